This is an optimization exercise on Yosys and OpenROAD, whose aim is small area and a short achievable clock period, not a production implementation.
The RTL was checked by simulation tests, not by an equivalence proof against the original design.
The runs stand in the order in which they began. Some may have run side by side, so a run need not build on the results above it, and the first need not be the original design.
Some runs may be left out. An edit can pass the tests and still lose a function that they never use.
The flow treats the clock pin as an ideal source, which a real chip does not have.
Power figures rest on the tool's default switching activity, not on a simulated workload.

## design/flow/config.mk

```make
export PLATFORM = sky130hd
export DESIGN_NAME = mmu
export DESIGN_NICKNAME = mmu
export VERILOG_FILES = /design/flow/design.v
export SDC_FILE = /design/flow/constraint.sdc
export NUM_CORES = 4
export LEC_CHECK = 0
export CAP_MARGIN = 20
export CORE_MARGIN = 2
export CORE_UTILIZATION = 70
export CTS_CLUSTER_DIAMETER = 100
export CTS_CLUSTER_SIZE = 30
export PLACE_DENSITY = 0.8
export SETUP_SLACK_MARGIN = 2.8
export SLEW_MARGIN = 20
export SYNTH_HIERARCHICAL = 1
```

## design/flow/standard.sh

```bash
#!/bin/bash
# synth_recipe.tcl (not shown) runs the flow's synth.tcl, then flattens the netlist and writes it again
# the make line also repeats each setting of config.mk as NAME=value (left out here)
make -C /OpenROAD-flow-scripts/flow DESIGN_CONFIG=/design/flow/config.mk WORK_HOME=/design/flow/orfs CLKGATE_MAP_FILE= SYNTH_SCRIPT=/design/flow/synth_recipe.tcl "${@:-finish}"
```

## design/flow/flow/run.sh

```bash
#!/bin/bash
set -euo pipefail
export BUFFER_PORTS_ARGS="-buffer_cell sky130_fd_sc_hd__buf_2"
export PRE_IO_PLACEMENT_TCL="$PWD/flow/io.tcl"
bash standard.sh > standard_make.log 2>&1
```

## design/flow/constraint.sdc

```tcl
create_clock -name core_clock -period 6.0 [get_ports {clk}]
set_input_delay 1.2000 -clock core_clock [delete_from_list [all_inputs] [get_ports {clk}]]
set_output_delay 1.2000 -clock core_clock [all_outputs]
set_load 0.01 [all_outputs]
```

## design/flow/design.v

```verilog
module BRAM_SSP(
		clk, wen, wen_n, rsel, fwd, din, dout
		);
   input          clk;
   input  [255:0] wen;      
   input  [255:0] wen_n;    
   input  [63:0]  rsel;     
   input          fwd;      
   input  [31:0]  din;      
   output [31:0]  dout;     
   wire [31:0] 	  words [0:63];
   genvar w, b;
   generate
      for (w = 0; w < 64; w = w + 1) begin : g_w
	 reg  [31:0] word;
	 wire [31:0] nxt;
	 for (b = 0; b < 32; b = b + 1) begin : g_b
	    c_ao22 u (.a0(wen[4*w+b/8]), .b0(din[b]),
		      .a1(wen_n[4*w+b/8]), .b1(word[b]), .y(nxt[b]));
	 end
	 always @(posedge clk)
	   word <= nxt;
	 assign words[w] = word;
      end
      for (b = 0; b < 32; b = b + 1) begin : g_r
	 wire [22:0] t;
	 wire [5:0]  u;
	 wire [2:0]  v;
	 genvar k;
	 for (k = 0; k < 21; k = k + 1) begin : g_t
	    c_aoi222 a (.a0(rsel[3*k]),   .b0(words[3*k][b]),
			.a1(rsel[3*k+1]), .b1(words[3*k+1][b]),
			.a2(rsel[3*k+2]), .b2(words[3*k+2][b]), .y(t[k]));
	 end
	 c_nand2 a21 (.a(rsel[63]), .b(words[63][b]), .y(t[21]));
	 c_nand2 a22 (.a(fwd), .b(din[b]), .y(t[22]));
	 c_nand4 n0 (.a(t[0]),  .b(t[1]),  .c(t[2]),  .d(t[3]),  .y(u[0]));
	 c_nand4 n1 (.a(t[4]),  .b(t[5]),  .c(t[6]),  .d(t[7]),  .y(u[1]));
	 c_nand4 n2 (.a(t[8]),  .b(t[9]),  .c(t[10]), .d(t[11]), .y(u[2]));
	 c_nand4 n3 (.a(t[12]), .b(t[13]), .c(t[14]), .d(t[15]), .y(u[3]));
	 c_nand4 n4 (.a(t[16]), .b(t[17]), .c(t[18]), .d(t[19]), .y(u[4]));
	 c_nand3 n5 (.a(t[20]), .b(t[21]), .c(t[22]), .y(u[5]));
	 c_nor2  r0 (.a(u[0]), .b(u[1]), .y(v[0]));
	 c_nor2  r1 (.a(u[2]), .b(u[3]), .y(v[1]));
	 c_nor2  r2 (.a(u[4]), .b(u[5]), .y(v[2]));
	 c_nand3 o  (.a(v[0]), .b(v[1]), .c(v[2]), .y(dout[b]));
      end
   endgenerate
endmodule  
module c_ao22(a0, b0, a1, b1, y);
   input a0, b0, a1, b1;
   output y;
   assign y = (a0 & b0) | (a1 & b1);
endmodule
module c_aoi222(a0, b0, a1, b1, a2, b2, y);
   input a0, b0, a1, b1, a2, b2;
   output y;
   assign y = ~((a0 & b0) | (a1 & b1) | (a2 & b2));
endmodule
module c_and4(a, b, c, d, y);
   input a, b, c, d;
   output y;
   assign y = a & b & c & d;
endmodule
module c_and3(a, b, c, y);
   input a, b, c;
   output y;
   assign y = a & b & c;
endmodule
module c_nand4(a, b, c, d, y);
   input a, b, c, d;
   output y;
   assign y = ~(a & b & c & d);
endmodule
module c_nand3(a, b, c, y);
   input a, b, c;
   output y;
   assign y = ~(a & b & c);
endmodule
module c_nand2(a, b, y);
   input a, b;
   output y;
   assign y = ~(a & b);
endmodule
module c_nor2(a, b, y);
   input a, b;
   output y;
   assign y = ~(a | b);
endmodule
module mmu(
	   clk, resetb, dm_we,
	   im_addr, im_do, dm_addr, dm_di, dm_do,
	   dm_be, is_signed,
	   im_addr_out, im_data,
	   io_addr, io_en, io_we, io_data_read, io_data_write
	   );
   input wire clk, resetb, dm_we;
   input wire [31:0] im_addr, dm_addr, dm_di;
   input wire [3:0]  dm_be;
   input wire 	     is_signed;
   output wire [11:2] im_addr_out;
   input wire [31:0]  im_data, io_data_read;
   output reg [31:0]  io_data_write;
   output wire [31:0] dm_do;
   output reg [31:0]  im_do;
   output reg [7:0]   io_addr;
   output reg 	      io_en, io_we;
   assign im_addr_out[11:2] = im_addr[11:2];
   wire is_dm = (dm_addr[31] == 1'b0) && (dm_addr[30:28] != 3'b0);
   wire is_io = (dm_addr[31:8] == 24'h800000);
   wire [31:0] wdata;
   assign wdata[7:0]   = dm_di[7:0];
   assign wdata[15:8]  = dm_be[0] ? dm_di[15:8]  : dm_di[7:0];
   assign wdata[23:16] = dm_be[0] ? dm_di[23:16] : dm_di[7:0];
   assign wdata[31:24] = dm_be[0] ? dm_di[31:24] : (dm_be[2] ? dm_di[15:8] : dm_di[7:0]);
   wire [7:0] a_hi, a_lo;
   genvar k, l;
   generate
      for (k = 0; k < 8; k = k + 1) begin : g_pre
	 assign a_hi[k] = (dm_addr[7:5] == k);
	 assign a_lo[k] = (dm_addr[4:2] == k);
      end
   endgenerate
   wire [3:0]  lane_wr = {4{dm_we & is_dm}} & dm_be;
   wire [7:0]  a_lo_r  = a_lo & {8{~dm_we}};
   wire [31:0] a_lo_w;                  
   wire [255:0] wen, wen_n;
   wire [63:0] rsel;
   generate
      for (k = 0; k < 8; k = k + 1) begin : g_low
	 assign a_lo_w[4*k +: 4] = {4{a_lo[k]}} & lane_wr;
      end
      for (k = 0; k < 64; k = k + 1) begin : g_word
	 for (l = 0; l < 4; l = l + 1) begin : g_lane
	    c_nor2  we_p (.a(~a_hi[k/8]), .b(~a_lo_w[4*(k%8)+l]), .y(wen[4*k+l]));
	    c_nand2 we_n (.a(a_hi[k/8]), .b(a_lo_w[4*(k%8)+l]), .y(wen_n[4*k+l]));
	 end
	 c_nor2 rs (.a(~a_hi[k/8]), .b(~a_lo_r[k%8]), .y(rsel[k]));
      end
   endgenerate
   wire [31:0] ram_do;
   BRAM_SSP ram (
		 .clk(clk), .wen(wen), .wen_n(wen_n), .rsel(rsel), .fwd(dm_we),
		 .din(wdata), .dout(ram_do)
		 );
   wire b0001 = (dm_be == 4'b0001);
   wire b0010 = (dm_be == 4'b0010);
   wire b0011 = (dm_be == 4'b0011);
   wire b0100 = (dm_be == 4'b0100);
   wire b1000 = (dm_be == 4'b1000);
   wire b1100 = (dm_be == 4'b1100);
   wire b1111 = (dm_be == 4'b1111);
   wire [12:0] ctl = {
		      is_signed & b1000,                
		      is_signed & b0010,                
		      is_signed & (b1000 | b1100),      
		      is_signed & b0100,                
		      is_signed & (b0010 | b0011),      
		      is_signed & b0001,                
		      b1111,                            
		      b1100,                            
		      b1111 | b0011,                    
		      b1000,                            
		      b0100 | b1100,                    
		      b0010,                            
		      b1111 | b0011 | b0001             
		      };
   reg [12:0] cm;      
   reg [12:0] ci;      
   reg [31:0] rdata;   
   always @(posedge clk) begin
      cm <= ctl & {13{is_dm}};
      ci <= ctl & {13{is_io}};
      rdata <= ram_do;
      io_addr <= dm_addr[7:0];
      io_data_write <= wdata;
   end
   always @(posedge clk, negedge resetb) begin
      if (!resetb) begin
	 im_do <= 32'h00000013;
	 io_en <= 1'b0;
	 io_we <= 1'b0;
      end
      else begin
	 im_do <= im_data;
	 io_en <= is_io;
	 io_we <= is_io & dm_we;
      end
   end
   wire [31:0] v = io_data_read;
   wire [31:0] d = rdata;
   wire [15:0] st;
   wire        sbv_n, sbd_n, shv_n, shd_n;
   c_nand2 sb0 (.a(ci[7]),  .b(v[7]),  .y(st[0]));
   c_nand2 sb1 (.a(ci[11]), .b(v[15]), .y(st[1]));
   c_nand2 sb2 (.a(ci[9]),  .b(v[23]), .y(st[2]));
   c_nand2 sb3 (.a(ci[12]), .b(v[31]), .y(st[3]));
   c_and4  sbv (.a(st[0]), .b(st[1]), .c(st[2]), .d(st[3]), .y(sbv_n));
   c_nand2 sb4 (.a(cm[7]),  .b(d[7]),  .y(st[4]));
   c_nand2 sb5 (.a(cm[11]), .b(d[15]), .y(st[5]));
   c_nand2 sb6 (.a(cm[9]),  .b(d[23]), .y(st[6]));
   c_nand2 sb7 (.a(cm[12]), .b(d[31]), .y(st[7]));
   c_and4  sbd (.a(st[4]), .b(st[5]), .c(st[6]), .d(st[7]), .y(sbd_n));
   c_nand2 sh0 (.a(ci[7]),  .b(v[7]),  .y(st[8]));
   c_nand2 sh1 (.a(ci[8]),  .b(v[15]), .y(st[9]));
   c_nand2 sh2 (.a(ci[9]),  .b(v[23]), .y(st[10]));
   c_nand2 sh3 (.a(ci[10]), .b(v[31]), .y(st[11]));
   c_and4  shv (.a(st[8]), .b(st[9]), .c(st[10]), .d(st[11]), .y(shv_n));
   c_nand2 sh4 (.a(cm[7]),  .b(d[7]),  .y(st[12]));
   c_nand2 sh5 (.a(cm[8]),  .b(d[15]), .y(st[13]));
   c_nand2 sh6 (.a(cm[9]),  .b(d[23]), .y(st[14]));
   c_nand2 sh7 (.a(cm[10]), .b(d[31]), .y(st[15]));
   c_and4  shd (.a(st[12]), .b(st[13]), .c(st[14]), .d(st[15]), .y(shd_n));
   genvar j;
   generate
      for (j = 0; j < 8; j = j + 1) begin : g_lo
	 wire [7:0] t;
	 wire [1:0] a;
	 c_nand2 t0 (.a(ci[0]), .b(v[j]),    .y(t[0]));
	 c_nand2 t1 (.a(ci[1]), .b(v[8+j]),  .y(t[1]));
	 c_nand2 t2 (.a(ci[2]), .b(v[16+j]), .y(t[2]));
	 c_nand2 t3 (.a(ci[3]), .b(v[24+j]), .y(t[3]));
	 c_nand2 t4 (.a(cm[0]), .b(d[j]),    .y(t[4]));
	 c_nand2 t5 (.a(cm[1]), .b(d[8+j]),  .y(t[5]));
	 c_nand2 t6 (.a(cm[2]), .b(d[16+j]), .y(t[6]));
	 c_nand2 t7 (.a(cm[3]), .b(d[24+j]), .y(t[7]));
	 c_and4  a0 (.a(t[0]), .b(t[1]), .c(t[2]), .d(t[3]), .y(a[0]));
	 c_and4  a1 (.a(t[4]), .b(t[5]), .c(t[6]), .d(t[7]), .y(a[1]));
	 c_nand2 o  (.a(a[0]), .b(a[1]), .y(dm_do[j]));
      end
      for (j = 8; j < 16; j = j + 1) begin : g_mid
	 wire [3:0] t;
	 wire 	    a;
	 c_nand2 t0 (.a(ci[4]), .b(v[j]),    .y(t[0]));
	 c_nand2 t1 (.a(ci[5]), .b(v[j+16]), .y(t[1]));
	 c_nand2 t2 (.a(cm[4]), .b(d[j]),    .y(t[2]));
	 c_nand2 t3 (.a(cm[5]), .b(d[j+16]), .y(t[3]));
	 c_and4  a0 (.a(t[0]), .b(t[1]), .c(t[2]), .d(t[3]), .y(a));
	 c_nand3 o  (.a(a), .b(sbv_n), .c(sbd_n), .y(dm_do[j]));
      end
      for (j = 16; j < 32; j = j + 1) begin : g_hi
	 wire [1:0] t;
	 c_nand2 t0 (.a(ci[6]), .b(v[j]), .y(t[0]));
	 c_nand2 t1 (.a(cm[6]), .b(d[j]), .y(t[1]));
	 c_nand4 o  (.a(t[0]), .b(t[1]), .c(shv_n), .d(shd_n), .y(dm_do[j]));
      end
   endgenerate
endmodule  
```

## design/flow/flow/io.tcl

```tcl
# Pin groups: each output beside the input it depends on most.
set_io_pin_constraint -group -order -pin_names {io_data_read[0] dm_do[0] io_data_read[1] dm_do[1] io_data_read[2] dm_do[2] io_data_read[3] dm_do[3] io_data_read[4] dm_do[4] io_data_read[5] dm_do[5] io_data_read[6] dm_do[6] io_data_read[7] dm_do[7] io_data_read[8] dm_do[8] io_data_read[9] dm_do[9] io_data_read[10] dm_do[10] io_data_read[11] dm_do[11] io_data_read[12] dm_do[12] io_data_read[13] dm_do[13] io_data_read[14] dm_do[14] io_data_read[15] dm_do[15] io_data_read[16] dm_do[16] io_data_read[17] dm_do[17] io_data_read[18] dm_do[18] io_data_read[19] dm_do[19] io_data_read[20] dm_do[20] io_data_read[21] dm_do[21] io_data_read[22] dm_do[22] io_data_read[23] dm_do[23] io_data_read[24] dm_do[24] io_data_read[25] dm_do[25] io_data_read[26] dm_do[26] io_data_read[27] dm_do[27] io_data_read[28] dm_do[28] io_data_read[29] dm_do[29] io_data_read[30] dm_do[30] io_data_read[31] dm_do[31]}
set_io_pin_constraint -group -order -pin_names {im_addr[2] im_addr_out[2] im_addr[3] im_addr_out[3] im_addr[4] im_addr_out[4] im_addr[5] im_addr_out[5] im_addr[6] im_addr_out[6] im_addr[7] im_addr_out[7] im_addr[8] im_addr_out[8] im_addr[9] im_addr_out[9] im_addr[10] im_addr_out[10] im_addr[11] im_addr_out[11]}
set_io_pin_constraint -group -order -pin_names {dm_di[0] io_data_write[0] dm_di[1] io_data_write[1] dm_di[2] io_data_write[2] dm_di[3] io_data_write[3] dm_di[4] io_data_write[4] dm_di[5] io_data_write[5] dm_di[6] io_data_write[6] dm_di[7] io_data_write[7] dm_di[8] io_data_write[8] dm_di[9] io_data_write[9] dm_di[10] io_data_write[10] dm_di[11] io_data_write[11] dm_di[12] io_data_write[12] dm_di[13] io_data_write[13] dm_di[14] io_data_write[14] dm_di[15] io_data_write[15] dm_di[16] io_data_write[16] dm_di[17] io_data_write[17] dm_di[18] io_data_write[18] dm_di[19] io_data_write[19] dm_di[20] io_data_write[20] dm_di[21] io_data_write[21] dm_di[22] io_data_write[22] dm_di[23] io_data_write[23] dm_di[24] io_data_write[24] dm_di[25] io_data_write[25] dm_di[26] io_data_write[26] dm_di[27] io_data_write[27] dm_di[28] io_data_write[28] dm_di[29] io_data_write[29] dm_di[30] io_data_write[30] dm_di[31] io_data_write[31]}
set_io_pin_constraint -group -order -pin_names {im_data[0] im_do[0] im_data[1] im_do[1] im_data[2] im_do[2] im_data[3] im_do[3] im_data[4] im_do[4] im_data[5] im_do[5] im_data[6] im_do[6] im_data[7] im_do[7] im_data[8] im_do[8] im_data[9] im_do[9] im_data[10] im_do[10] im_data[11] im_do[11] im_data[12] im_do[12] im_data[13] im_do[13] im_data[14] im_do[14] im_data[15] im_do[15] im_data[16] im_do[16] im_data[17] im_do[17] im_data[18] im_do[18] im_data[19] im_do[19] im_data[20] im_do[20] im_data[21] im_do[21] im_data[22] im_do[22] im_data[23] im_do[23] im_data[24] im_do[24] im_data[25] im_do[25] im_data[26] im_do[26] im_data[27] im_do[27] im_data[28] im_do[28] im_data[29] im_do[29] im_data[30] im_do[30] im_data[31] im_do[31]}
```

==> results.txt, run 1 <==
status=finished clean; Worst Tran Pin Value=1150 ps; Seq/Total Area, Yosys=58.5%; Synth top area share=57.3%; clk_skew=13.3 ps; dpl hpwl=171,000 um; WL final=257,000 um; syn nets=6,497; RSZ-0062 raised after global routing=yes; clock latency (worst-skew pair)=720 ps; WL/cell=31.3 um; top cells by area, synth=dfxtp_1, a22o_1, a222oi_1; CP endpoint kind=flip-flop; yosys warns=8; Placed Cells=8,099; Worst path top cell family by delay=simple AND/OR/NAND/NOR gates; sequence of cells on the critical path=buf_4, buf_4, nand4b_1, nor2_2, nand2_1, a22o_1; max cap viols=0; syn avg cell area=11.8 um2; Clock power frac=29.0%; most common cell after layout, fill and taps aside=dfxtp_1; Final Hold Vio Count=0; first-pass GRT wire length=380,000 um; CTS Root Cell=clkbuf_16; Final ANT Viol Nets=0; nets=6,965; drt via density=7.97; Worst setup SP type=primary input; Worst Path Arrival=4040 ps; most frequent CP cell=buf_4; Hold Crit Class=flip-flop to flip-flop; Leak=30.9 nW; Final Util=77.1%; Fmax=292 MHz; Final Critical Period=3430 ps; vias in the first global route=60,300; Int Pwr=18.4 mW; Via Count=65,400; Yosys top cell by area=dfxtp_1; CP max stage cell=nor2_2; Ports=284; Max-slew headroom=23.2%; Yosys reg bits=2,180; DR DRC count=0; setup total negative slack=0 ps; switching power=5.64 mW; Comb pwr share=6.3%; Seq pwr share=64.7%; die footprint=0.110 mm2; PortBufs=241; DR pass1 iterations=12; GRT Overall Usage=44.2%; count of final setup violators=0; area delta synth->final=9.66%; die height=331 um; Mapped Area=0.0750 mm2; Setup CP Type=primary input to flip-flop; antenna violations before repair=10; Synth Instances=6,329; VDD IR-drop max=0.000339 V; First DRT Iteration DRCs=14,500; layout cell share with drive strength beyond 1=11.0%; Buf/Inv on CP=2; Yosys cell types=42; CP peak stage delay=850 ps; largest net degree at the start of global routing=68; CTS H-tree depth=3; Sink Count=2,180; most frequent cells in the layout=dfxtp_1, a22o_1, a222oi_1; worst-path fanout max=20; Clk pin slew, worst setup/hold paths=110 ps; Power Density=292 mW/mm2; core area=0.107 mm2; final count of pins violating max slew=0; FP Rows=120; TritonCTS Buffers=82; hold_buf cts=0; CTS tree=done; CP required=6610 ps; setup ws final=2570 ps; Max clock buf depth=3; Final Wtd Congestion=1.02; switching share of power=23.5%; die width=331 um; total gr overflow=0; Starting Density=70.3%; DP Worst Slack=1550 ps; Tcrit/Tclk final=57.1%; Finished Layout Cells=8,213
## per-stage QoR
stage / instance area (um2) / hold WS, ps / total power [mW]
5_1_grt: 82200 / 491 / 24.6
4_1_cts: 81800 / 483 / 23.9
3_5_place_dp: 79200 / 451 / 17.2
2_1_floorplan: 75200 / 438 / 16.5
3_3_place_gp: 79200 / 451 / 17.2
6_report: 82200 / 482 / 24.0
## cell families (layout without fill, tap and decap cells)
kind of cell / count (synthesis) / after routing / share of synthesized area (%)
XOR/XNOR: 1 / 1 / 0.0117
buffers and inverters: 39 / 513 / 0.274
multiplexers: 8 / 8 / 0.107
AO/OA/AOI/OAI: 2729 / 2729 / 33.0
flip-flops: 2180 / 2180 / 58.5
other: 0 / 3 / 0
AND/OR/NAND/NOR: 1372 / 1376 / 8.19
## routing by layer
metal	share of wire, %	GRT usage [%]
met1	38	60.6
met2	43	65.5
met3	15	13.3
met4	4.6	17.8
met5	0.048	0.347
## layout make-up
class                           instances  area [um2]
Antenna cell                            3        7.51
Sequential cell                      2180       43800
Clock inverter                          1        11.3
Clock buffer                           93        2240
Inverter                               10        51.3
Multi-Input combinational cell       4114       31800
Fill cell                            7123       24400
Timing Repair Buffer                  409        2520
Tap cell                             1403        1760
## state kept, by name, summed over array words and instances (netlist names)
register       flops
ci                13
cm                13
im_do             32
io_addr            8
io_data_write     32
io_en              1
io_we              1
ram.g_w.word    2048
rdata             32
## Yosys stat by module (local to each module, per instance)
module	cell area, um2	flip-flops and latches	times used
BRAM_SSP	41000	2048	1
mmu	4260	132	1
c_aoi222	10.0	0	672
c_and4	8.76	0	28
c_ao22	8.76	0	2048
c_nand4	6.26	0	176
c_nand3	5.00	0	72
c_nand2	3.75	0	472
c_nor2	3.75	0	416
## cell usage after synthesis (all sizes together)
cell    count
dfstp       3
a22o     2048
o21ai       9
nor4        7
nand4     178
or2         2
nor3b       2
clkbuf     11
inv        10
mux2i       8
dfxtp    2146
xnor2       1
or3         3
and4       28
nand2     557
nor3       17
nor2      465
a222oi    672
and2        1
dfrtp      31
and3        2
nand3      77
nand4b      4
or3b        5
buf        18
and3b       2
nand3b      5
or4b        2
nor4b       4
or4         1
nand2b     10
## power by group through the flow
stage                     Combinational, mW  Clock (mW)  Sequential [mW]
after floorplan                       0.819           0             15.7
after global placement                 1.36           0             15.8
after detailed placement               1.41           0             15.8
after CTS                              1.43        6.96             15.5
after global routing                   1.56        7.41             15.6
final                                  1.51        6.97             15.5
## path summary, 6_finish.rpt
check,start,endpoint,slack (ps),cells past startpoint
max reg2reg,ram.g_w[36].word[1]$_DFF_P_,rdata[1]$_DFF_P_,4100,4
max in group asynchronous,resetb,im_do[6]$_DFF_PN0_,4910,1
min reg2reg,ram.g_w[28].word[0]$_DFF_P_,ram.g_w[28].word[0]$_DFF_P_,480,1
min,ram.g_w[28].word[0]$_DFF_P_,ram.g_w[28].word[0]$_DFF_P_,480,1
min in group asynchronous,resetb,im_do[30]$_DFF_PN0_,570,1
max,dm_we,ram.g_w[62].word[15]$_DFF_P_,2570,6
## timing repair
action,4_1_cts,5_1_grt
endpoints found under the setup margin,1416,1185
buffers inserted,4,9
pin swaps,11,31
cloned,3,1
gates resized for setup,86,96
==> run 2, diff against run 1 <==
==> design/flow/flow/run.sh (replaced) <==
#!/bin/bash
set -euo pipefail
export BUFFER_PORTS_ARGS="-buffer_cell sky130_fd_sc_hd__buf_2"
export PRE_IO_PLACEMENT_TCL="$PWD/flow/io.tcl"
export FASTROUTE_TCL="$PWD/flow/fastroute.tcl"
export POST_CTS_TCL="$PWD/flow/post_cts.tcl"
bash standard.sh > standard_make.log 2>&1
==> design/flow/flow/fastroute.tcl (new file) <==
# Global routing layer capacities: reserve more of met1 and met2 for pin
# access, so that global routes use met3 and met4 more.
set_global_routing_layer_adjustment met1 0.45
set_global_routing_layer_adjustment met2 0.3
set_global_routing_layer_adjustment met3-met5 0.15
set_routing_layers -clock met3-met5
set_routing_layers -signal met1-met5
==> design/flow/flow/post_cts.tcl (new file) <==
# After CTS (sourced by ORFS's cts step through POST_CTS_TCL): further setup
# repair in steps of rising margin, then legalize the placement again.
estimate_parasitics -placement
proc my_wns {} { return [sta::time_sta_ui [sta::worst_slack_cmd max]] }
puts "post_cts: start wns [my_wns] area [rsz::design_area]"
foreach m {2.9 3.0 3.1 3.2} {
  repair_timing -setup -setup_margin $m -repair_tns 100 -match_cell_footprint -verbose
  puts "post_cts: margin $m wns [my_wns] area [rsz::design_area]"
}
detailed_placement
check_placement -verbose
estimate_parasitics -placement
puts "post_cts: end wns [my_wns] area [rsz::design_area]"
==> run 2 against run 1 <==
Still clean. Clock power about the same. Die area unchanged. Power up 0.33%. Setup slack better by 270 ps. Fmax up 8.6%. Sequential cell count unchanged. Synthesized cell count unchanged. Global-route usage up 9.1 points. Sequential share of layout area down 0.66 points. Critical path depth up 4.
==> results.txt, run 2 <==
status=finished clean; most instantiated cells after synthesis=dfxtp_1, a22o_1, a222oi_1; VDD IR-drop max=0.000290 V; die height=331 um; switching power=5.69 mW; final count of pins violating max slew=0; dpl cell area=0.0792 mm2; Worst Tran Pin Value=1070 ps; Hold Crit Class=flip-flop to flip-flop; Worst setup SP type=primary input; syn avg cell area=11.8 um2; CP required=6590 ps; WL final=264,000 um; Worst Path Arrival=3750 ps; first-pass GRT wire length=393,000 um; Starting Density=70.3%; worst-path fanout max=32; Tcrit/Tclk final=52.6%; CP endpoint kind=flip-flop; Yosys cell types=42; die width=331 um; Power Density=289 mW/mm2; top_reg_cell synth=dfxtp_1; Comb pwr share=6.5%; Seq pwr share=64.5%; Mapped Area=0.0750 mm2; area delta synth->final=11.1%; First DRT Iteration DRCs=10,200; Via Count=65,000; asr flop ratio synth=1.56%; Clk pin slew, worst setup/hold paths=110 ps; Final Hold Vio Count=0; dpl hpwl=172,000 um; FP Rows=120; count of final setup violators=0; GRT Overall Usage=53.3%; Ports=284; DR pass1 iterations=10; Synth Instances=6,329; clk_skew=17.7 ps; die footprint=0.110 mm2; core area=0.107 mm2; Yosys reg bits=2,180; Final Wtd Congestion=1.04; antenna violations before repair=10; PortBufs=241; Seq/Total Area, Yosys=58.5%; RSZ-0062 raised after global routing=no; Sink Count=2,180; layout cell share with drive strength beyond 1=13.0%; clock latency (worst-skew pair)=730 ps; max reg flops=2,048; nets=6,995; setup total negative slack=0 ps; Post-synth EDFFs=0; drt via density=7.88; Overall Power=24.1 mW; syn nets=6,497; max cap viols=0; Synth top area share=57.3%; most frequent cells in the layout=dfxtp_1, a22o_1, a222oi_1; largest net degree at the start of global routing=69; yosys warns=8; Fmax=317 MHz; cell area after layout=0.0833 mm2; top-count cell post-synth=dfxtp_1; vias in the first global route=65,400; top cells by area, synth=dfxtp_1, a22o_1, a222oi_1; most common cell after layout, fill and taps aside=dfxtp_1; Max-slew headroom=29.0%; Int Pwr=18.4 mW; Leak=31.4 nW; Final ANT Viol Nets=0; Final Critical Period=3150 ps; Final Util=78.1%; Biggest register=ram.g_w.word; switching share of power=23.6%; Yosys top cell by area=dfxtp_1; DR DRC count=0; Clock power frac=29.0%; total gr overflow=0; CTS tree=done; Setup CP Type=primary input to flip-flop; WL/cell=32.0 um
[run 2: cell counts after synthesis]
Identical to the previous run, type by type.
[run 2: critical path, cell delays in order]
cell	delay (ps)
buf_4	240
and3b_2	280
nand2_4	180
buf_4	190
nor2_2	40
buf_4	250
a222oi_1	570
nand4_1	360
nor2_1	300
nand3_1	120
[run 2: cell type report]
cell class                      instances  area, um2
Sequential cell                      2180      43900
Clock inverter                          3       47.5
Timing Repair Buffer                  432       3160
Antenna cell                            3       7.51
Inverter                               10       57.6
Tap cell                             1403       1760
Multi-Input combinational cell       4119      32200
Fill cell                            6998      23300
Clock buffer                           92       2200
Timing Repair inverter                  2       15.0
[run 2: power groups by stage]
| stage | registers [mW] | logic [mW] | clock network [mW] |
|---|---|---|---|
| after global placement | 15.8 | 1.35 | 0 |
| after floorplan | 15.7 | 0.819 | 0 |
| after global routing | 15.6 | 1.64 | 7.43 |
| after detailed placement | 15.8 | 1.41 | 0 |
| final | 15.5 | 1.57 | 6.98 |
[run 2: per-module statistics from Yosys (local to each module, per instance)]
module    times used  cell area, um2  flops+latches  cells inside
mmu                1            4260            132           397
c_and4            28            8.76              0             1
c_nand4          176            6.26              0             1
BRAM_SSP           1           41000           2048          2048
c_ao22          2048            8.76              0             1
c_nand2          472            3.75              0             1
c_nand3           72            5.00              0             1
c_aoi222         672            10.0              0             1
c_nor2           416            3.75              0             1
[run 2: cells by family (layout without fill, tap and decap cells)]
group	Yosys count	count (layout)	synth area share, %
flops	2180	2180	58.5
compound gates	2729	2729	33.0
simple gates	1372	1381	8.19
other cells	0	3	0
mux	8	8	0.107
buf+inv	39	539	0.274
xor+xnor	1	1	0.0117
[run 2: metrics by stage]
stage / instances / setup slack (ps) / hold WS (ps)
final: 8244 / 2850 / 482
after floorplan: 6329 / 2430 / 438
after detailed placement: 8091 / 1470 / 451
after global placement: 8091 / 1530 / 451
after global routing: 8242 / 2830 / 489
[run 2: per-layer routing]
metal	track usage, %	part of all wire (%)	vias up
li1	-	-	27600
met1	74.0	35	31200
met2	73.9	41	4910
met3	31.9	17	1228
met4	30.0	7.3	18
met5	0	0.051	-
[run 2: final timing paths]
check / start / end / slack (ps) / cells after the start
max: dm_addr[3] / rdata[27]$_DFF_P_ / 2850 / 10
min: ram.g_w[63].word[17]$_DFF_P_ / ram.g_w[63].word[17]$_DFF_P_ / 480 / 1
max reg2reg: ram.g_w[12].word[27]$_DFF_P_ / rdata[27]$_DFF_P_ / 4150 / 4
min reg2reg: ram.g_w[63].word[17]$_DFF_P_ / ram.g_w[63].word[17]$_DFF_P_ / 480 / 1
max in group asynchronous: resetb / im_do[11]$_DFF_PN0_ / 4940 / 1
min in group asynchronous: resetb / im_do[31]$_DFF_PN0_ / 550 / 1
==> run 3, diff against run 2 <==
--- a/design/flow/design.v
+++ b/design/flow/design.v
@@ -57,4 +57,9 @@
    output y;
    assign y = ~((a0 & b0) | (a1 & b1) | (a2 & b2));
+endmodule
+module c_and2(a, b, y);
+   input a, b;
+   output y;
+   assign y = a & b;
 endmodule
 module c_and4(a, b, c, d, y);
@@ -122,19 +127,24 @@
       end
    endgenerate
-   wire [3:0]  lane_wr = {4{dm_we & is_dm}} & dm_be;
-   wire [7:0]  a_lo_r  = a_lo & {8{~dm_we}};
-   wire [31:0] a_lo_w;                  
+   wire [3:0]   lane_wr = {4{dm_we & is_dm}} & dm_be;
+   wire 	rd_n = dm_we;
+   wire [31:0]  a_lo_w, a_lo_w_n;        
+   wire [7:0] 	a_lo_r_n;                
    wire [255:0] wen, wen_n;
-   wire [63:0] rsel;
+   wire [63:0]  rsel;
    generate
       for (k = 0; k < 8; k = k + 1) begin : g_low
-	 assign a_lo_w[4*k +: 4] = {4{a_lo[k]}} & lane_wr;
+	 for (l = 0; l < 4; l = l + 1) begin : g_lane
+	    c_nand2 wn (.a(a_lo[k]), .b(lane_wr[l]), .y(a_lo_w_n[4*k+l]));
+	    c_and2  wp (.a(a_lo[k]), .b(lane_wr[l]), .y(a_lo_w[4*k+l]));
+	 end
+	 c_nand2 rn (.a(a_lo[k]), .b(~rd_n), .y(a_lo_r_n[k]));
       end
       for (k = 0; k < 64; k = k + 1) begin : g_word
 	 for (l = 0; l < 4; l = l + 1) begin : g_lane
-	    c_nor2  we_p (.a(~a_hi[k/8]), .b(~a_lo_w[4*(k%8)+l]), .y(wen[4*k+l]));
-	    c_nand2 we_n (.a(a_hi[k/8]), .b(a_lo_w[4*(k%8)+l]), .y(wen_n[4*k+l]));
-	 end
-	 c_nor2 rs (.a(~a_hi[k/8]), .b(~a_lo_r[k%8]), .y(rsel[k]));
+	    c_nor2  we_p (.a(~a_hi[k/8]), .b(a_lo_w_n[4*(k%8)+l]), .y(wen[4*k+l]));
+	    c_nand2 we_n (.a(a_hi[k/8]),  .b(a_lo_w[4*(k%8)+l]),   .y(wen_n[4*k+l]));
+	 end
+	 c_nor2 rs (.a(~a_hi[k/8]), .b(a_lo_r_n[k%8]), .y(rsel[k]));
       end
    endgenerate
==> run 3 against run 2 <==
Power up 0.23%. Cell count is 0.51% lower. Setup slack worse by 57 ps. Fmax fell by 1.8%. Clock-buffer cell count fell by 2. Register-to-register slack got worse by 110 ps. Clock power about the same. Cell area increased by 0.21%. Combinational power increased by 6%. Non-clock buffer count shrank 21. Synthesized cell count down 0.30%. Largest cell class unchanged.
==> results.txt, run 3 <==
status=finished clean; Synth top area share=57.4%; asr flop ratio synth=1.56%; drt via density=7.95; RSZ-0062 raised after global routing=no; CTS tree=done; Leak=31.3 nW; Yosys top cell by area=dfxtp_1; most instantiated cells after synthesis=dfxtp_1, a22o_1, a222oi_1; Worst Path Arrival=3810 ps; Reg2Reg Depth=4; Fmax=311 MHz; yosys warns=8; CP max stage cell=a222oi_1; nets=6,962; die footprint=0.110 mm2; layout cell share with drive strength beyond 1=14.5%; Worst Hold Depth=1; die height=331 um; Yosys cell types=34; antenna violations before repair=20; Mapped Area=0.0749 mm2; setup total negative slack=0 ps; Power Density=289 mW/mm2; core area=0.106 mm2; CP peak stage delay=670 ps; Post-synth EDFFs=0; hold_sp=ram.g_w[49].word[3]$_DFF_P_; reg2reg start=ram.g_w[42].word[21]$_DFF_P_; most common cell after layout, fill and taps aside=dfxtp_1; Crit Reg-Reg Endpoint=rdata[21]$_DFF_P_; most frequent cells in the layout=dfxtp_1, a22o_1, a222oi_1; clk_skew=19.6 ps; Setup CP Type=primary input to flip-flop; GRT Overall Usage=54.9%; Biggest register=ram.g_w.word; Yosys reg bits=2,180; PortBufs=241; max reg flops=2,048; DR DRC count=0; Post-Synth Adder-Cell Area=0%; first-pass GRT wire length=397,000 um; FP Rows=119; VDD IR-drop max=0.000256 V; Clk pin slew, worst setup/hold paths=110 ps; dpl hpwl=174,000 um; Tcrit/Tclk final=53.5%; complex-gate fraction of the synthesized area=33.0%; Hold Crit Class=flip-flop to flip-flop; Synth Instances=6,310; WL final=271,000 um; count of final setup violators=0; CP required=6600 ps; max cap viols=0; syn nets=6,478; DR pass1 iterations=10; Ports=284; Final Wtd Congestion=1.03; Via Count=65,200; largest net degree at the start of global routing=68; Sink Count=2,180; Worst Tran Pin Value=1120 ps; worst-path fanout max=32; top-count cell post-synth=dfxtp_1; CP endpoint kind=flip-flop; Worst setup SP type=primary input; end of the worst hold path=ram.g_w[49].word[3]$_DFF_P_; area share of and/or/nand/nor cells after synthesis=8.15%; Post-Synth XOR/XNOR Area=0.0117%; Final Critical Period=3210 ps; vias in the first global route=65,400; sequence of cells on the critical path=buf_4, nor3b_1, buf_4, nand2_8, nor2_2, buf_6, a222oi_1, nand4_1, nor2_2, nand3_1; final count of pins violating max slew=0; largest family of logic cells by synthesized area=compound AO/OA/AOI/OAI gates; top_reg_cell synth=dfxtp_1; Seq/Total Area, Yosys=58.5%; Starting Density=70.8%; die width=331 um; Final Hold Vio Count=0; clock latency (worst-skew pair)=720 ps; syn avg cell area=11.9 um2; mux cell area share after synthesis=0.107%; First DRT Iteration DRCs=9,280; R2R setup slack=4040 ps; Final ANT Viol Nets=0; top cells by area, synth=dfxtp_1, a22o_1, a222oi_1; Overall Power=24.1 mW; WL/cell=33.0 um; area delta synth->final=11.5%; Max-slew headroom=23.9%; total gr overflow=0
-- run 3: changes by cell type after synthesis, sizes merged, moves of 3 or more --
cell and delta:
nor4b -4, nand3 -3, and2 +31, nor2 -29, or3b -3, clkbuf -7, and3 +4
-- run 3: cells by family (layout without fill, tap and decap cells) --
kind of cell	count (synthesis)	count (layout)
buffers and inverters	30	513
AO/OA/AOI/OAI	2729	2733
XOR/XNOR	1	1
other	0	9
AND/OR/NAND/NOR	1362	1367
multiplexers	8	8
flip-flops	2180	2180
-- run 3: per-module statistics from Yosys (local to each module, per instance) --
module | area (um2) | cells
c_aoi222 | 10.0 | 1
c_ao22 | 8.76 | 1
c_nand2 | 3.75 | 1
BRAM_SSP | 41000 | 2048
c_and4 | 8.76 | 1
mmu | 3830 | 306
c_and2 | 6.26 | 1
c_nor2 | 3.75 | 1
c_nand3 | 5.00 | 1
c_nand4 | 6.26 | 1
-- run 3: area by class of cell --
| class | count | area (um2) |
|---|---|---|
| Tap cell | 1391 | 1740 |
| Clock inverter | 2 | 20.0 |
| Timing Repair Buffer | 411 | 3080 |
| Antenna cell | 9 | 22.5 |
| Clock buffer | 90 | 2190 |
| Sequential cell | 2180 | 43900 |
| Fill cell | 6788 | 22200 |
| Timing Repair inverter | 1 | 7.51 |
| Inverter | 9 | 60.1 |
| Multi-Input combinational cell | 4109 | 32500 |
-- run 3: per-stage QoR --
step / cells / setup WS [ps] / util (%) / hold slack, ps / cell area (um2)
after global placement: 8056 / 1750 / 74.8 / 450 / 79100
after floorplan: 6310 / 2430 / - / 438 / 75100
after detailed placement: 8056 / 1710 / 74.8 / 451 / 79100
after global routing: 8196 / 2820 / 79.0 / 491 / 83500
final: 8202 / 2790 / 79.0 / 480 / 83500
-- run 3: worst max-delay path, delay by kind of cell --
kind            cells  cell delay [ps]
simple gates        6             1310
compound gates      1              670
buf+inv             3              590
-- run 3: worst max-delay path by stage --
stage | endpoint | depth (start not counted) | from
floorplan | rdata[24]$_DFF_P_ | 6 | dm_addr[5]
global placement | rdata[12]$_DFF_P_ | 9 | dm_addr[6]
detailed placement | rdata[21]$_DFF_P_ | 10 | dm_addr[4]
global route | dm_do[8] | 5 | io_data_read[7]
finish | rdata[21]$_DFF_P_ | 10 | dm_addr[3]
-- run 3: routing by layer --
layer	GRT usage [%]	part of all wire, %
met5	1.65	0.16
met2	73.9	40
met1	73.2	34
met3	35.3	18
met4	35.5	8.5
-- run 3: power by group --
group          internal, mW  switching (mW)
Combinational         0.626            1.04
Clock                  2.63            4.32
Sequential             15.1           0.407
==> run 4, diff against run 3 <==
--- a/design/flow/design.v
+++ b/design/flow/design.v
@@ -57,9 +57,4 @@
    output y;
    assign y = ~((a0 & b0) | (a1 & b1) | (a2 & b2));
-endmodule
-module c_and2(a, b, y);
-   input a, b;
-   output y;
-   assign y = a & b;
 endmodule
 module c_and4(a, b, c, d, y);
@@ -127,24 +122,19 @@
       end
    endgenerate
-   wire [3:0]   lane_wr = {4{dm_we & is_dm}} & dm_be;
-   wire 	rd_n = dm_we;
-   wire [31:0]  a_lo_w, a_lo_w_n;        
-   wire [7:0] 	a_lo_r_n;                
+   wire [3:0]  lane_wr = {4{dm_we & is_dm}} & dm_be;
+   wire [7:0]  a_lo_r  = a_lo & {8{~dm_we}};
+   wire [31:0] a_lo_w;                  
    wire [255:0] wen, wen_n;
-   wire [63:0]  rsel;
+   wire [63:0] rsel;
    generate
       for (k = 0; k < 8; k = k + 1) begin : g_low
-	 for (l = 0; l < 4; l = l + 1) begin : g_lane
-	    c_nand2 wn (.a(a_lo[k]), .b(lane_wr[l]), .y(a_lo_w_n[4*k+l]));
-	    c_and2  wp (.a(a_lo[k]), .b(lane_wr[l]), .y(a_lo_w[4*k+l]));
-	 end
-	 c_nand2 rn (.a(a_lo[k]), .b(~rd_n), .y(a_lo_r_n[k]));
+	 assign a_lo_w[4*k +: 4] = {4{a_lo[k]}} & lane_wr;
       end
       for (k = 0; k < 64; k = k + 1) begin : g_word
 	 for (l = 0; l < 4; l = l + 1) begin : g_lane
-	    c_nor2  we_p (.a(~a_hi[k/8]), .b(a_lo_w_n[4*(k%8)+l]), .y(wen[4*k+l]));
-	    c_nand2 we_n (.a(a_hi[k/8]),  .b(a_lo_w[4*(k%8)+l]),   .y(wen_n[4*k+l]));
+	    c_nor2  we_p (.a(~a_hi[k/8]), .b(~a_lo_w[4*(k%8)+l]), .y(wen[4*k+l]));
+	    c_nand2 we_n (.a(a_hi[k/8]), .b(a_lo_w[4*(k%8)+l]), .y(wen_n[4*k+l]));
 	 end
-	 c_nor2 rs (.a(~a_hi[k/8]), .b(a_lo_r_n[k%8]), .y(rsel[k]));
+	 c_nor2 rs (.a(~a_hi[k/8]), .b(~a_lo_r[k%8]), .y(rsel[k]));
       end
    endgenerate
==> design/flow/flow/run.sh (replaced) <==
#!/bin/bash
set -euo pipefail
export BUFFER_PORTS_ARGS="-buffer_cell sky130_fd_sc_hd__buf_1"
export PRE_IO_PLACEMENT_TCL="$PWD/flow/io.tcl"
export FASTROUTE_TCL="$PWD/flow/fastroute.tcl"
export POST_CTS_TCL="$PWD/flow/post_cts.tcl"
bash standard.sh > standard_make.log 2>&1
--- a/design/flow/flow/post_cts.tcl
+++ b/design/flow/flow/post_cts.tcl
@@ -4,5 +4,5 @@
 proc my_wns {} { return [sta::time_sta_ui [sta::worst_slack_cmd max]] }
 puts "post_cts: start wns [my_wns] area [rsz::design_area]"
-foreach m {2.9 3.0 3.1 3.2} {
+foreach m {2.9 3.0 3.1 3.2 3.3 3.4} {
   repair_timing -setup -setup_margin $m -repair_tns 100 -match_cell_footprint -verbose
   puts "post_cts: margin $m wns [my_wns] area [rsz::design_area]"
--- a/design/flow/config.mk
+++ b/design/flow/config.mk
@@ -12,5 +12,5 @@
 export CTS_CLUSTER_SIZE = 30
 export PLACE_DENSITY = 0.8
-export SETUP_SLACK_MARGIN = 2.8
+export SETUP_SLACK_MARGIN = 3.1
 export SLEW_MARGIN = 20
 export SYNTH_HIERARCHICAL = 1
==> run 4 against run 3 <==
Still clean on timing, DRC and antenna. Global-route usage increased by 0.23 points. Synthesized cell count increased by 0.30%. Power decreased by 0.16%. Die area about the same. Clock-buffer cell count decreased by 2. Fmax increased by 1.1%. Via count increased by 1.6%. Non-clock buffer count increased by 109. Combinational power about the same. Setup slack improved by 36 ps. Critical path type is now primary input to output port. Critical endpoint is now dm_do[8].
==> results.txt, run 4 <==
status=finished clean; Final Wtd Congestion=1.01; die height=331 um; nets=7,081; Leak=31.6 nW; Worst setup SP type=primary input; DR DRC count=0; Worst Hold Depth=1; worst-path fanout max=8; Post-Synth XOR/XNOR Area=0.0117%; vias in the first global route=66,400; Hold Crit Class=flip-flop to flip-flop; largest net degree at the start of global routing=68; yosys warns=8; Via Count=66,300; DP Worst Slack=1220 ps; drt via density=7.95; GRT Overall Usage=55.2%; antenna violations before repair=12; most frequent cells in the layout=dfxtp_1, a22o_1, a222oi_1; Max-slew headroom=25.8%; R2R setup slack=4120 ps; setup ws final=2820 ps; hold_sp=ram.g_w[58].word[3]$_DFF_P_; Fmax=315 MHz; Placed Cells=8,095; Clk pin slew, worst setup/hold paths=100 ps; Final ANT Viol Nets=0; CP required=4800 ps; CTS tree=done; die width=331 um; VDD IR-drop max=0.000298 V; top_reg_cell synth=dfxtp_1; end of the worst hold path=ram.g_w[58].word[3]$_DFF_P_; Starting Density=70.3%; PortBufs=241; Tcrit/Tclk final=52.9%; dpl hpwl=173,000 um; Ports=284; Worst Tran Pin Value=1110 ps; top cells by area, synth=dfxtp_1, a22o_1, a222oi_1; WL/cell=33.0 um; count of final setup violators=0; Yosys reg bits=2,180; First DRT Iteration DRCs=10,200; Synth top area share=57.3%; Synth Instances=6,329; Biggest register=ram.g_w.word; clock latency (worst-skew pair)=730 ps; RSZ-0062 raised after global routing=yes; Reg2Reg Depth=4; final count of pins violating max slew=0; Seq/Total Area, Yosys=58.5%; layout cell share with drive strength beyond 1=12.3%; Worst Path Arrival=1980 ps; syn nets=6,497; Mapped Area=0.0750 mm2; Sink Count=2,180; Yosys cell types=42; max reg flops=2,048; Yosys top cell by area=dfxtp_1; FP Rows=120; CP endpoint kind=output port; area delta synth->final=13.3%; Setup CP Type=primary input to output port; most common cell after layout, fill and taps aside=dfxtp_1; Finished Layout Cells=8,334; largest family of logic cells by synthesized area=compound AO/OA/AOI/OAI gates; Post-Synth Adder-Cell Area=0%; WL final=275,000 um; Crit Reg-Reg Endpoint=rdata[18]$_DFF_P_; asr flop ratio synth=1.56%; syn avg cell area=11.8 um2; DR pass1 iterations=14; max cap viols=0; Worst setup startpoint=io_data_read[15]; Final Hold Vio Count=0; complex-gate fraction of the synthesized area=33.0%; top-count cell post-synth=dfxtp_1; total gr overflow=0; die footprint=0.110 mm2; Post-synth EDFFs=0; setup total negative slack=0 ps; clk_skew=33.1 ps; area share of and/or/nand/nor cells after synthesis=8.19%; mux cell area share after synthesis=0.107%; core area=0.107 mm2; first-pass GRT wire length=404,000 um; Final Critical Period=3180 ps; reg2reg start=ram.g_w[39].word[18]$_DFF_P_; final hold slack=479 ps; most instantiated cells after synthesis=dfxtp_1, a22o_1, a222oi_1; Overall Power=24.1 mW; Power Density=284 mW/mm2
## run 4: cell count changes after synthesis, sizes merged, moves of 3 or more
cell,change
and2,-31
nor2,+29
clkbuf,+7
and3,-4
nor4b,+4
nand3,+3
or3b,+3
## run 4: per-layer routing
metal,vias to the layer above,GRT usage (%),share of wire (%)
li1,27800,-,-
met1,31600,75.2,34
met2,5480,74.5,40
met3,1396,33.5,18
met4,12,35.8,8.5
met5,-,1.30,0.14
## run 4: worst max-delay path by stage
stage                     slack, ps           endpoint
after floorplan                2430   rdata[0]$_DFF_P_
final                          2820           dm_do[8]
after detailed placement       1220  rdata[13]$_DFF_P_
after global routing           2820           dm_do[8]
after global placement         1260  rdata[13]$_DFF_P_
## run 4: critical path, cell delays in order
cell     delay, ps
buf_12         110
nand2_2         50
and4_4         350
nand3_2        110
buf_2          150
## run 4: through the flow
step | area [um2] | util [%]
after global routing | 84900 | 79.6
after detailed placement | 79000 | 74.1
after floorplan | 75300 | -
final | 84900 | 79.7
after global placement | 79000 | 74.1
## run 4: layout make-up
class / count / area, um2
clock buffers: 88 / 2120
diodes: 11 / 27.5
clock inverters: 3 / 36.3
inverters: 10 / 72.6
repair buffers: 520 / 4500
well taps: 1403 / 1760
multi-input cells: 4118 / 32500
flip-flops and latches: 2180 / 43900
repair inverters: 1 / 7.51
fillers: 6578 / 21700
## run 4: logic make-up after synthesis
kind of cell | count (synthesis)
compound gates | 2729
xor+xnor | 1
buf+inv | 39
flops | 2180
mux | 8
simple gates | 1372
## run 4: Yosys stat by module, one instance, submodules excluded, excerpt
module	flip-flops and latches	cell area [um2]	cells	times used
c_aoi222	0	10.0	1	672
c_nor2	0	3.75	1	416
c_and4	0	8.76	1	28
c_ao22	0	8.76	1	2048
c_nand4	0	6.26	1	176
c_nand2	0	3.75	1	472
mmu	132	4260	397	1
## run 4: power breakdown
part,switching (mW),internal (mW)
clock network,4.35,2.56
logic,1.02,0.634
registers,0.422,15.1
total,5.79,18.3
==> run 5, diff against run 4 <==
--- a/design/flow/design.v
+++ b/design/flow/design.v
@@ -101,5 +101,5 @@
    output wire [11:2] im_addr_out;
    input wire [31:0]  im_data, io_data_read;
-   output reg [31:0]  io_data_write;
+   output wire [31:0] io_data_write;
    output wire [31:0] dm_do;
    output reg [31:0]  im_do;
@@ -123,5 +123,6 @@
    endgenerate
    wire [3:0]  lane_wr = {4{dm_we & is_dm}} & dm_be;
-   wire [7:0]  a_lo_r  = a_lo & {8{~dm_we}};
+   wire        ld_dm   = ~dm_addr[31] & ~dm_we;
+   wire [7:0]  a_lo_r  = a_lo & {8{ld_dm}};
    wire [31:0] a_lo_w;                  
    wire [255:0] wen, wen_n;
@@ -141,5 +142,5 @@
    wire [31:0] ram_do;
    BRAM_SSP ram (
-		 .clk(clk), .wen(wen), .wen_n(wen_n), .rsel(rsel), .fwd(dm_we),
+		 .clk(clk), .wen(wen), .wen_n(wen_n), .rsel(rsel), .fwd(~ld_dm),
 		 .din(wdata), .dout(ram_do)
 		 );
@@ -168,5 +169,5 @@
    reg [12:0] cm;      
    reg [12:0] ci;      
-   reg [31:0] rdata;   
+   reg [31:0] rdata;
    always @(posedge clk) begin
       cm <= ctl & {13{is_dm}};
@@ -174,5 +175,4 @@
       rdata <= ram_do;
       io_addr <= dm_addr[7:0];
-      io_data_write <= wdata;
    end
    always @(posedge clk, negedge resetb) begin
@@ -190,4 +190,5 @@
    wire [31:0] v = io_data_read;
    wire [31:0] d = rdata;
+   assign io_data_write = rdata;
    wire [15:0] st;
    wire        sbv_n, sbd_n, shv_n, shd_n;
==> design/flow/flow/run.sh (replaced) <==
#!/bin/bash
set -euo pipefail
export BUFFER_PORTS_ARGS="-buffer_cell sky130_fd_sc_hd__buf_2"
export PRE_IO_PLACEMENT_TCL="$PWD/flow/io.tcl"
export FASTROUTE_TCL="$PWD/flow/fastroute.tcl"
export POST_CTS_TCL="$PWD/flow/post_cts.tcl"
bash standard.sh > standard_make.log 2>&1
--- a/design/flow/flow/post_cts.tcl
+++ b/design/flow/flow/post_cts.tcl
@@ -4,5 +4,5 @@
 proc my_wns {} { return [sta::time_sta_ui [sta::worst_slack_cmd max]] }
 puts "post_cts: start wns [my_wns] area [rsz::design_area]"
-foreach m {2.9 3.0 3.1 3.2 3.3 3.4} {
+foreach m {2.9 3.0 3.1 3.2} {
   repair_timing -setup -setup_margin $m -repair_tns 100 -match_cell_footprint -verbose
   puts "post_cts: margin $m wns [my_wns] area [rsz::design_area]"
--- a/design/flow/config.mk
+++ b/design/flow/config.mk
@@ -12,5 +12,5 @@
 export CTS_CLUSTER_SIZE = 30
 export PLACE_DENSITY = 0.8
-export SETUP_SLACK_MARGIN = 3.1
+export SETUP_SLACK_MARGIN = 2.8
 export SLEW_MARGIN = 20
 export SYNTH_HIERARCHICAL = 1
==> run 5 against run 4 <==
Register-to-register slack got worse by 160 ps. Highest routed layer unchanged. Clock power is essentially flat. Die area fell by 0.72%. Setup slack worse by 110 ps. Worst hold slack improved by 1.5 ps. Combinational power decreased by 5%. Clock skew fell by 5.1 ps. Via count fell by 1.6%. Cell area down 2.1%.
==> results.txt, run 5 <==
met2 routed WL=107,000 um; status=finished clean; Post-Synth Adder-Cell Area=0%; DR pass1 iterations=29; Starting Density=70.6%; drt via density=7.93; Worst Hold Depth=1; max cap viols=0; Hold Crit Class=flip-flop to flip-flop; PortBufs=241; syn nets=6,472; GRT Overall Usage=54.8%; First DRT Iteration DRCs=9,643; WL final=268,000 um; area delta synth->final=11.7%; Fmax=305 MHz; largest registers=ram.g_w.word: 2048 flops, im_do: 32 flops, rdata: 32 flops; Synth top area share=56.9%; end of the worst hold path=ram.g_w[4].word[24]$_DFF_P_; Comb pwr share=6.6%; Power Density=286 mW/mm2; Worst Tran Pin Value=1060 ps; Sink Count=2,148; Tcrit/Tclk final=54.7%; mux cell area share after synthesis=0.108%; Top Metal Used=met5; Worst setup SP type=primary input; largest net degree at the start of global routing=67; FP Rows=119; die width=330 um; Final Util=78.9%; max reg flops=2,048; Leak=31.2 nW; worst-path fanout max=20; switching share of power=23.8%; count of final setup violators=0; yosys warns=8; Crit Reg-Reg Endpoint=rdata[17]$_DFF_P_; Final Wtd Congestion=1.07; syn avg cell area=11.8 um2; Yosys top cell by area=dfxtp_1; area share of and/or/nand/nor cells after synthesis=8.35%; CP required=6510 ps; total gr overflow=0; CP endpoint kind=flip-flop; antenna violations before repair=10; Reg2Reg Depth=4; Ports=284; CTS tree=done; most common cell after layout, fill and taps aside=dfxtp_1; Post-synth EDFFs=0; clk_skew=28.0 ps; Final Hold Vio Count=0; Max-slew headroom=29.2%; asr flop ratio synth=1.58%; Yosys reg bits=2,148; DR DRC count=0; met3 wire length=43,000 um; Synth Instances=6,304; most frequent cells in the layout=dfxtp_1, a22o_1, a222oi_1; Metal-1 WL=92,400 um; Final ANT Viol Nets=0; Biggest register=ram.g_w.word; Int Pwr=18.1 mW; die height=330 um; final hold slack=480 ps; Seq/Total Area, Yosys=58.0%; Final Critical Period=3280 ps; hold_sp=ram.g_w[4].word[24]$_DFF_P_; Via Count=65,200; Clk pin slew, worst setup/hold paths=110 ps; Clock power frac=29.1%; dpl hpwl=172,000 um; largest family of logic cells by synthesized area=compound AO/OA/AOI/OAI gates; clock latency (worst-skew pair)=740 ps; final count of pins violating max slew=0; WL/cell=32.6 um; Post-Synth XOR/XNOR Area=0.0118%; reg2reg start=ram.g_w[53].word[17]$_DFF_P_; die footprint=0.109 mm2; switching power=5.67 mW; nets=6,987; vias in the first global route=64,900; setup total negative slack=0 ps; Worst Path Arrival=3790 ps; Yosys cell types=44; core area=0.105 mm2; most instantiated cells after synthesis=dfxtp_1, a22o_1, a222oi_1; layout cell share with drive strength beyond 1=14.0%; complex-gate fraction of the synthesized area=33.2%; Setup CP Type=primary input to flip-flop; VDD IR-drop max=0.000281 V; top cells by area, synth=dfxtp_1, a22o_1, a222oi_1; Mapped Area=0.0744 mm2; top-count cell post-synth=dfxtp_1; Seq pwr share=64.4%; first-pass GRT wire length=395,000 um; RSZ-0062 raised after global routing=no; top_reg_cell synth=dfxtp_1; R2R setup slack=3960 ps
-- run 5: stage by stage --
stage | power (mW) | area (um2) | worst slack [ps] | instances
global placement | 16.9 | 78600 | 1450 | 8055
finish | 23.8 | 83100 | 2720 | 8222
floorplan | 16.3 | 74700 | 2430 | 6304
detailed placement | 17.0 | 78600 | 1410 | 8055
global route | 24.3 | 83100 | 2800 | 8222
-- run 5: area by class of cell --
type                    count  area [um2]
diodes                      2        5.00
repair inverters            1        7.51
multi-input cells        4125       32500
clock inverters             2        25.0
clock buffers              91        2190
repair buffers            451        3380
flip-flops and latches   2148       43200
fillers                  6735       22300
well taps                1391        1740
inverters                  11        63.8
-- run 5: routing by layer --
metal,track usage (%),vias to the layer above
li1,-,27600
met3,30.9,1373
met2,74.1,5023
met4,37.9,15
met5,0.826,-
met1,75.6,31200
-- run 5: how the worst max path moves through the flow --
stage,startpoint,end,slack (ps),cells past startpoint
2_1_floorplan,dm_addr[6],rdata[0]$_DFF_P_,2430,6
3_3_place_gp,dm_addr[3],rdata[9]$_DFF_P_,1450,9
3_5_place_dp,dm_addr[3],rdata[9]$_DFF_P_,1410,9
5_1_grt,dm_addr[2],rdata[17]$_DFF_P_,2800,11
6_report,dm_addr[5],rdata[17]$_DFF_P_,2720,9
-- run 5: critical path, stage by stage --
cell	delay (ps)
buf_8	170
nand3_2	320
buf_12	310
nor2_2	180
buf_4	260
a222oi_1	470
nand4_1	310
nor2_2	250
nand3_1	280
-- run 5: logic make-up (layout without fill, tap and decap cells) --
logic type,count (synthesis),after routing
AND/OR/NAND/NOR,1378,1386
multiplexers,8,8
XOR/XNOR,1,1
flip-flops,2148,2148
AO/OA/AOI/OAI,2729,2730
buffers and inverters,40,556
other,0,2
-- run 5: modules after synthesis, one instance, submodules excluded, a selection --
module    flops+latches  copies in the design
c_and4                0                    28
mmu                 100                     1
c_aoi222              0                   672
c_nand2               0                   472
c_nand4               0                   176
c_nor2                0                   416
BRAM_SSP           2048                     1
-- run 5: power by group through the flow --
stage / Clock (mW) / Combinational, mW / Sequential (mW)
floorplan: 0 / 0.822 / 15.5
global placement: 0 / 1.33 / 15.6
detailed placement: 0 / 1.39 / 15.6
global route: 7.33 / 1.63 / 15.4
finish: 6.92 / 1.57 / 15.3
==> run 6, diff against run 5 <==
==> design/flow/flow/run.sh (replaced) <==
#!/bin/bash
set -euo pipefail
export BUFFER_PORTS_ARGS="-buffer_cell sky130_fd_sc_hd__buf_2"
export PRE_IO_PLACEMENT_TCL="$PWD/flow/io.tcl"
export FASTROUTE_TCL="$PWD/flow/fastroute.tcl"
bash standard.sh > standard_make.log 2>&1
removed: design/flow/flow/post_cts.tcl
==> run 6 against run 5 <==
Wire length fell by 2.4%. Global-route usage fell by 1.6 points. Sequential cell count did not move. Setup slack got worse by 190 ps. Synthesized cell count did not move. Cell count fell by 0.41%. Sequential power barely moved. Clock-buffer cell count did not move. Combinational power fell by 4%.
==> results.txt, run 6 <==
Worst Path Arrival=4140 ps; core area=0.105 mm2; CTS H-tree depth=3; Seq pwr share=64.6%; Clock power frac=29.1%; status=finished clean; FP Rows=119; Max clock buf depth=3; mux cell area share after synthesis=0.108%; nets=6,950; CTS Root Cell=clkbuf_16; Starting Density=70.6%; Final Critical Period=3470 ps; Final ANT Viol Nets=0; R2R setup slack=3990 ps; Sink Count=2,148; top cells by area, synth=dfxtp_1, a22o_1, a222oi_1; largest family of logic cells by synthesized area=compound AO/OA/AOI/OAI gates; max reg flops=2,048; Post-synth EDFFs=0; most instantiated cells after synthesis=dfxtp_1, a22o_1, a222oi_1; area delta synth->final=10.0%; Post-Synth Adder-Cell Area=0%; Placed Cells=8,055; Post-Synth XOR/XNOR Area=0.0118%; most common cell after layout, fill and taps aside=dfxtp_1; gr busiest metal=met1; Power Density=289 mW/mm2; CTS tree=done; largest registers=ram.g_w.word: 2048 flops, im_do: 32 flops, rdata: 32 flops; DR pass1 iterations=27; Mapped Area=0.0744 mm2; yosys warns=8; total gr overflow=0; DR DRC count=0; area share of and/or/nand/nor cells after synthesis=8.35%; syn avg cell area=11.8 um2; Worst setup SP type=primary input; Ports=284; Yosys top cell by area=dfxtp_1; max cap viols=0; Synth Instances=6,304; top_reg_cell synth=dfxtp_1; Leak=30.7 nW; Final Wtd Congestion=1.07; VDD IR-drop max=0.000268 V; TritonCTS Buffers=81; Synth top area share=56.9%; Hold Crit Class=flip-flop to flip-flop; die footprint=0.109 mm2; complex-gate fraction of the synthesized area=33.2%; switching share of power=23.6%; Seq/Total Area, Yosys=58.0%; layout cell share with drive strength beyond 1=11.4%; Yosys reg bits=2,148; Tcrit/Tclk final=57.8%; Setup CP Type=primary input to flip-flop; most frequent cells in the layout=dfxtp_1, a22o_1, a222oi_1; met1 usage=74.6%; PortBufs=241; antenna violations before repair=8; syn nets=6,472; Int Pwr=18.1 mW; Max-slew headroom=25.3%; Yosys cell types=44; Final Hold Vio Count=0; WL/cell=31.9 um; dpl hpwl=172,000 um; vias in the first global route=63,700; Clk pin slew, worst setup/hold paths=110 ps; Biggest register=ram.g_w.word; Via Count=64,400; RSZ-0062 raised after global routing=yes; Fmax=288 MHz; worst-path fanout max=8; largest net degree at the start of global routing=67; final count of pins violating max slew=0; die height=330 um; met3 GRT Util=28.5%; clock latency (worst-skew pair)=730 ps; die width=330 um; count of final setup violators=0; Filler cells=6,988; Overall Power=23.7 mW; Worst Tran Pin Value=1120 ps; First DRT Iteration DRCs=9,145; asr flop ratio synth=1.58%; setup total negative slack=0 ps; hold_buf cts=0; top-count cell post-synth=dfxtp_1; GRT Overall Usage=53.2%; grt met2 use=71.9%; clk_skew=24.9 ps; switching power=5.60 mW; Comb pwr share=6.3%; CP required=6670 ps; Finished Layout Cells=8,188; CP endpoint kind=flip-flop; WL final=261,000 um; drt via density=7.87; first-pass GRT wire length=384,000 um
## run 6: cell types whose count changed in the layout (fill, tap and decap cells not counted), moves of 18 or more
cell,before,now
nand2_1,488,526
nand2_2,61,22
nor2_2,174,112
nor2_1,231,308
dfxtp_1,2092,2110
buf_2,198,231
buf_6,49,7
## run 6: area by class of cell
class | count | area, um2 | share of cell area (%)
clock buffer | 91 | 2190 | 2.68
antenna | 5 | 12.5 | 0.0153
timing repair buffer | 420 | 2660 | 3.25
inverter | 11 | 60.1 | 0.0733
sequential | 2148 | 43200 | 52.7
multi-input combinational | 4120 | 32000 | 39.1
tap | 1391 | 1740 | 2.13
clock inverter | 2 | 25.0 | 0.0306
## run 6: final timing paths
| path | depth (start not counted) | startpoint | endpoint |
|---|---|---|---|
| max in group asynchronous | 1 | resetb | im_do[14]$_DFF_PN0_ |
| setup reg to reg | 4 | ram.g_w[9].word[14]$_DFF_P_ | rdata[14]$_DFF_P_ |
| min in group asynchronous | 1 | resetb | im_do[21]$_DFF_PN0_ |
| hold / removal | 1 | ram.g_w[27].word[29]$_DFF_P_ | ram.g_w[27].word[29]$_DFF_P_ |
| hold reg to reg | 1 | ram.g_w[27].word[29]$_DFF_P_ | ram.g_w[27].word[29]$_DFF_P_ |
| setup / recovery | 6 | dm_we | ram.g_w[49].word[8]$_DFF_P_ |
## run 6: logic make-up after synthesis
kind of cell / after synthesis
XOR/XNOR: 1
AO/OA/AOI/OAI: 2729
buffers and inverters: 40
multiplexers: 8
AND/OR/NAND/NOR: 1378
flip-flops: 2148
## run 6: worst max-delay path: stages
cell     delay (ps)
buf_2           250
inv_2           230
nor4b_2         730
nand2_1         740
nor2_1          730
a22o_1          250
## run 6: power by group through the flow
stage	Combinational, mW	Clock, mW	Sequential, mW
2_1_floorplan	0.822	0	15.5
3_3_place_gp	1.33	0	15.6
3_5_place_dp	1.39	0	15.6
4_1_cts	1.40	6.87	15.3
5_1_grt	1.56	7.33	15.4
6_report	1.50	6.89	15.3
## run 6: through the flow
step | setup slack [ps] | util, % | area (um2) | hold WS, ps
2_1_floorplan | 2430 | - | 74700 | 438
3_3_place_gp | 1450 | 74.6 | 78600 | 450
3_5_place_dp | 1410 | 74.6 | 78600 | 452
4_1_cts | 2720 | 77.0 | 81200 | 482
5_1_grt | 2540 | 77.7 | 81900 | 492
6_report | 2530 | 77.7 | 81900 | 478
## run 6: timing repair
action	CTS	global route
endpoints found under the setup margin	601	1776
hold endpoints to repair	0	0
gates resized for setup	90	135
gates cloned	1	3
setup buffers	9	21
pin swaps	11	38
## run 6: per-module statistics from Yosys (local to each module, per instance)
module / copies in the design / area (um2) / flip-flops and latches
c_and4: 28 / 8.76 / 0
c_ao22: 2048 / 8.76 / 0
c_aoi222: 672 / 10.0 / 0
c_nand3: 72 / 5.00 / 0
c_nand2: 472 / 3.75 / 0
c_nor2: 416 / 3.75 / 0
BRAM_SSP: 1 / 41000 / 2048
c_nand4: 176 / 6.26 / 0
mmu: 1 / 3710 / 100
## run 6: metal layers
metal  part of all wire [%]  wire length [um]
met2                     40            104000
met4                    9.7             25400
met5                   0.14               368
met1                     35             91300
met3                     15             40300
==> run 7, diff against run 6 <==
--- a/design/flow/design.v
+++ b/design/flow/design.v
@@ -101,5 +101,5 @@
    output wire [11:2] im_addr_out;
    input wire [31:0]  im_data, io_data_read;
-   output wire [31:0] io_data_write;
+   output reg [31:0]  io_data_write;
    output wire [31:0] dm_do;
    output reg [31:0]  im_do;
@@ -123,6 +123,5 @@
    endgenerate
    wire [3:0]  lane_wr = {4{dm_we & is_dm}} & dm_be;
-   wire        ld_dm   = ~dm_addr[31] & ~dm_we;
-   wire [7:0]  a_lo_r  = a_lo & {8{ld_dm}};
+   wire [7:0]  a_lo_r  = a_lo & {8{~dm_we}};
    wire [31:0] a_lo_w;                  
    wire [255:0] wen, wen_n;
@@ -142,5 +141,5 @@
    wire [31:0] ram_do;
    BRAM_SSP ram (
-		 .clk(clk), .wen(wen), .wen_n(wen_n), .rsel(rsel), .fwd(~ld_dm),
+		 .clk(clk), .wen(wen), .wen_n(wen_n), .rsel(rsel), .fwd(dm_we),
 		 .din(wdata), .dout(ram_do)
 		 );
@@ -169,5 +168,5 @@
    reg [12:0] cm;      
    reg [12:0] ci;      
-   reg [31:0] rdata;
+   reg [31:0] rdata;   
    always @(posedge clk) begin
       cm <= ctl & {13{is_dm}};
@@ -175,4 +174,5 @@
       rdata <= ram_do;
       io_addr <= dm_addr[7:0];
+      io_data_write <= wdata;
    end
    always @(posedge clk, negedge resetb) begin
@@ -190,27 +190,35 @@
    wire [31:0] v = io_data_read;
    wire [31:0] d = rdata;
-   assign io_data_write = rdata;
-   wire [15:0] st;
-   wire        sbv_n, sbd_n, shv_n, shd_n;
-   c_nand2 sb0 (.a(ci[7]),  .b(v[7]),  .y(st[0]));
-   c_nand2 sb1 (.a(ci[11]), .b(v[15]), .y(st[1]));
-   c_nand2 sb2 (.a(ci[9]),  .b(v[23]), .y(st[2]));
-   c_nand2 sb3 (.a(ci[12]), .b(v[31]), .y(st[3]));
-   c_and4  sbv (.a(st[0]), .b(st[1]), .c(st[2]), .d(st[3]), .y(sbv_n));
-   c_nand2 sb4 (.a(cm[7]),  .b(d[7]),  .y(st[4]));
-   c_nand2 sb5 (.a(cm[11]), .b(d[15]), .y(st[5]));
-   c_nand2 sb6 (.a(cm[9]),  .b(d[23]), .y(st[6]));
-   c_nand2 sb7 (.a(cm[12]), .b(d[31]), .y(st[7]));
-   c_and4  sbd (.a(st[4]), .b(st[5]), .c(st[6]), .d(st[7]), .y(sbd_n));
-   c_nand2 sh0 (.a(ci[7]),  .b(v[7]),  .y(st[8]));
-   c_nand2 sh1 (.a(ci[8]),  .b(v[15]), .y(st[9]));
-   c_nand2 sh2 (.a(ci[9]),  .b(v[23]), .y(st[10]));
-   c_nand2 sh3 (.a(ci[10]), .b(v[31]), .y(st[11]));
-   c_and4  shv (.a(st[8]), .b(st[9]), .c(st[10]), .d(st[11]), .y(shv_n));
-   c_nand2 sh4 (.a(cm[7]),  .b(d[7]),  .y(st[12]));
-   c_nand2 sh5 (.a(cm[8]),  .b(d[15]), .y(st[13]));
-   c_nand2 sh6 (.a(cm[9]),  .b(d[23]), .y(st[14]));
-   c_nand2 sh7 (.a(cm[10]), .b(d[31]), .y(st[15]));
-   c_and4  shd (.a(st[12]), .b(st[13]), .c(st[14]), .d(st[15]), .y(shd_n));
+   wire [1:0]  sbv_n, sbd_n;             
+   wire [3:0]  shv_n, shd_n;             
+   genvar c;
+   generate
+      for (c = 0; c < 2; c = c + 1) begin : g_sb
+	 wire [7:0] st;
+	 c_nand2 sb0 (.a(ci[7]),  .b(v[7]),  .y(st[0]));
+	 c_nand2 sb1 (.a(ci[11]), .b(v[15]), .y(st[1]));
+	 c_nand2 sb2 (.a(ci[9]),  .b(v[23]), .y(st[2]));
+	 c_nand2 sb3 (.a(ci[12]), .b(v[31]), .y(st[3]));
+	 c_and4  sbv (.a(st[0]), .b(st[1]), .c(st[2]), .d(st[3]), .y(sbv_n[c]));
+	 c_nand2 sb4 (.a(cm[7]),  .b(d[7]),  .y(st[4]));
+	 c_nand2 sb5 (.a(cm[11]), .b(d[15]), .y(st[5]));
+	 c_nand2 sb6 (.a(cm[9]),  .b(d[23]), .y(st[6]));
+	 c_nand2 sb7 (.a(cm[12]), .b(d[31]), .y(st[7]));
+	 c_and4  sbd (.a(st[4]), .b(st[5]), .c(st[6]), .d(st[7]), .y(sbd_n[c]));
+      end
+      for (c = 0; c < 4; c = c + 1) begin : g_sh
+	 wire [7:0] st;
+	 c_nand2 sh0 (.a(ci[7]),  .b(v[7]),  .y(st[0]));
+	 c_nand2 sh1 (.a(ci[8]),  .b(v[15]), .y(st[1]));
+	 c_nand2 sh2 (.a(ci[9]),  .b(v[23]), .y(st[2]));
+	 c_nand2 sh3 (.a(ci[10]), .b(v[31]), .y(st[3]));
+	 c_and4  shv (.a(st[0]), .b(st[1]), .c(st[2]), .d(st[3]), .y(shv_n[c]));
+	 c_nand2 sh4 (.a(cm[7]),  .b(d[7]),  .y(st[4]));
+	 c_nand2 sh5 (.a(cm[8]),  .b(d[15]), .y(st[5]));
+	 c_nand2 sh6 (.a(cm[9]),  .b(d[23]), .y(st[6]));
+	 c_nand2 sh7 (.a(cm[10]), .b(d[31]), .y(st[7]));
+	 c_and4  shd (.a(st[4]), .b(st[5]), .c(st[6]), .d(st[7]), .y(shd_n[c]));
+      end
+   endgenerate
    genvar j;
    generate
@@ -238,5 +246,5 @@
 	 c_nand2 t3 (.a(cm[5]), .b(d[j+16]), .y(t[3]));
 	 c_and4  a0 (.a(t[0]), .b(t[1]), .c(t[2]), .d(t[3]), .y(a));
-	 c_nand3 o  (.a(a), .b(sbv_n), .c(sbd_n), .y(dm_do[j]));
+	 c_nand3 o  (.a(a), .b(sbv_n[(j-8)/4]), .c(sbd_n[(j-8)/4]), .y(dm_do[j]));
       end
       for (j = 16; j < 32; j = j + 1) begin : g_hi
@@ -244,5 +252,5 @@
 	 c_nand2 t0 (.a(ci[6]), .b(v[j]), .y(t[0]));
 	 c_nand2 t1 (.a(cm[6]), .b(d[j]), .y(t[1]));
-	 c_nand4 o  (.a(t[0]), .b(t[1]), .c(shv_n), .d(shd_n), .y(dm_do[j]));
+	 c_nand4 o  (.a(t[0]), .b(t[1]), .c(shv_n[(j-16)/4]), .d(shd_n[(j-16)/4]), .y(dm_do[j]));
       end
    endgenerate
--- a/design/flow/flow/run.sh
+++ b/design/flow/flow/run.sh
@@ -4,3 +4,5 @@
 export PRE_IO_PLACEMENT_TCL="$PWD/flow/io.tcl"
 export FASTROUTE_TCL="$PWD/flow/fastroute.tcl"
+export POST_CTS_TCL="$PWD/flow/post_cts.tcl"
+export PRE_GLOBAL_ROUTE_TCL="$PWD/flow/pre_grt.tcl"
 bash standard.sh > standard_make.log 2>&1
==> design/flow/flow/post_cts.tcl (new file) <==
# After CTS (sourced by ORFS's cts step through POST_CTS_TCL): further setup
# repair in steps of rising margin, then legalize the placement again.
estimate_parasitics -placement
proc my_wns {} { return [sta::time_sta_ui [sta::worst_slack_cmd max]] }
puts "post_cts: start wns [my_wns] area [rsz::design_area]"
foreach m {2.9 3.0 3.1 3.2} {
  repair_timing -setup -setup_margin $m -repair_tns 100 -match_cell_footprint -verbose
  puts "post_cts: margin $m wns [my_wns] area [rsz::design_area]"
}
detailed_placement
check_placement -verbose
estimate_parasitics -placement
puts "post_cts: end wns [my_wns] area [rsz::design_area]"
==> design/flow/flow/pre_grt.tcl (new file) <==
# Before global routing (sourced by ORFS's global route step through
# PRE_GLOBAL_ROUTE_TCL): the setup repair that follows global routing aims
# for a larger margin than the earlier steps.
set ::env(SETUP_SLACK_MARGIN) 3.0
==> run 7 against run 6 <==
Critical path depth is 1 lower. Sequential power hardly changed. Synthesized area is 0.99% higher. Clock power hardly changed. Largest cell class unchanged. Largest power group unchanged.
==> results.txt, run 7 <==
Starting Density=70.4%; Synth Instances=6,369; Final Wtd Congestion=1.04; Tcrit/Tclk final=52.3%; Clock power frac=28.7%; count of final setup violators=0; Worst Tran Pin Value=1040 ps; DR DRC count=0; Fmax=318 MHz; end of the worst hold path=ram.g_w[52].word[8]$_DFF_P_; Clk pin slew, worst setup/hold paths=100 ps; syn avg cell area=11.8 um2; total gr overflow=0; CTS tree=done; Filler cells=6,914; syn nets=6,537; RSZ-0062 raised after global routing=yes; Seq/Total Area, Yosys=58.3%; vias in the first global route=65,000; reg2reg start=ram.g_w[45].word[22]$_DFF_P_; antenna violations before repair=14; Leak=31.4 nW; Biggest register=ram.g_w.word; worst-path fanout max=8; most common cell after layout, fill and taps aside=dfxtp_1; Via Count=65,300; top_reg_cell synth=dfxtp_1; nets=7,040; max reg flops=2,048; Sink Count=2,180; die footprint=0.110 mm2; Power Density=287 mW/mm2; first-pass GRT wire length=392,000 um; most instantiated cells after synthesis=dfxtp_1, a22o_1, a222oi_1; WL/cell=31.7 um; asr flop ratio synth=1.56%; Mapped Area=0.0751 mm2; Worst Hold Depth=1; Final Critical Period=3140 ps; PortBufs=241; Yosys reg bits=2,180; Synth top area share=57.2%; drt via density=7.87; Ports=284; top-count cell post-synth=dfxtp_1; CP required=4800 ps; die width=332 um; First DRT Iteration DRCs=9,536; status=finished clean; switching share of power=23.7%; top cells by area, synth=dfxtp_1, a22o_1, a222oi_1; FP Rows=120; Reg2Reg Depth=4; Yosys cell types=42; Worst setup SP type=primary input; Int Pwr=18.3 mW; area delta synth->final=11.2%; final count of pins violating max slew=0; DP Worst Slack=1420 ps; Final ANT Viol Nets=0; setup ws final=2860 ps; Placed Cells=8,154; DR pass1 iterations=12; clock latency (worst-skew pair)=730 ps; yosys warns=8; setup total negative slack=0 ps; Finished Layout Cells=8,294; Setup CP Type=primary input to output port; layout cell share with drive strength beyond 1=13.3%; Hold Crit Class=flip-flop to flip-flop; CP endpoint kind=output port; Max-slew headroom=30.6%; largest net degree at the start of global routing=69; dpl hpwl=175,000 um; Crit Reg-Reg Endpoint=rdata[22]$_DFF_P_; Final Util=78.3%; Post-synth EDFFs=0; Worst Path Arrival=1940 ps; Overall Power=24.0 mW; R2R setup slack=4150 ps; most frequent cells in the layout=dfxtp_1, a22o_1, a222oi_1; GRT Overall Usage=52.8%; Comb pwr share=6.6%; Seq pwr share=64.7%; core area=0.107 mm2; Yosys top cell by area=dfxtp_1; hold_sp=ram.g_w[52].word[8]$_DFF_P_; clk_skew=23.1 ps; VDD IR-drop max=0.000285 V; die height=332 um; Final Hold Vio Count=0; max cap viols=0; WL final=263,000 um; switching power=5.68 mW
## run 7: cell count changes after synthesis, sizes merged, moves of 3 or more
cell,change
dfxtp,+32
and4,+8
nor2,-3
nand2,+27
## run 7: how the worst max path moves through the flow
stage | from | cells after the start | to
after global placement | dm_addr[2] | 9 | rdata[15]$_DFF_P_
final | io_data_read[15] | 5 | dm_do[26]
after floorplan | dm_addr[6] | 6 | rdata[0]$_DFF_P_
after detailed placement | dm_addr[2] | 9 | rdata[15]$_DFF_P_
after global routing | io_data_read[23] | 5 | dm_do[29]
## run 7: per-layer routing
layer | routed length (um) | track usage, % | vias up
met1 | 91300 | 73.5 | 31400
li1 | - | - | 27700
met5 | 563 | 1.95 | -
met3 | 43900 | 30.2 | 1195
met2 | 108000 | 74.8 | 4886
met4 | 19200 | 28.9 | 34
## run 7: per-module statistics from Yosys, one instance, submodules excluded
module	cells	flip-flops and latches
c_nand4	1	0
c_ao22	1	0
BRAM_SSP	2048	2048
c_aoi222	1	0
c_nand2	1	0
c_and4	1	0
c_nor2	1	0
c_nand3	1	0
mmu	397	132
## run 7: critical path, cell delays in order
cell and delay [ps]:
buf_12 120, nand2_4 40, and4_4 270, nand4_1 130
buf_2 170
## run 7: power groups by stage
stage | combinational, mW | clock, mW | sequential (mW)
floorplan | 0.820 | 0 | 15.7
global route | 1.64 | 7.34 | 15.6
global placement | 1.36 | 0 | 15.8
detailed placement | 1.41 | 0 | 15.8
finish | 1.58 | 6.89 | 15.5
## run 7: logic make-up (layout without fill, tap and decap cells)
logic type | count (synthesis) | count (layout) | share of synthesized area (%)
XOR/XNOR | 1 | 1 | 0.0117
buffers and inverters | 39 | 548 | 0.273
multiplexers | 8 | 8 | 0.107
flip-flops | 2180 | 2180 | 58.3
other | 0 | 8 | 0
AO/OA/AOI/OAI | 2729 | 2729 | 32.9
AND/OR/NAND/NOR | 1412 | 1417 | 8.42
## run 7: per-stage QoR
| stage | cell area (um2) | hold slack, ps |
|---|---|---|
| after floorplan | 75400 | 438 |
| after detailed placement | 79500 | 452 |
| after global placement | 79500 | 450 |
| final | 83600 | 482 |
| after global routing | 83600 | 490 |
## run 7: cell type report
| class | count | area [um2] | area share [%] |
|---|---|---|---|
| Timing Repair inverter | 1 | 7.51 | 0.00898 |
| Multi-Input combinational cell | 4155 | 32500 | 38.8 |
| Clock inverter | 8 | 103 | 0.123 |
| Antenna cell | 8 | 20.0 | 0.0240 |
| Timing Repair Buffer | 442 | 3220 | 3.85 |
| Clock buffer | 87 | 2090 | 2.50 |
| Sequential cell | 2180 | 43900 | 52.5 |
| Tap cell | 1403 | 1760 | 2.10 |
| Inverter | 10 | 57.6 | 0.0689 |
==> run 8, diff against run 7 <==
--- a/design/flow/design.v
+++ b/design/flow/design.v
@@ -101,5 +101,5 @@
    output wire [11:2] im_addr_out;
    input wire [31:0]  im_data, io_data_read;
-   output reg [31:0]  io_data_write;
+   output wire [31:0] io_data_write;
    output wire [31:0] dm_do;
    output reg [31:0]  im_do;
@@ -123,5 +123,6 @@
    endgenerate
    wire [3:0]  lane_wr = {4{dm_we & is_dm}} & dm_be;
-   wire [7:0]  a_lo_r  = a_lo & {8{~dm_we}};
+   wire        ld_dm   = ~dm_addr[31] & ~dm_we;
+   wire [7:0]  a_lo_r  = a_lo & {8{ld_dm}};
    wire [31:0] a_lo_w;                  
    wire [255:0] wen, wen_n;
@@ -141,5 +142,5 @@
    wire [31:0] ram_do;
    BRAM_SSP ram (
-		 .clk(clk), .wen(wen), .wen_n(wen_n), .rsel(rsel), .fwd(dm_we),
+		 .clk(clk), .wen(wen), .wen_n(wen_n), .rsel(rsel), .fwd(~ld_dm),
 		 .din(wdata), .dout(ram_do)
 		 );
@@ -168,5 +169,5 @@
    reg [12:0] cm;      
    reg [12:0] ci;      
-   reg [31:0] rdata;   
+   reg [31:0] rdata;
    always @(posedge clk) begin
       cm <= ctl & {13{is_dm}};
@@ -174,5 +175,4 @@
       rdata <= ram_do;
       io_addr <= dm_addr[7:0];
-      io_data_write <= wdata;
    end
    always @(posedge clk, negedge resetb) begin
@@ -190,4 +190,5 @@
    wire [31:0] v = io_data_read;
    wire [31:0] d = rdata;
+   assign io_data_write = rdata;
    wire [1:0]  sbv_n, sbd_n;             
    wire [3:0]  shv_n, shd_n;             
==> run 8 against run 7 <==
Sequential share of layout area shrank 0.72 points. Clock power shrank 0.9%. Power shrank 0.83%. Clock skew shrank 5.8 ps. Critical endpoint is now ram.g_w[50].word[29]$_DFF_P_. Largest cell class unchanged. First-iteration DRC count grew 2.5%. Combinational power is essentially flat. Clock-buffer cell count grew 2.
==> results.txt, run 8 <==
worst-path fanout max=8; CP endpoint kind=flip-flop; most frequent cells in the layout=dfxtp_1, a22o_1, a222oi_1; die width=330 um; status=finished clean; clk_skew=17.2 ps; Via Count=66,200; dpl hpwl=178,000 um; max reg flops=2,048; largest registers=ram.g_w.word: 2048 flops, im_do: 32 flops, rdata: 32 flops; VDD IR-drop max=0.000285 V; Tcrit/Tclk final=54.3%; Final ANT Viol Nets=0; Worst setup startpoint=dm_we; total gr overflow=0; clock latency (worst-skew pair)=730 ps; vias in the first global route=65,300; Power Density=285 mW/mm2; top-count cell post-synth=dfxtp_1; Sink Count=2,148; DR pass1 iterations=13; Final Critical Period=3260 ps; die footprint=0.109 mm2; first-pass GRT wire length=399,000 um; yosys warns=8; Worst Hold Depth=1; Worst setup endpoint=ram.g_w[50].word[29]$_DFF_P_; CP required=6670 ps; Crit. path cell count=6; sequence of cells on the critical path=buf_2, inv_2, nor4_4, nand2_1, nor2_1, a22o_1; die height=330 um; most common cell after layout, fill and taps aside=dfxtp_1; Hold Crit Class=flip-flop to flip-flop; cell area after layout=0.0836 mm2; asr flop ratio synth=1.58%; CP peak stage delay=730 ps; Biggest register=ram.g_w.word; Yosys top cell by area=dfxtp_1; GRT Overall Usage=55.3%; Placed Cells=8,079; layout cell share with drive strength beyond 1=14.2%; Leak=31.2 nW; largest net degree at the start of global routing=67; Worst path top cell family by delay=simple AND/OR/NAND/NOR gates; syn nets=6,512; Fmax=307 MHz; drt via density=7.99; count of final setup violators=0; max cap viols=0; Crit Reg-Reg Endpoint=rdata[12]$_DFF_P_; WL/cell=32.9 um; syn avg cell area=11.8 um2; setup total negative slack=0 ps; Mapped Area=0.0746 mm2; Worst Tran Pin Value=1050 ps; most instantiated cells after synthesis=dfxtp_1, a22o_1, a222oi_1; Final Util=79.2%; WL final=273,000 um; Reg2Reg Depth=4; Finished Layout Cells=8,281; First DRT Iteration DRCs=9,770; Worst setup SP type=primary input; CTS tree=done; Synth Instances=6,344; Yosys cell types=44; FP Rows=119; top_reg_cell synth=dfxtp_1; nets=7,029; final count of pins violating max slew=0; core area=0.106 mm2; dpl cell area=0.0787 mm2; Buf/Inv on CP=2; Clk pin slew, worst setup/hold paths=100 ps; Seq/Total Area, Yosys=57.9%; Post-synth EDFFs=0; Setup CP Type=primary input to flip-flop; Ports=284; R2R setup slack=4170 ps; top cells by area, synth=dfxtp_1, a22o_1, a222oi_1; Overall Power=23.8 mW; Final Wtd Congestion=1.06; Starting Density=70.7%; antenna violations before repair=25; DR DRC count=0; PortBufs=241; Synth top area share=56.7%; Max-slew headroom=30.0%; RSZ-0062 raised after global routing=yes; Worst Path Arrival=3920 ps; CP max stage cell=nor2_1; Final Hold Vio Count=0; reg2reg start=ram.g_w[51].word[12]$_DFF_P_; area delta synth->final=12.0%; Yosys reg bits=2,148
[run 8: how the worst min path moves through the flow]
stage                                 start                           end  slack [ps]
2_1_floorplan    ram.g_w[0].word[0]$_DFF_P_    ram.g_w[0].word[0]$_DFF_P_         440
3_3_place_gp    ram.g_w[42].word[2]$_DFF_P_   ram.g_w[42].word[2]$_DFF_P_         450
3_5_place_dp    ram.g_w[41].word[5]$_DFF_P_   ram.g_w[41].word[5]$_DFF_P_         450
5_1_grt         ram.g_w[33].word[4]$_DFF_P_   ram.g_w[33].word[4]$_DFF_P_         490
6_report       ram.g_w[45].word[24]$_DFF_P_  ram.g_w[45].word[24]$_DFF_P_         480
[run 8: final cells by class]
type / instances / area (um2)
Timing Repair Buffer: 450 / 3530
Fill cell: 6730 / 22000
Antenna cell: 19 / 47.5
Sequential cell: 2148 / 43300
Tap cell: 1391 / 1740
Inverter: 11 / 67.6
Clock buffer: 89 / 2140
Timing Repair inverter: 4 / 30.0
Clock inverter: 4 / 35.0
Multi-Input combinational cell: 4165 / 32700
[run 8: cells by family (layout without fill, tap and decap cells)]
kind of cell | Yosys count | count (layout) | share of synthesized area [%]
multiplexers | 8 | 8 | 0.107
XOR/XNOR | 1 | 1 | 0.0117
other | 0 | 19 | 0
flip-flops | 2148 | 2148 | 57.9
buffers and inverters | 40 | 558 | 0.300
AO/OA/AOI/OAI | 2729 | 2729 | 33.1
AND/OR/NAND/NOR | 1418 | 1427 | 8.59
[run 8: routing by layer]
metal / share of wire, % / GRT usage (%) / wire length, um
met5: 0.15 / 2.35 / 404
met4: 7.5 / 31.9 / 20500
met3: 18 / 35.1 / 48000
met2: 41 / 76.2 / 111000
met1: 34 / 74.7 / 92800
[run 8: power by group]
group	leakage, nW	internal (mW)	switching (mW)
sequential	17.6	14.9	0.460
combinational	12.6	0.617	0.992
clock	1.07	2.58	4.25
[run 8: through the flow]
| stage | setup WS [ps] | hold slack (ps) |
|---|---|---|
| final | 2740 | 480 |
| after global placement | 1620 | 450 |
| after floorplan | 2430 | 438 |
| after detailed placement | 1610 | 452 |
| after global routing | 2790 | 492 |
[run 8: modules after synthesis (local to each module, per instance), a selection]
module	area [um2]	flops+latches
BRAM_SSP	41000	2048
c_nor2	3.75	0
mmu	3710	100
c_and4	8.76	0
c_nand3	5.00	0
c_ao22	8.76	0
==> run 9, diff against run 8 <==
--- a/design/flow/design.v
+++ b/design/flow/design.v
@@ -101,5 +101,5 @@
    output wire [11:2] im_addr_out;
    input wire [31:0]  im_data, io_data_read;
-   output wire [31:0] io_data_write;
+   output reg [31:0]  io_data_write;
    output wire [31:0] dm_do;
    output reg [31:0]  im_do;
@@ -123,6 +123,5 @@
    endgenerate
    wire [3:0]  lane_wr = {4{dm_we & is_dm}} & dm_be;
-   wire        ld_dm   = ~dm_addr[31] & ~dm_we;
-   wire [7:0]  a_lo_r  = a_lo & {8{ld_dm}};
+   wire [7:0]  a_lo_r  = a_lo & {8{~dm_we}};
    wire [31:0] a_lo_w;                  
    wire [255:0] wen, wen_n;
@@ -142,5 +141,5 @@
    wire [31:0] ram_do;
    BRAM_SSP ram (
-		 .clk(clk), .wen(wen), .wen_n(wen_n), .rsel(rsel), .fwd(~ld_dm),
+		 .clk(clk), .wen(wen), .wen_n(wen_n), .rsel(rsel), .fwd(dm_we),
 		 .din(wdata), .dout(ram_do)
 		 );
@@ -169,5 +168,5 @@
    reg [12:0] cm;      
    reg [12:0] ci;      
-   reg [31:0] rdata;
+   reg [31:0] rdata;   
    always @(posedge clk) begin
       cm <= ctl & {13{is_dm}};
@@ -175,4 +174,5 @@
       rdata <= ram_do;
       io_addr <= dm_addr[7:0];
+      io_data_write <= wdata;
    end
    always @(posedge clk, negedge resetb) begin
@@ -190,5 +190,4 @@
    wire [31:0] v = io_data_read;
    wire [31:0] d = rdata;
-   assign io_data_write = rdata;
    wire [1:0]  sbv_n, sbd_n;             
    wire [3:0]  shv_n, shd_n;             
==> design/flow/flow/run.sh (replaced) <==
#!/bin/bash
set -euo pipefail
export BUFFER_PORTS_ARGS="-buffer_cell sky130_fd_sc_hd__buf_1"
export PRE_IO_PLACEMENT_TCL="$PWD/flow/io.tcl"
export FASTROUTE_TCL="$PWD/flow/fastroute.tcl"
export POST_CTS_TCL="$PWD/flow/post_cts.tcl"
export PRE_GLOBAL_ROUTE_TCL="$PWD/flow/pre_grt.tcl"
bash standard.sh > standard_make.log 2>&1
==> design/flow/flow/pre_grt.tcl (replaced) <==
# Before global routing (sourced by ORFS's global route step through
# PRE_GLOBAL_ROUTE_TCL): the setup repair that follows global routing aims
# for a larger margin than the earlier steps.
set ::env(SETUP_SLACK_MARGIN) 3.1
==> run 9 against run 8 <==
Global-route usage fell by 2.2 points. Wire length fell by 2.5%. Clock power rose by 1%. Die area rose by 0.72%. Cell count rose by 0.37%. Critical endpoint is now dm_do[28]. Highest routed layer unchanged.
==> results.txt, run 9 <==
worst-path fanout max=8; sequence of cells on the critical path=buf_12, nand2_2, and4_4, nand4_1, buf_2; nets=7,065; Max-slew headroom=31.1%; count of final setup violators=0; Tcrit/Tclk final=52.1%; PortBufs=241; yosys warns=8; most common cell after layout, fill and taps aside=dfxtp_1; Sink Count=2,180; final count of pins violating max slew=0; status=finished clean; Biggest register=ram.g_w.word; die height=332 um; dpl hpwl=175,000 um; Leak=31.1 nW; WL/cell=32.0 um; grt met2 use=74.3%; VDD IR-drop max=0.000259 V; DR DRC count=0; CP max stage cell=and4_4; gr busiest metal=met1; Finished Layout Cells=8,312; total gr overflow=0; Synth Instances=6,369; top cells by area, synth=dfxtp_1, a22o_1, a222oi_1; max cap viols=0; Starting Density=70.4%; clk_skew=18.6 ps; CP endpoint kind=output port; setup total negative slack=0 ps; Ports=284; Buf/Inv on CP=2; Placed Cells=8,143; Final Wtd Congestion=1.05; CP required=4800 ps; cell area after layout=0.0841 mm2; WL final=266,000 um; FP Rows=120; drt via density=7.87; area delta synth->final=11.9%; Overall Power=24.0 mW; Final Hold Vio Count=0; dpl cell area=0.0792 mm2; asr flop ratio synth=1.56%; Mapped Area=0.0751 mm2; layout cell share with drive strength beyond 1=12.2%; Worst Tran Pin Value=1030 ps; RSZ-0062 raised after global routing=yes; Synth top area share=57.2%; met3 GRT Util=31.1%; core area=0.107 mm2; Worst path top cell family by delay=simple AND/OR/NAND/NOR gates; Via Count=65,400; vias in the first global route=65,100; die footprint=0.110 mm2; most instantiated cells after synthesis=dfxtp_1, a22o_1, a222oi_1; clock latency (worst-skew pair)=720 ps; DR pass1 iterations=10; Fmax=320 MHz; top-count cell post-synth=dfxtp_1; Clk pin slew, worst setup/hold paths=110 ps; max reg flops=2,048; Yosys cell types=42; Post-synth EDFFs=0; top_reg_cell synth=dfxtp_1; syn avg cell area=11.8 um2; Worst Path Arrival=1920 ps; antenna violations before repair=13; syn nets=6,537; Setup CP Type=primary input to output port; met1 usage=74.3%; Final Critical Period=3120 ps; Hold Crit Class=flip-flop to flip-flop; first-pass GRT wire length=394,000 um; Yosys reg bits=2,180; Final ANT Viol Nets=0; Power Density=286 mW/mm2; Yosys top cell by area=dfxtp_1; die width=332 um; largest net degree at the start of global routing=67; CTS tree=done; Seq/Total Area, Yosys=58.3%; Worst setup SP type=primary input; most frequent cells in the layout=dfxtp_1, a22o_1, a222oi_1; GRT Overall Usage=53.1%; CP peak stage delay=260 ps; First DRT Iteration DRCs=9,801
run 9: cell types whose count changed after synthesis, moves of 2 or more:
cell	change
clkbuf_1	+2
buf_6	-2
or2_2	-2
dfxtp_1	+32
nor4_1	+4
nor2_2	-7
nor2_1	+5
nand2_1	-5
nor4_2	-2
run 9: area by class of cell:
cell class / count / area [um2]
Antenna cell: 4 / 10.0
Clock buffer: 90 / 2170
Clock inverter: 2 / 27.5
Fill cell: 6853 / 22700
Inverter: 10 / 68.8
Multi-Input combinational cell: 4155 / 32800
Sequential cell: 2180 / 43900
Tap cell: 1403 / 1760
Timing Repair Buffer: 466 / 3400
Timing Repair inverter: 2 / 15.0
run 9: per-stage QoR:
step                      hold slack [ps]  worst slack [ps]  utilization [%]
after detailed placement              451              1180             74.2
after floorplan                       438              2430                -
final                                 480              2880             78.8
after global routing                  490              2860             78.8
after global placement                450              1290             74.2
run 9: per-layer routing:
metal,share of wire [%],vias to the layer above
met5,0.048,-
met4,7.5,22
met3,17,1236
met2,41,5026
met1,35,31400
li1,-,27800
run 9: per-module statistics from Yosys (local to each module, per instance):
| module | area, um2 | flip-flops and latches | times used | cells inside |
|---|---|---|---|---|
| c_and4 | 8.76 | 0 | 36 | 1 |
| c_nand2 | 3.75 | 0 | 504 | 1 |
| BRAM_SSP | 41000 | 2048 | 1 | 2048 |
| c_nand3 | 5.00 | 0 | 72 | 1 |
| mmu | 4260 | 132 | 1 | 397 |
| c_aoi222 | 10.0 | 0 | 672 | 1 |
| c_nand4 | 6.26 | 0 | 176 | 1 |
| c_nor2 | 3.75 | 0 | 416 | 1 |
| c_ao22 | 8.76 | 0 | 2048 | 1 |
run 9: cells by family (layout without fill, tap and decap cells):
group,after synthesis,count (layout),share of synthesized area (%)
xor+xnor,1,1,0.0117
flops,2180,2180,58.3
compound gates,2729,2729,32.9
other cells,0,4,0
mux,8,8,0.107
buf+inv,39,570,0.273
simple gates,1412,1417,8.42
run 9: path summary, 6_finish.rpt:
path,cells past startpoint,end,slack [ps],startpoint
worst max register to register,4,rdata[25]$_DFF_P_,4120,ram.g_w[42].word[25]$_DFF_P_
min in group asynchronous,1,im_do[22]$_DFF_PN0_,590,resetb
worst min register to register,1,ram.g_w[49].word[4]$_DFF_P_,480,ram.g_w[49].word[4]$_DFF_P_
worst max-delay path,5,dm_do[28],2880,io_data_read[15]
max in group asynchronous,1,im_do[5]$_DFF_PN0_,4860,resetb
worst min-delay path,1,ram.g_w[49].word[4]$_DFF_P_,480,ram.g_w[49].word[4]$_DFF_P_
run 9: report_power, final:
group / leakage (nW) / switching (mW) / internal [mW]
clock: 1.08 / 4.30 / 2.61
combinational: 12.2 / 0.990 / 0.600
sequential: 17.8 / 0.405 / 15.1
total: 31.1 / 5.69 / 18.3
run 9: worst reg2reg max path, delay by kind of cell, from the launching register on:
family / cells / cell delay, ps
AND/OR/NAND/NOR: 3 / 780
flip-flops: 1 / 340
AO/OA/AOI/OAI: 1 / 640

## port drivers added, routing unchanged
How much do the figures lean on ideal ports? The routed layouts below were timed once more, with nothing changed but the port constraints.
Step 1 assumes that a clkbuf_16 drives the clock port and a buf_2 every other input.
Step 2 moves the port delays by t, midway between the first and last clock arrival at a register: inputs arrive t later, outputs are due t later. That takes back most of the time a late clock gives input paths.
Slacks: ideal / step 1 / step 2; pairs: ideal / step 1.
run | shift t [ns] | slack for setup (ns) | hold WS [ns] | worst data-port slew with drivers (ns)
run 1 | 0.790 | 2.574 / 2.621 / 1.832 | 0.482 / 0.482 / 0.482 | 0.06
run 2 | 0.800 | 2.845 / 2.803 / 2.089 | 0.482 / 0.482 / 0.482 | 0.07
run 3 | 0.792 | 2.788 / 2.786 / 1.994 | 0.480 / 0.480 / 0.480 | 0.26
run 4 | 0.797 | 2.824 / 2.755 / 1.958 | 0.479 / 0.479 / 0.479 | 0.30
run 5 | 0.802 | 2.719 / 2.760 / 1.957 | 0.480 / 0.478 / 0.480 | 0.13
run 6 | 0.799 | 2.531 / 2.569 / 1.770 | 0.478 / 0.471 / 0.478 | 0.14
run 7 | 0.797 | 2.859 / 2.777 / 2.109 | 0.482 / 0.482 / 0.482 | 0.15
run 8 | 0.799 | 2.743 / 2.730 / 1.930 | 0.480 / 0.480 / 0.480 | 0.17
run 9 | 0.790 | 2.875 / 2.769 / 2.152 | 0.480 / 0.480 / 0.480 | 0.19
After both steps setup and hold are still met in every run listed. For run 4, which loses most, drivers alone change the setup slack by -0.069 ns; drivers and shift together by -0.866 ns.
